This is an optimization exercise on Yosys and OpenROAD, whose aim is a short achievable clock period and few clock cycles, not a production implementation. RTL that was checked went through simulation tests only; none was proved equivalent to the original. Order is by start time. A run may have started before the one above it ended, and the first run may already hold edits. Not every run is shown, and edits may drop behaviour that the tests do not exercise. The RTL of run 2 was laid out without a check of its function.

==> design/flow/design.v <==
`timescale 1ns / 1ps
module mux4x1 (
    input wire [15:0] in0,
    input wire [15:0] in1,
    input wire [15:0] in2,
    input wire [15:0] in3, 
    input wire [1:0] sel,          
    output wire [15:0] out   
);
    assign out = (sel == 2'b00) ? in0 :
                 (sel == 2'b01) ? in1 :
                 (sel == 2'b10) ? in2 :
                                  in3;
endmodule
`timescale 1ns / 1ps
module ProgramCounter (
    input wire clk,               
    input wire reset,              
    input wire PC_enable,             
    input wire [1:0] PC_op,
    input wire [15:0] offset,   
    output reg [15:0] PC_output    
);
    reg [15:0] PC;   
    always @(posedge clk or posedge reset) begin
        if (reset) begin
            PC <= 16'b0;           
        end 
        else if (PC_enable) begin
            case (PC_op)
                2'b00: PC <= PC;     
                2'b01: PC <= PC + 1;        
                2'b10: PC <= PC + 2;      
                2'b11: PC <= PC + offset;   
                default: PC <= PC;          
            endcase
        end
    end
    always @(*) begin
        PC_output = PC;
    end
endmodule
`timescale 1ns / 1ps
module Register_File(
    input [15:0] Write_data,
    input [3:0] Write_reg,
    input reset,
    input Write_enable,
    input [3:0] Read_reg_1,
    input [3:0] Read_reg_2,
    output [15:0] Read_data_1,
    output [15:0] Read_data_2,
    input [3:0] Read_reg_3,
    output [15:0] Read_data_3,
    input clk
    );
    reg [15:0] Register [0:15];
    integer i; 
    always @(posedge clk or posedge reset) begin
        if (reset) begin
            for (i = 0; i < 16; i = i + 1)
                Register[i] <= 16'b0;
        end else if (Write_enable) begin
            Register[Write_reg] <= Write_data;
        end
    end
    assign Read_data_1 = Register[Read_reg_1];
    assign Read_data_2 = Register[Read_reg_2];
    assign Read_data_3 = Register[Read_reg_3];   
endmodule
`timescale 1ns / 1ps
module IR(
        input [15:0] IR_Input,
        output reg [6:0] IR_control,
        output reg [15:0] instruction_datapath,  
        input clk,
        input reset,
        input IR_enable,
        input IR_control_enable,
        output reg [3:0] IR_data1,  
        output reg [3:0] IR_data2,  
        output reg [4:0] IR_opcode  
);
reg [15:0] instruction_control;
always @(posedge clk)
begin
if(reset)
begin
 instruction_control <= 16'b0;
 instruction_datapath <= 16'b0;
end
else if (IR_enable)
begin
  instruction_control  = (IR_control_enable) ? IR_Input : instruction_control;
  instruction_datapath = (IR_control_enable) ? 16'b0 : IR_Input;
end
end
always @(*) begin
  IR_data1 = instruction_control[8:5];
  IR_data2 = instruction_control[4:1];
  IR_opcode = instruction_control[13:9];
  IR_control = instruction_control[15:9];
end
endmodule
`timescale 1ns / 1ps
module ALU_pro(
    input clk,
    input reset,
    input ALU_enable,
    input [4:0] ALU_op,
    input [15:0] A,
    input [15:0] B,
    output reg [15:0]  ALU_out
    );
    reg [15:0] ALU_out_hold;
    always @(posedge clk)
    ALU_out_hold <= ALU_out;
    always @(*)
    begin
    ALU_out = ALU_out_hold;
    if (reset)
    begin
    ALU_out = 16'b0;
    end
    else
    begin
    if(ALU_enable)
    begin
    case (ALU_op)
    5'b00001: ALU_out = A+B;
    5'b00010: ALU_out = A-B;
    5'b00011: ALU_out = A+1;
    5'b00100: ALU_out = A-1;
    5'b00101: ALU_out = A&B;
    5'b00110: ALU_out = A|B;
    5'b00111: ALU_out = ~A;
    5'b00000: ALU_out = A^B;
    5'b01000: ALU_out = A-B;
    5'b01001: ALU_out = A-B;
    5'b01010: ALU_out = A-B;
    default: ALU_out = A;
    endcase
    end
    end
    end
endmodule
`timescale 1ns / 1ps
module Data_memory(
    input enable_read,
    input enable_write,
    input [5:0] address_write,
    input [15:0] data_write,
    input [5:0] address_read,
    output reg [15:0] data_read,
    input [5:0] address_dbg,
    output [15:0] data_dbg,
    input clk,
    input reset
);
    reg [15:0] data_mem [0:63];
    reg [5:0] address_read_reg;
    reg [5:0] address_write_reg;
    integer i;
    always @(posedge clk) begin
        if (reset) begin
            for (i = 0; i < 64; i = i + 1) begin
                data_mem[i] <= 16'b00;
            end
        end else begin
            if (enable_read) begin
                data_read <= data_mem[address_read_reg]; 
            end
            if (enable_write) begin
                data_mem[address_write_reg] <= data_write; 
            end
        end
    end
    assign data_dbg = data_mem[address_dbg];
    always @(*)
    begin
    address_read_reg = address_read;
    address_write_reg = address_write;
    end
endmodule
`timescale 1ns / 1ps
module AC(
    input clk,
    input reset,
    input [15:0] AC_input,
    output [15:0] AC_output,
    input AC_enable
);
    reg [15:0] AC;
    always @(posedge clk) begin
        if (reset)
            AC <= 16'b0;
        else if (AC_enable)
            AC <= AC_input;
    end
    assign AC_output = AC;
endmodule
`timescale 1ns / 1ps
module Flags(
input clk,
input reset,
input [15:0] ALU_out,
input Zero_flag_enable,
output reg Zero_flag
    );
wire zero_next;  
assign zero_next = (ALU_out == 16'b0);
always @(posedge clk or posedge reset) begin
    if (reset)
       Zero_flag <= 1'b0;
    else if (Zero_flag_enable)
        Zero_flag <= zero_next;
end
endmodule
`timescale 1ns / 1ps
module Shifter(
    input [15:0] A,
    output reg [15:0] Shifter_out,
    input  reset,
    input Shifter_enable,
    input [4:0] Shifter_op
    );
    always @(*)
    begin
    if(reset)
    begin
    Shifter_out = 16'b00;
    end
    else
    begin
    if(Shifter_enable)
    begin
    case (Shifter_op)
    5'b10000 : Shifter_out = {A[0],A[15:1]};
    5'b10001 : Shifter_out = {A[14:0],A[15]};
    5'b10010 : Shifter_out = A >> 1;
    5'b10011 : Shifter_out = A << 1;
    5'b10100 : Shifter_out = {A[15],A[15:1]};
    5'b10101 : Shifter_out = A <<< 1;
    default : Shifter_out = A;
    endcase
    end
    else
    begin
    Shifter_out = A;
    end
    end
    end
endmodule
`timescale 1ns / 1ps
module I_memory(
    input [5:0] address_read,
    output reg [15:0] Instruction_out,
    output [5:0] mem_addr,
    input [15:0] mem_data,
    input clk,
    input reset
    );
    assign mem_addr = address_read;
    always @(posedge clk)
    begin
        if (!reset)
        begin
        Instruction_out <= mem_data;
        end
    end
endmodule
`timescale 1ns / 1ps
module ALU_out_pro (                
    input clk,
    input reset,              
    input ALU_out_enable,             
    input [15:0] ALU_out_in,     
    output reg [15:0] ALU_out_out      
);
    reg [15:0] ALU_out_hold;
    always @(posedge clk)
        ALU_out_hold <= ALU_out_out;
    always @(*) begin
        ALU_out_out = ALU_out_hold;
        if (reset) 
            ALU_out_out = 16'b0;                
        else if (ALU_out_enable) 
            ALU_out_out = ALU_out_in;               
    end
endmodule
`timescale 1ns / 1ps
module AR(
    input clk,
    input reset,
    input [15:0] AR_input,
    output [15:0] AR_output,
    input AR_enable
    );
  reg [15:0] AR ;
always@(posedge clk)
begin
if(reset)
begin
AR <= 16'b0;
end
else
begin
if(AR_enable)
begin
AR <= AR_input;
end
else
begin
AR <= AR;
end
end
end
assign AR_output = AR;
endmodule
`timescale 1ns / 1ps
module DataPath(
    input clk,
    input reset,
    input PC_enable,
    input [1:0] PC_op,
    input [1:0] mux1_sel,
    input [1:0] mux2_sel,
    input Reg_Write_enable,
    input IR_enable,
    input IR_control_enable,
    output [6:0] IR_control,
    input ALU_enable,
    input Datamem_enable_read,
    input Datamem_enable_write,
    input AC_enable,
    input Zero_flag_enable,
    output Zero_flag,
    input Shifter_enable,
    input ALU_out_enable,
    input AR_enable,
    output [5:0] imem_addr,
    input [15:0] imem_data,
    input [5:0] dbg_addr,
    output [15:0] dbg_reg,
    output [15:0] dbg_mem
    );
    wire [15:0] Databus1;
    wire [15:0] Databus2;
    wire [15:0] Addressbus;
    wire [15:0] Data_mem_mux1;
    wire [15:0] ALU_Shifter;
    wire [15:0] IR_mux1;
    wire [15:0] I_mem_IR;
    wire [15:0] AC_ALU;
    wire [15:0] Reg_AC;
    wire [15:0] ALU_out_mux2;
    wire [15:0] Reg_mux1; 
    wire [15:0] Shifter_ALU_out;
    wire [15:0] PC_I_memory;
    wire [3:0] IR_Reg1, IR_Reg2;
    wire [4:0] IR_ALU;
    ProgramCounter PC( .clk(clk), .reset(reset), .PC_enable(PC_enable), .PC_op(PC_op), .offset(Databus1), .PC_output(PC_I_memory));
    mux4x1 mux1( .sel(mux1_sel), .in0(Reg_mux1), .in1(Data_mem_mux1), .in2(IR_mux1), .in3(16'b0), .out(Databus1));
    mux4x1 mux2( .sel(mux2_sel), .in0(ALU_out_mux2), .in1(Databus1), .in2(16'b0), .in3(16'b1111111111111111), .out(Databus2));
    Register_File Registers( .clk(clk), .reset(reset), .Write_enable(Reg_Write_enable), .Write_reg(IR_Reg2), .Read_reg_1(IR_Reg1), .Read_reg_2(IR_Reg2), .Write_data(Databus2), .Read_data_1(Reg_mux1), .Read_data_2(Reg_AC), .Read_reg_3(dbg_addr[3:0]), .Read_data_3(dbg_reg));
    IR IR( .clk(clk), .reset(reset), .IR_enable(IR_enable), .IR_control_enable(IR_control_enable), .IR_control(IR_control), .IR_data1(IR_Reg1), .IR_data2(IR_Reg2), .IR_opcode(IR_ALU), .instruction_datapath(IR_mux1), .IR_Input(I_mem_IR));
    ALU_pro ALU( .clk(clk), .reset(reset), .ALU_enable(ALU_enable), .ALU_op(IR_ALU), .A(AC_ALU), .B(Databus1), .ALU_out(ALU_Shifter));
    Data_memory DM( .clk(clk), .reset(reset), .enable_read(Datamem_enable_read), .enable_write(Datamem_enable_write), .address_write(Addressbus[5:0]), .data_write(Databus2), .address_read(Addressbus[5:0]), .data_read(Data_mem_mux1), .address_dbg(dbg_addr), .data_dbg(dbg_mem));
    AC AC( .clk(clk), .reset(reset), .AC_enable(AC_enable), .AC_input(Reg_AC), .AC_output(AC_ALU) );
    Flags Flags( .clk(clk), .reset(reset), .Zero_flag_enable(Zero_flag_enable), .Zero_flag(Zero_flag), .ALU_out(ALU_out_mux2) );
    Shifter Shifter(  .reset(reset), .Shifter_enable(Shifter_enable), .Shifter_op(IR_ALU), .A(ALU_Shifter), .Shifter_out(Shifter_ALU_out));
    I_memory IM( .clk(clk), .reset(reset), .address_read(PC_I_memory[5:0]), .Instruction_out(I_mem_IR), .mem_addr(imem_addr), .mem_data(imem_data) );
    ALU_out_pro ALU_out( .clk(clk), .reset(reset), .ALU_out_enable(ALU_out_enable), .ALU_out_in(Shifter_ALU_out), .ALU_out_out(ALU_out_mux2));
    AR AR( .clk(clk), .reset(reset), .AR_enable(AR_enable), .AR_input(Databus1), .AR_output(Addressbus));
    endmodule
`timescale 1ns / 1ps
module Control_unit(
    input clk,
    input reset,
    output reg PC_enable,
    output reg [1:0] PC_op,
    output reg [1:0] mux1_sel,
    output reg [1:0] mux2_sel,
    output reg Reg_Write_enable,
    output reg IR_enable,
    output reg IR_control_enable,
    input [6:0] IR_control,
    output reg ALU_enable,
    output reg Datamem_enable_read,
    output reg Datamem_enable_write,
    output reg AC_enable,
    output reg Zero_flag_enable,
    input  Zero_flag,
    output reg Shifter_enable,
    output reg ALU_out_enable,
    output reg AR_enable,
    output halted
    );
    parameter Fetch = 3'b000;
    parameter Decode = 3'b001;
    parameter Decode2 = 3'b010;
    parameter Execute1 = 3'b011;
    parameter Execute2 = 3'b100;
    parameter Wait1 = 3'b101;
    parameter Wait2 = 3'b110;
    parameter Wait3 = 3'b111;
    parameter Direct = 2'b00;
    parameter Indirect = 2'b01;
    parameter Immediate = 2'b10;
    reg [2:0] state;
    reg [2:0] Next_state;
    reg [4:0] opcode;
    reg [1:0] addressing_mode;
    reg execute;
    reg fetch;
    reg PC_enable_hold;
    reg [1:0] PC_op_hold;
    reg [1:0] mux1_sel_hold;
    reg [1:0] mux2_sel_hold;
    reg Reg_Write_enable_hold;
    reg IR_enable_hold;
    reg IR_control_enable_hold;
    reg ALU_enable_hold;
    reg Datamem_enable_read_hold;
    reg Datamem_enable_write_hold;
    reg AC_enable_hold;
    reg Zero_flag_enable_hold;
    reg Shifter_enable_hold;
    reg ALU_out_enable_hold;
    reg AR_enable_hold;
    reg [2:0] Next_state_hold;
    reg [4:0] opcode_hold;
    reg [1:0] addressing_mode_hold;
    reg execute_hold;
    reg fetch_hold;
    always@(posedge clk)
    begin
    PC_enable_hold <= PC_enable;
    PC_op_hold <= PC_op;
    mux1_sel_hold <= mux1_sel;
    mux2_sel_hold <= mux2_sel;
    Reg_Write_enable_hold <= Reg_Write_enable;
    IR_enable_hold <= IR_enable;
    IR_control_enable_hold <= IR_control_enable;
    ALU_enable_hold <= ALU_enable;
    Datamem_enable_read_hold <= Datamem_enable_read;
    Datamem_enable_write_hold <= Datamem_enable_write;
    AC_enable_hold <= AC_enable;
    Zero_flag_enable_hold <= Zero_flag_enable;
    Shifter_enable_hold <= Shifter_enable;
    ALU_out_enable_hold <= ALU_out_enable;
    AR_enable_hold <= AR_enable;
    Next_state_hold <= Next_state;
    opcode_hold <= opcode;
    addressing_mode_hold <= addressing_mode;
    execute_hold <= execute;
    fetch_hold <= fetch;
    end
    assign halted = (state == Decode) &&
                    (((IR_control[6:5] == Indirect) && (IR_control[4:3] != 2'b00)) ||
                     ((IR_control[6:5] == Direct) && (IR_control[4:2] == 3'b111)));
    always@(posedge clk or posedge reset)
    begin
    if(reset)
    begin
    state <= Fetch;
    end
    else
    begin
    state <= Next_state;
    end
    end
    always@(*)
    begin
    PC_enable = PC_enable_hold;
    PC_op = PC_op_hold;
    mux1_sel = mux1_sel_hold;
    mux2_sel = mux2_sel_hold;
    Reg_Write_enable = Reg_Write_enable_hold;
    IR_enable = IR_enable_hold;
    IR_control_enable = IR_control_enable_hold;
    ALU_enable = ALU_enable_hold;
    Datamem_enable_read = Datamem_enable_read_hold;
    Datamem_enable_write = Datamem_enable_write_hold;
    AC_enable = AC_enable_hold;
    Zero_flag_enable = Zero_flag_enable_hold;
    Shifter_enable = Shifter_enable_hold;
    ALU_out_enable = ALU_out_enable_hold;
    AR_enable = AR_enable_hold;
    Next_state = Next_state_hold;
    opcode = opcode_hold;
    addressing_mode = addressing_mode_hold;
    execute = execute_hold;
    fetch = fetch_hold;
    case(state)
    Wait1:begin
            PC_op=2'b00;
            Next_state = Wait2;
         end
    Wait2:begin
            Next_state = Decode;
          end       
    Wait3:begin
            case(addressing_mode)
                Direct:begin
                            casez(opcode)
                            5'b01???:begin
                                        mux2_sel = 2'b00;
                                        Reg_Write_enable = 1'b1;
                                        Next_state = Fetch;                           
                                     end
                            endcase
                       end
                Immediate:begin
                            casez(opcode)
                            5'b00???:begin
                                        mux2_sel = 2'b00;
                                        Reg_Write_enable = 1'b1;
                                        Next_state = Fetch;                           
                                     end
                            5'b11011:begin
                                        Next_state = Fetch;
                                     end
                            5'b11000:begin
                                        Next_state = Fetch;
                                     end
                            default:begin
                                    Next_state = Fetch;
                                    end
                        endcase
                          end
            default:begin
                        Next_state = Fetch;
                    end
            endcase    
          end
    Fetch: begin
            PC_enable=1'b0;
            PC_op=2'b0;
            mux1_sel=2'b11;
            mux2_sel=2'b11;
            Reg_Write_enable=1'b0;
            IR_enable=1'b0;
            IR_control_enable=1'b1;
            ALU_enable=1'b0;
            Datamem_enable_read=1'b0;
            Datamem_enable_write=1'b0;
            AC_enable=1'b0;
            Zero_flag_enable=1'b0;
            Shifter_enable=1'b0;
            ALU_out_enable=1'b0;
            AR_enable=1'b0;
            PC_enable = 1'b1;
            PC_op = 2'b01;
            IR_control_enable = 1'b1;
            IR_enable = 1'b1;
            execute = 1'b0;  
            fetch = 1'b0;  
            Next_state = Wait1;
            end
    Decode:begin
            addressing_mode = IR_control[6:5];
            opcode = IR_control[4:0];
            case(addressing_mode)
            Indirect:begin
                        casez(opcode)
                        5'b00???:begin
                                    mux1_sel = 2'b00;
                                    AR_enable = 1'b1;
                                    Datamem_enable_read = 1'b1;
                                    AC_enable = 1'b1;
                                    Next_state = Execute1;
                                 end
                        endcase
                     end
            Direct:begin
                        casez(opcode)
                        5'b01???:begin
                                    AC_enable = 1'b1;
                                    mux1_sel = 2'b00;
                                    Next_state = Execute1;
                                 end
                        5'b10???:begin
                                    AC_enable = 1'b1;
                                    mux1_sel = 2'b00;
                                    Next_state = Execute1;
                                 end
                        5'b00???:begin
                                    AC_enable = 1'b1;
                                    mux1_sel = 2'b00;
                                    Next_state = Execute1;
                                 end
                        5'b01100:begin
                                    mux2_sel = 2'b11;
                                    Reg_Write_enable = 1'b1;
                                    Next_state = Fetch;
                                 end
                        5'b01011:begin
                                    mux1_sel = 2'b11;
                                    mux2_sel = 2'b01;
                                    Reg_Write_enable = 1'b1;
                                    Next_state = Fetch;
                                 end
                        5'b01010:begin
                                    AC_enable = 1'b1;
                                    mux1_sel = 2'b00;
                                    ALU_enable = 1'b1;
                                    ALU_out_enable = 1'b1;
                                    Zero_flag_enable=1'b1;
                                    Next_state = Execute1;
                                 end
                        5'b11011:begin
                                    mux1_sel = 2'b00;
                                    mux2_sel = 2'b01;
                                    PC_enable = 1'b1;
                                    PC_op = 2'b11;
                                    Next_state = Fetch;
                                 end
                        5'b11010:begin
                                    mux1_sel = 2'b00;
                                    mux2_sel = 2'b01;
                                    Reg_Write_enable = 1'b1;
                                    Next_state = Fetch;
                                 end
                        5'b11000:begin
                                    mux1_sel = 2'b00;
                                    AR_enable = 1'b1;
                                    Datamem_enable_read = 1'b1;
                                    Next_state = Execute1;
                                 end
                        5'b11001:begin
                                    AC_enable = 1'b1;
                                    mux1_sel = 2'b00;
                                    AR_enable = 1'b1;
                                    Next_state = Execute1;
                                 end                        
                        endcase
                   end
            Immediate:begin
                        casez(opcode)
                        5'b00???:begin
                                    PC_enable = 1'b1;
                                    PC_op = 2'b01;
                                    AC_enable = 1'b1;
                                    Next_state = Execute1;
                                 end
                        5'b01010:begin
                                    PC_enable = 1'b1;
                                    PC_op = 2'b01;
                                    AC_enable = 1'b1;
                                    Next_state = Execute1;
                                 end
                        5'b11011:begin
                                    PC_enable = 1'b1;
                                    PC_op = 2'b01;
                                    Next_state = Execute1;                                   
                                 end
                        5'b11000:begin
                                    PC_enable = 1'b1;
                                    PC_op = 2'b01;
                                    Next_state = Execute1;
                                 end
                        default:begin
                                    Next_state = Fetch;
                                end
                        endcase   
                      end
            default:begin
                        Next_state = Fetch;
                    end
            endcase
           end  
    Execute1:begin
            case(addressing_mode)
                Indirect:begin
                            casez(opcode)
                            5'b00???:begin
                                        mux1_sel = 2'b01;
                                        ALU_enable = 1'b1;
                                        ALU_out_enable = 1'b1;
                                        Next_state = Execute2;
                                     end
                            endcase
                         end
                Direct:begin
                        casez(opcode)
                        5'b01???:begin
                                    ALU_enable = 1'b1;
                                    ALU_out_enable = 1'b1;
                                    PC_enable = 1'b0;
                                    Next_state = Execute2;
                                 end 
                        5'b10???:begin
                                    Shifter_enable=1'b1;
                                    ALU_enable = 1'b1;
                                    ALU_out_enable = 1'b1;
                                    mux2_sel = 2'b00;
                                    Reg_Write_enable = 1'b1;
                                    Next_state = Fetch;
                                 end                                       
                        5'b00???:begin
                                    ALU_enable = 1'b1;
                                    ALU_out_enable = 1'b1;
                                    mux2_sel = 2'b00;
                                    Reg_Write_enable = 1'b1;
                                    Next_state = Fetch;
                                 end 
                        5'b01010:begin
                                    Zero_flag_enable=1'b1;
                                    Next_state = Wait3;
                                 end
                        5'b11000:begin
                                    mux1_sel = 2'b01;
                                    mux2_sel = 2'b01;
                                    Reg_Write_enable = 1'b1;
                                    Next_state = Fetch;
                                 end
                        5'b11001:begin
                                    ALU_enable = 1'b1;
                                    ALU_out_enable = 1'b1;
                                    mux2_sel = 2'b00;
                                    Datamem_enable_write = 1'b1;
                                    Next_state = Fetch;
                                 end 
                        endcase
                   end
                Immediate:begin
                        casez(opcode)
                            5'b00???:begin
                                        PC_op = 2'b00;
                                        Next_state = Execute2;                           
                                     end
                            5'b01010:begin
                                        PC_op = 2'b00;
                                        IR_enable=1'b1;
                                        Next_state = Execute2;                                       
                                     end
                            5'b11011:begin
                                        PC_op = 2'b00;
                                        IR_enable=1'b1;
                                        Next_state = Execute2;                                        
                                     end
                            5'b11000:begin
                                        PC_op = 2'b00;
                                        IR_enable=1'b1;
                                        Next_state = Execute2;
                                     end
                            default:begin
                                    Next_state = Fetch;
                                    end
                        endcase
                          end
            default:begin
                        Next_state = Fetch;
                    end
            endcase
            end 
    Execute2:begin
            case(addressing_mode)
                Direct:begin
                            casez(opcode)
                            5'b01???:begin
                                        Next_state = Wait3;
                                     end
                            endcase
                       end
                Indirect:begin
                            casez(opcode)
                            5'b00???:begin
                                        mux2_sel = 2'b00;
                                        Reg_Write_enable = 1'b1;
                                        Next_state = Fetch;
                                     end
                            endcase
                     end
                Immediate:begin
                        casez(opcode)
                            5'b00???:begin
                                        mux1_sel = 2'b10;
                                        ALU_enable = 1'b1;
                                        IR_control_enable = 1'b0;
                                        ALU_out_enable = 1'b1;
                                        Next_state = Wait3;
                                     end
                            5'b01010:begin
                                        IR_control_enable = 1'b0;
                                        mux1_sel = 2'b10;
                                        ALU_enable = 1'b1;
                                        ALU_out_enable = 1'b1;
                                        Zero_flag_enable=1'b0;
                                        Next_state = Wait3;
                                     end
                            5'b11011:begin
                                        IR_control_enable = 1'b0;
                                        mux1_sel = 2'b10;
                                        PC_enable = 1'b1;
                                        PC_op = 2'b11;
                                        Next_state = Wait3;
                                     end
                            5'b11000:begin
                                        IR_control_enable = 1'b0;
                                        mux1_sel = 2'b10;
                                        mux2_sel = 2'b01;
                                        Reg_Write_enable = 1'b1;
                                        Next_state = Wait3;    
                                     end
                            default:begin
                                        Next_state = Fetch;
                                    end
                        endcase
                          end
            default:begin
                        Next_state = Fetch;
                    end
            endcase
             end
     endcase
    end
endmodule
`timescale 1ns / 1ps
module risc16(
    input clk,
    input reset,
    output [5:0] imem_addr,
    input [15:0] imem_data,
    output halted,
    input [5:0] dbg_addr,
    output reg [15:0] dbg_reg,
    output reg [15:0] dbg_mem
    );
    wire PC_enable;
    wire [1:0] PC_op;
    wire [1:0] mux1_sel;
    wire [1:0] mux2_sel;
    wire Reg_Write_enable;
    wire IR_enable;
    wire IR_control_enable;
    wire [6:0] IR_control;
    wire ALU_enable;
    wire Datamem_enable_read;
    wire Datamem_enable_write;
    wire AC_enable;
    wire Zero_flag_enable;
    wire Zero_flag;
    wire Shifter_enable;
    wire ALU_out_enable;
    wire AR_enable;
    wire [15:0] reg_value;
    wire [15:0] mem_value;
    DataPath body( .clk(clk),
                   .reset(reset),
                   .PC_enable(PC_enable),
                   .PC_op(PC_op),
                   .mux1_sel(mux1_sel),
                   .mux2_sel(mux2_sel),
                   .Reg_Write_enable(Reg_Write_enable),
                   .IR_enable(IR_enable),
                   .IR_control_enable(IR_control_enable),
                   .IR_control(IR_control),
                   .ALU_enable(ALU_enable),
                   .Datamem_enable_read(Datamem_enable_read),
                   .Datamem_enable_write(Datamem_enable_write),
                   .AC_enable(AC_enable),
                   .Zero_flag_enable(Zero_flag_enable),
                   .Zero_flag(Zero_flag),
                   .Shifter_enable(Shifter_enable),
                   .ALU_out_enable(ALU_out_enable),
                   .AR_enable(AR_enable),
                   .imem_addr(imem_addr),
                   .imem_data(imem_data),
                   .dbg_addr(dbg_addr),
                   .dbg_reg(reg_value),
                   .dbg_mem(mem_value) );
    Control_unit brain( .clk(clk),
                        .reset(reset),
                        .PC_enable(PC_enable),
                        .PC_op(PC_op), .mux1_sel(mux1_sel),
                        .mux2_sel(mux2_sel),
                        .Reg_Write_enable(Reg_Write_enable),
                        .IR_enable(IR_enable),
                        .IR_control_enable(IR_control_enable),
                        .IR_control(IR_control),
                        .ALU_enable(ALU_enable),
                        .Datamem_enable_read(Datamem_enable_read),
                        .Datamem_enable_write(Datamem_enable_write),
                        .AC_enable(AC_enable),
                        .Zero_flag_enable(Zero_flag_enable),
                        .Zero_flag(Zero_flag),
                        .Shifter_enable(Shifter_enable),
                        .ALU_out_enable(ALU_out_enable),
                        .AR_enable(AR_enable),
                        .halted(halted));
    always @(posedge clk)
    begin
        dbg_reg <= reg_value;
        dbg_mem <= mem_value;
    end
endmodule
==> design/flow/run.sh <==
#!/bin/bash
# synth_recipe.tcl (not shown) runs the flow's synth.tcl, then flattens the netlist and writes it again
# the make line also repeats each setting of config.mk as NAME=value (left out here)
make -C /OpenROAD-flow-scripts/flow DESIGN_CONFIG=/design/flow/config.mk WORK_HOME=/design/flow/orfs CLKGATE_MAP_FILE= SYNTH_SCRIPT=/design/flow/synth_recipe.tcl finish
==> design/flow/config.mk <==
export PLATFORM = sky130hd
export DESIGN_NAME = risc16
export DESIGN_NICKNAME = risc16
export VERILOG_FILES = /design/flow/design.v
export SDC_FILE = /design/flow/constraint.sdc
export NUM_CORES = 4
export LEC_CHECK = 0
export CAP_MARGIN = 40
export CORE_MARGIN = 2
export CORE_UTILIZATION = 25
export PLACE_DENSITY = 0.5
export SLEW_MARGIN = 20
==> design/flow/constraint.sdc <==
create_clock -name core_clock -period 12.0 [get_ports {clk}]
set_input_delay 2.4000 -clock core_clock [delete_from_list [all_inputs] [get_ports {clk}]]
set_output_delay 2.4000 -clock core_clock [all_outputs]
set_load 0.01 [all_outputs]
==> metrics.csv, run 1 <==
stage;metric;value;unit
routing;final_antenna_net_count;0;
routing;route.detailed.drc;0;
timing;timing.final.ws_setup;2.74;ns
status;status;finished clean;
setup_path;critical-path-max-stage-delay;0.80;ns
floorplanning;die-area;0.307;mm2
final_layout;fill_cells;30650;
yosys;ys_warn_count;14;
yosys;synth.distinct_cells;92;
yosys;synth_edf_count;1063;
routing;vias;62654;
setup_path;r2r_start;body.IR.instruction_control[12]$_SDFFE_PP0P_;
setup_path;cp-start-kind;flop;
timing;fin_crit;9.26;ns
final_layout;final_layout_size_suffix_gt1_share;16.3;%
floorplanning;fp.dieH;554;um
hold_path;hold_path.class;reg -> reg;
global_routing;grt_pass1_vias;59433;
timing;tightest_slew;1.02;ns
floorplanning;io_pins;63;
yosys;synthesis.area;0.0756;mm2
yosys;syn_inst;6610;
global_routing;grt_busiest_layer;met2;
job;maxCapViolCount;0;
setup_path;required;12.54;ns
placed_design;dp.cells;10302;
clocking;cts_setup_buffers;0;
final_layout;syn_to_final_growth;16.8;%
timing;max_freq;108;MHz
routing;routed_wl;334000;um
clocking;tritoncts;done;
setup_path;cpMaxStageDelayCell;dfxtp_1;
final_layout;largest_reg_flops;1024;
setup_path;rrSetupSlack;2.74;ns
placed_design;placed_area;0.0828;mm2
yosys;syn_nets;6695;
placed_design;hpwl;213000;um
final_layout;regArea;0.0413;mm2
global_routing;antenna_found_initial;23;
setup_path;end_kind;flop;
clocking;insertion_delay;0.86;ns
setup_path;worstSetupPathType;reg -> reg;
clocking;cts.sinks;1465;
timing;fin_crit_sh;77.2;%
placed_design;gp_congestion;0.943;
hold_path;whs_path_depth;2;
setup_path;worstPathMaxFanout;45;
yosys;ys_ff_latch;1465;
global_routing;use_met2;30.9;%
yosys;ys_seq_area_share;54.6;%
hold_path;worstHoldStart;body.ALU_out.ALU_out_hold[5]$_DFF_P_;
clocking;clockBufferDepth;4;
final_layout;layout_commonest_cell;edfxtp_1;
timing;report.final.setup_viol;0;
clocking;cts.htree.levels;4;
placed_design;numPortBuffers;62;
clocking;cts_repair_resize_count;0;
yosys;avgSynthCellArea;11.4;um2
final_layout;fin_cells;10614;
final_layout;regMostFlops;body.DM.data_mem;
routing;drtIter0Drc;9928;
final_layout;multi_input_area;0.0318;mm2
global_routing;grt_usage;21.0;%
global_routing;grtUsageMet1;28.1;%
global_routing;grt_pass1_wl;467000;um
timing;timing.setup.tns;0;ns
global_routing;grt_max_degree;138;
yosys;yosys.area.top_type;edfxtp_1;
setup_path;worstPathArrival;9.81;ns
routing;dr.pass1.iters;8;
floorplanning;core_area;0.300;mm2
routing;vias_per_cell;5.90;
clocking;cts_inserted_buffers;168;
timing;slew_viol_final;0;
timing;max_slew_margin;31.9;%
final_layout;most-common-layout-cells;1063 x edfxtp_1, 1002 x nor2_1, 599 x a22oi_1, 503 x nand2_1, 340 x mux4_2;
timing;rsz0062_at_grt;no;
floorplanning;initial_utilization;25.2;%
yosys;synthArstFlopShare;18.1;%
timing;clock_skew;0.0776;ns
clocking;path_clk_slew;0.06;ns
yosys;yosysTopAreaCellShare;42.2;%
floorplanning;num_rows;201;
global_routing;use_met3;6.02;%
global_routing;grt_remaining_overflow;0;
timing;hold_viol_final;0;
clocking;cts_hold_buffers;0;
final_layout;fin_nets;6609;
setup_path;r2r_end;body.DM.data_mem[54][13]$_SDFFCE_PN0P_;
final_layout;reg_top3;body.DM.data_mem: 1024 flops, body.Registers.Register: 256 flops;
hold_path;hold_end;body.ALU_out.ALU_out_hold[5]$_DFF_P_;
final_layout;stdcell_area;0.0883;mm2
yosys;synth_area_leaders;edfxtp_1 42%, mux4_2 10%, dfrtp_1 8.8%, a22oi_1 6.0%, nor2_1 5.0%;
setup_path;worstRegToRegCells;31;
floorplanning;die_w;554;um
clocking;cts_root_buffer;clkbuf_16;
yosys;synth_ff_type;edfxtp_1;
placed_design;pre_cts_slack;2.78;ns
routing;wire_per_inst;31.4;um
## routing by layer
metal  wire (um)  vias to the layer above  share of wire (%)
li1            -                    25420                  -
met3       42500                      945                 13
met2      143000                     4651                 43
met1      130000                    31616                 39
met4       18400                       22                5.5
met5         179                        -              0.054
## per-stage QoR
step                      utilization, %  hold slack [ns]
after floorplan                        -            0.406
after global placement              26.9            0.440
after detailed placement            27.6            0.452
after CTS                           29.3            0.461
after global routing                29.4            0.486
final                               29.4            0.458
## cell type report
type,instances,area share [%]
sequential,1465,46.8
multi-input combinational,4402,36.0
tap,3958,5.61
clock buffer,219,5.18
timing repair buffer,410,5.15
clock inverter,75,0.872
inverter,77,0.336
antenna,8,0.0227
## synth_stat cells, types with 127 or more instances
library cell	instances
mux4_2	340
nor3_1	196
a21oi_1	176
edfxtp_1	1063
o21ai_0	314
a22oi_1	599
clkbuf_1	555
dfrtp_1	265
dfxtp_1	137
nor2_1	1008
a221oi_1	127
nand2_1	518
## how the worst max path moves through the flow
| stage | start | endpoint | slack [ns] | cells after the start |
|---|---|---|---|---|
| after floorplan | reset | body.DM.data_mem[26][0]$_SDFFCE_PN0P_ | 2.75 | 5 |
| after global placement | body.IR.instruction_control[13]$_SDFFE_PP0P_ | body.DM.data_mem[38][12]$_SDFFCE_PN0P_ | 2.99 | 29 |
| after detailed placement | body.IR.instruction_control[12]$_SDFFE_PP0P_ | body.DM.data_mem[40][13]$_SDFFCE_PN0P_ | 2.78 | 30 |
| after CTS | body.IR.instruction_control[12]$_SDFFE_PP0P_ | body.DM.data_mem[61][13]$_SDFFCE_PN0P_ | 2.76 | 30 |
| after global routing | body.IR.instruction_control[12]$_SDFFE_PP0P_ | body.DM.data_mem[56][13]$_SDFFCE_PN0P_ | 2.03 | 31 |
| final | body.IR.instruction_control[12]$_SDFFE_PP0P_ | body.DM.data_mem[54][13]$_SDFFCE_PN0P_ | 2.74 | 31 |
## cell families (layout without fill, tap and decap cells)
family                     Yosys count  in the layout  synth area share [%]
and+or+nand+nor                   2102           2102                  12.0
AOI/OAI and AO/OA                 1774           1774                  16.6
DFF                               1465           1465                  54.6
buffers and inverters              743            781                  3.83
muxes                              449            449                  11.6
adders and majority gates           61             61                  1.03
xor gates and xnor gates            16             16                 0.185
other                                0              8                     0
## critical path: cells and delay by family (launching register included)
kind / cells / cell delay [ns]
AO/OA/AOI/OAI: 12 / 2.77
AND/OR/NAND/NOR: 9 / 2.36
buffers and inverters: 6 / 1.95
adder cells (fa/ha/maj): 3 / 0.94
flip-flops: 1 / 0.80
XOR/XNOR: 1 / 0.07
Testbench counts, summed over its fixed seeds: cycles 420,570.
Power of run 1 is not shown: the default activity estimate is doubtful for this run.
==> inputs of run 2 (changes only) <==
==> design/flow/design.v (replaced) <==
module risc16(
    input clk,
    input reset,
    output [5:0] imem_addr,
    input [15:0] imem_data,
    output halted,
    input [5:0] dbg_addr,
    output reg [15:0] dbg_reg,
    output reg [15:0] dbg_mem
    );
    reg [5:0] pc;
    reg [5:0] ar;
    reg [15:0] ir;
    reg ir_v;
    reg hlt;
    reg        e_we_reg;
    reg [3:0]  e_rd;
    reg        e_we_mem;
    reg [5:0]  e_maddr;
    reg [15:0] e_a, e_b;
    reg        e_cin;
    reg        e_sum, e_xor, e_and, e_or, e_shr, e_shl;
    reg        e_fr0, e_fr15, e_fl15;
    assign imem_addr = pc;
    assign halted = hlt;
    wire [15:0] rf [0:15];
    wire [15:0] dm [0:63];
    wire [15:0] e_res;
    genvar gi;
    generate
        for (gi = 0; gi < 16; gi = gi + 1) begin : g_rf
            reg [15:0] r;
            always @(posedge clk or posedge reset)
                if (reset) r <= 16'd0;
                else if (e_we_reg && e_rd == gi) r <= e_res;
            assign rf[gi] = r;
        end
        for (gi = 0; gi < 64; gi = gi + 1) begin : g_dm
            reg [15:0] m;
            always @(posedge clk or posedge reset)
                if (reset) m <= 16'd0;
                else if (e_we_mem && e_maddr == gi) m <= e_a;
            assign dm[gi] = m;
        end
    endgenerate
    wire [15:0] e_add = e_a + e_b + {15'd0, e_cin};
    wire e_fr = (e_fr0 & e_a[0]) | (e_fr15 & e_a[15]);
    wire e_fl = e_fl15 & e_a[15];
    assign e_res = ({16{e_sum}} & e_add)
                 | ({16{e_xor}} & (e_a ^ e_b))
                 | ({16{e_and}} & (e_a & e_b))
                 | ({16{e_or}}  & (e_a | e_b))
                 | ({16{e_shr}} & {e_fr, e_a[15:1]})
                 | ({16{e_shl}} & {e_a[14:0], e_fl});
    wire [1:0] mode = ir[15:14];
    wire [4:0] op   = ir[13:9];
    wire [3:0] rs   = ir[8:5];
    wire [3:0] rd   = ir[4:1];
    wire [2:0] o    = op[2:0];
    wire m00 = mode == 2'b00, m01 = mode == 2'b01, m10 = mode == 2'b10;
    wire d_halt   = (m01 && op[4:3] != 2'b00) || (m00 && op[4:2] == 3'b111);
    wire d_alu_r  = m00 && op[4:3] == 2'b00;           
    wire d_sub_r  = m00 && op[4:3] == 2'b01 && o <= 3'd2;    
    wire d_shift  = m00 && op[4:3] == 2'b10 && o <= 3'd5;
    wire d_load   = m00 && op == 5'b11000;
    wire d_store  = m00 && op == 5'b11001;
    wire d_move   = m00 && op == 5'b11010;
    wire d_jreg   = m00 && op == 5'b11011;
    wire d_alu_m  = m01 && op[4:3] == 2'b00;           
    wire d_alu_i  = m10 && op[4:3] == 2'b00;           
    wire d_ldi    = m10 && op == 5'b11000;
    wire d_jimm   = m10 && op == 5'b11011;
    wire d_two    = d_alu_i || d_ldi || d_jimm || (m10 && op == 5'b01010);
    wire d_alu    = d_alu_r || d_alu_m || d_alu_i;
    wire d_we_reg = d_alu || d_sub_r || d_shift || d_load || d_move || d_ldi;
    wire d_noe    = !(d_we_reg || d_store);           
    wire fwd_s = e_we_reg && e_rd == rs;
    wire fwd_d = e_we_reg && e_rd == rd;
    wire [15:0] rs_v = fwd_s ? e_res : rf[rs];
    wire [15:0] rd_v = fwd_d ? e_res : rf[rd];
    wire [5:0] mra = d_load ? ar : rf[rs][5:0];
    wire [15:0] mv = (e_we_mem && e_maddr == mra) ? e_a : dm[mra];
    wire stall = ir_v && d_alu_m && fwd_s;
    wire [15:0] y = d_alu_i ? imem_data : d_alu_m ? mv : rs_v;
    wire d_cin = d_alu && (o == 3'd2 || o == 3'd3) || d_sub_r;
    reg [15:0] b_n;
    always @(*) begin
        if (d_load) b_n = mv;
        else if (d_move) b_n = rs_v;
        else if (d_ldi) b_n = imem_data;
        else if (d_sub_r) b_n = ~rs_v;
        else case (o)
            3'd2: b_n = ~y;
            3'd3: b_n = 16'h0000;
            3'd4, 3'd7: b_n = 16'hffff;
            default: b_n = y;
        endcase
    end
    wire [15:0] a_n = (d_load || d_move || d_ldi) ? 16'd0 : rd_v;
    wire f_halt = (imem_data[15:14] == 2'b01 && imem_data[13:12] != 2'b00) ||
                  (imem_data[15:14] == 2'b00 && imem_data[13:11] == 3'b111);
    wire d_take = ir_v && (d_jreg || d_two);        
    always @(posedge clk or posedge reset) begin
        if (reset) begin
            pc <= 6'd1; ar <= 6'd0; ir <= 16'd0; ir_v <= 1'b0; hlt <= 1'b0;
            e_we_reg <= 1'b0; e_rd <= 4'd0; e_we_mem <= 1'b0; e_maddr <= 6'd0;
            e_a <= 16'd0; e_b <= 16'd0; e_cin <= 1'b0;
            e_sum <= 1'b0; e_xor <= 1'b0; e_and <= 1'b0; e_or <= 1'b0; e_shr <= 1'b0; e_shl <= 1'b0;
            e_fr0 <= 1'b0; e_fr15 <= 1'b0; e_fl15 <= 1'b0;
        end else if (!hlt) begin
            if (!ir_v || stall || d_halt) begin
                e_we_reg <= 1'b0; e_we_mem <= 1'b0;
            end else begin
                e_we_reg <= d_we_reg; e_we_mem <= d_store;
                e_rd <= rd; e_maddr <= rs_v[5:0];
                e_a <= a_n; e_b <= b_n; e_cin <= d_cin;
                e_sum <= d_alu && (o == 3'd1 || o == 3'd2 || o == 3'd3 || o == 3'd4) || d_sub_r;
                e_xor <= d_alu && (o == 3'd0 || o == 3'd7);
                e_and <= d_alu && o == 3'd5;
                e_or  <= d_alu && o == 3'd6 || d_load || d_move || d_ldi;
                e_shr <= d_shift && (o == 3'd0 || o == 3'd2 || o == 3'd4);
                e_shl <= d_shift && (o == 3'd1 || o == 3'd3 || o == 3'd5);
                e_fr0 <= o == 3'd0; e_fr15 <= o == 3'd4; e_fl15 <= o == 3'd1;
            end
            if (ir_v && !stall && (d_load || d_alu_m)) ar <= mv[5:0];
            else if (ir_v && d_store) ar <= rs_v[5:0];
            if (ir_v && d_halt) begin
                hlt <= 1'b1;
            end else if (stall) begin
            end else if (d_take) begin
                ir_v <= 1'b0;
                if (d_jreg) pc <= pc + rs_v[5:0];
                else if (d_jimm) pc <= pc + 6'd1 + imem_data[5:0];
                else pc <= pc + 6'd1;
            end else begin
                ir <= imem_data; ir_v <= 1'b1;
                pc <= pc + 6'd1;
                if (f_halt && (!ir_v || d_noe)) hlt <= 1'b1;
            end
        end
    end
    always @(posedge clk) begin
        dbg_reg <= rf[dbg_addr[3:0]];
        dbg_mem <= dm[dbg_addr];
    end
endmodule
--- a/design/flow/config.mk
+++ b/design/flow/config.mk
@@ -7,2 +7,3 @@
 export LEC_CHECK = 0
+export ABC_CLOCK_PERIOD_IN_PS = 3000
 export CAP_MARGIN = 40
@@ -11,2 +12,3 @@
 export PLACE_DENSITY = 0.5
+export SETUP_SLACK_MARGIN = 5
 export SLEW_MARGIN = 20
==> metrics.csv, run 2 <==
stage;metric;value;unit;change
setup_path;worstSetupPathType;reg -> reg;;
yosys;syn_inst;7474;;+13%
hold_path;worstHoldStart;e_fr15$_DFFE_PP0P_;;
floorplanning;io_pins;63;;unchanged
global_routing;grt_max_degree;146;;+5.8%
yosys;synthesis.area;0.0714;mm2;-5.6%
routing;final_antenna_net_count;0;;unchanged
clocking;insertion_delay;0.89;ns;+0.03 ns
yosys;ys_top_cells_by_count;1362 x dfrtp_1, 1171 x nand2_1, 1044 x o21ai_0;;
timing;timing.setup.tns;0;ns;unchanged
status;status;finished clean;;
final_layout;fill_cells;29544;;-3.6%
timing;hold_viol_final;0;;unchanged
yosys;post-synth-top-count-cell;dfrtp_1;;
floorplanning;fp.dieH;538;um;-2.8%
yosys;synthArstFlopShare;97.7;%;+80 points
setup_path;r2r_end;e_b[15]$_DFFE_PP0P_;;
final_layout;final_layout_size_suffix_gt1_share;18.1;%;+1.8 points
setup_path;end_kind;flop;;
setup_path;required;12.74;ns;+0.20 ns
timing;max_freq;142;MHz;+31%
floorplanning;core_area;0.284;mm2;-5.3%
placed_design;hpwl;353000;um;+66%
clocking;cts_inserted_buffers;178;;+6.0%
yosys;yosysTopAreaCellShare;47.7;%;+5.5 points
setup_path;rrSetupSlack;4.95;ns;+2.21 ns
setup_path;r2r_start;ir[6]$_DFFE_PP0P_;;
job;maxCapViolCount;0;;unchanged
clocking;cts.htree.levels;4;;unchanged
clocking;path_clk_slew;0.06;ns;about the same
timing;rsz0062_at_grt;yes;;
yosys;synth_edf_count;0;;-100%
yosys;ys_seq_area_share;48.7;%;-6.0 points
yosys;synth_ff_type;dfrtp_1;;
timing;hold_slack;0.488;ns;+0.0297 ns
setup_path;crit_path_start;ir[6]$_DFFE_PP0P_;;
routing;routed.top_layer;met5;;
floorplanning;initial_utilization;25.1;%;-0.077 points
final_layout;layout_commonest_cell;dfrtp_1;;
floorplanning;die_w;538;um;-2.8%
routing;route.detailed.drc;0;;unchanged
global_routing;grt_usage;35.8;%;+15 points
yosys;yosys.area.top_type;dfrtp_1;;
routing;vias_per_cell;6.65;;+13%
routing;routed_wl;536000;um;+61%
placed_design;numPortBuffers;62;;unchanged
yosys;syn_nets;7545;;+13%
final_layout;most-common-layout-cells;1358 x dfrtp_1, 1123 x nand2_1, 1042 x o21ai_0, 599 x a22oi_1;;
hold_path;hold_path.class;reg -> reg;;
final_layout;largest_reg_flops;1024;;unchanged
routing;wl_met3;68300;um;+61%
setup_path;worstPathArrival;7.79;ns;-2.02 ns
routing;wl_met1;208000;um;+60%
floorplanning;die-area;0.290;mm2;-5.5%
global_routing;grt_pass1_vias;69190;;+16%
global_routing;grt_pass1_wl;698000;um;+50%
yosys;avgSynthCellArea;9.55;um2;-16%
routing;drtIter0Drc;14852;;+50%
setup_path;cp-start-kind;flop;;
timing;report.final.setup_viol;0;;unchanged
yosys;synth.distinct_cells;102;;+11%
hold_path;whs_path_depth;2;;unchanged
routing;wl_met2;215000;um;+50%
global_routing;antenna_found_initial;70;;+200%
clocking;cts.sinks;1395;;-4.8%
yosys;synth_area_leaders;dfrtp_1 48%, o21ai_0 7.3%, a22oi_1 6.3%, nand2_1 6.2%, mux2_2 5.5%;;
yosys;ys_ff_latch;1395;;-4.8%
routing;dr.pass1.iters;12;;+4
final_layout;reg_top3;g_dm.m: 1024 flops, g_rf.r: 256 flops;;
clocking;clockBufferDepth;4;;unchanged
floorplanning;num_rows;196;;-2.5%
timing;tightest_slew;1.29;ns;+0.265 ns
timing;max_slew_margin;14.2;%;-18 points
routing;vias;76238;;+22%
timing;fin_crit;7.05;ns;-2.21 ns
final_layout;fin_nets;7572;;+15%
global_routing;grt_remaining_overflow;0;;unchanged
routing;wire_per_inst;46.8;um;+49%
clocking;tritoncts;done;;
final_layout;syn_to_final_growth;20.3;%;
final_layout;regMostFlops;g_dm.m;;
placed_design;gp_congestion;1.03;;+9.5%
setup_path;worstRegToRegCells;20;;-35%
timing;clock_skew;0.0840;ns;+0.00642 ns
clocking;cts_root_buffer;clkbuf_16;;
hold_path;hold_end;e_fr15$_DFFE_PP0P_;;
setup_path;worstPathMaxFanout;53;;+18%
yosys;ys_warn_count;1;;-13
timing;fin_crit_sh;58.8;%;-18 points
timing;slew_viol_final;0;;unchanged
[run 2: final cells by class]
cell class | instances | area (um2) | area share (%)
Clock inverter | 70 | 897 | 1.04
Multi-Input combinational cell | 5360 | 35000 | 40.7
Sequential cell | 1395 | 34800 | 40.5
Antenna cell | 66 | 165 | 0.192
Timing Repair Buffer | 509 | 4960 | 5.78
Tap cell | 3762 | 4710 | 5.48
Clock buffer | 250 | 5160 | 6.01
Inverter | 57 | 223 | 0.259
[run 2: how the worst max path moves through the flow]
| stage | endpoint | slack (ns) | cells after the start |
|---|---|---|---|
| finish | e_b[15]$_DFFE_PP0P_ | 4.95 | 20 |
| global placement | e_b[15]$_DFFE_PP0P_ | 4.30 | 18 |
| floorplan | ar[0]$_DFFE_PP0P_ | -9.25 | 1 |
| detailed placement | e_b[15]$_DFFE_PP0P_ | 4.56 | 19 |
| CTS | e_b[2]$_DFFE_PP0P_ | 5.02 | 18 |
| global route | e_b[1]$_DFFE_PP0P_ | 4.98 | 18 |
[run 2: worst max-delay path: stages (launching register included)]
cell	delay, ns
dfrtp_4	0.63
buf_8	0.37
nor2b_1	0.21
buf_4	0.21
a22o_1	0.18
a221o_1	0.33
o31ai_4	0.62
o21a_2	0.36
nor2_4	0.12
buf_4	0.41
and2_1	0.53
buf_4	0.35
a221oi_1	0.33
nand3_1	0.12
nor4_1	0.35
nand4_1	0.24
o211ai_1	0.47
buf_6	0.25
mux2i_1	0.10
or4_1	0.43
a31oi_1	0.18
[run 2: kinds of logic after synthesis]
logic type	share of synthesized area, %
AND/OR/NAND/NOR	13.4
AO/OA/AOI/OAI	26.1
flip-flops	48.7
buffers and inverters	3.96
multiplexers	6.58
adder cells (fa/ha/maj)	0.866
XOR/XNOR	0.442
[run 2: metrics by stage]
stage / worst slack (ns) / instance area [um2] / std cells / util [%]
global route: 4.98 / 85700 / 11410 / 30.1
global placement: 4.30 / 77900 / 10988 / 27.4
CTS: 5.02 / 85400 / 11387 / 30.0
detailed placement: 4.56 / 79300 / 11067 / 27.9
floorplan: -9.25 / 71400 / 7474 / -
finish: 4.95 / 85900 / 11469 / 30.2
[run 2: what timing repair did]
| action | in CTS | in global routing |
|---|---|---|
| gates cloned | 0 | 1 |
| buffers inserted | 0 | 1 |
| pin swaps | 0 | 1 |
| hold buffers | 0 | 0 |
| setup endpoints to repair | 14 | 11 |
| resized for setup | 11 | 11 |
[run 2: layer usage]
| metal | track usage [%] | vias up |
|---|---|---|
| met2 | 49.4 | 7022 |
| met5 | 0.279 | - |
| met1 | 45.5 | 38723 |
| li1 | - | 28280 |
| met3 | 13.7 | 2183 |
| met4 | 25.0 | 30 |
Power of run 2 is not shown: the default activity estimate is doubtful for this run.
==> inputs of run 3 (changes only) <==
==> design/flow/design.v (replaced) <==
module risc16(
    input clk,
    input reset,
    output [5:0] imem_addr,
    input [15:0] imem_data,
    output halted,
    input [5:0] dbg_addr,
    output reg [15:0] dbg_reg,
    output reg [15:0] dbg_mem
    );
    reg [5:0] pc;
    reg [5:0] pc1;           
    wire [5:0] pc2 = pc1 + 6'd1;
    reg [5:0] ar;
    reg hlt;
    reg rst_q;               
    reg        ir_v;
    reg [3:0]  d_rd;
    reg [15:0] d_rs_oh, d_rd_oh;
    reg [5:0]  ps6;          
    reg        whit_s;       
    reg        hz_s, hz_d;   
    reg        c_halt, c_load, c_store, c_jreg, c_alu_m, c_jimm, c_two, c_we_reg, c_noe;
    reg        c_pass;       
    reg        b_l, b_i, b_in, b_m, b_mn, b_r, b_rn, b_one;
    reg        c_fb;         
    reg        c_inv, c_cin, c_sum, c_xor, c_and, c_shr, c_shl, c_fr0, c_fr15, c_fl15;
    reg [15:0] e_wen;        
    reg        e_we_reg;
    reg        e_we_mem;
    reg [5:0]  e_maddr;
    reg [15:0] e_a, e_b;
    reg        e_fa, e_fb;   
    reg        e_inv, e_cin;
    reg        e_sum, e_xor, e_and, e_shr, e_shl;
    reg        e_fr0, e_fr15, e_fl15;
    reg [15:0] r_last;       
    reg [15:0] r_last_n;     
    assign imem_addr = pc;
    assign halted = hlt;
    wire [15:0] rf [0:15];
    wire [15:0] dm [0:63];
    wire [15:0] e_res;
    wire [15:0] e_av = e_fa ? r_last : e_a;
    wire [15:0] e_bv = e_fb ? (e_inv ? r_last_n : r_last) : e_b;
    genvar gi;
    generate
        for (gi = 0; gi < 16; gi = gi + 1) begin : g_rf
            reg [15:0] r;
            always @(posedge clk or posedge reset)
                if (reset) r <= 16'd0;
                else if (e_wen[gi]) r <= e_res;
            assign rf[gi] = r;
        end
        for (gi = 0; gi < 64; gi = gi + 1) begin : g_dm
            reg [15:0] m;
            always @(posedge clk)
                if (rst_q) m <= 16'd0;
                else if (e_we_mem && e_maddr == gi) m <= e_av;
            assign dm[gi] = m;
        end
    endgenerate
    wire [15:0] e_p = e_av ^ e_bv;
    wire [15:0] e_g = e_av & e_bv;
    wire [15:0] g0 = {e_g[15:1], e_g[0] | (e_p[0] & e_cin)};
    wire [15:0] p0 = e_p;
    wire [15:0] g1 = {g0[15:1] | (p0[15:1] & g0[14:0]), g0[0]};
    wire [15:0] p1 = {p0[15:1] & p0[14:0], p0[0]};
    wire [15:0] g2 = {g1[15:2] | (p1[15:2] & g1[13:0]), g1[1:0]};
    wire [15:0] p2 = {p1[15:2] & p1[13:0], p1[1:0]};
    wire [15:0] g3 = {g2[15:4] | (p2[15:4] & g2[11:0]), g2[3:0]};
    wire [15:0] p3 = {p2[15:4] & p2[11:0], p2[3:0]};
    wire [15:0] g4 = {g3[15:8] | (p3[15:8] & g3[7:0]), g3[7:0]};
    wire [15:0] e_add = e_p ^ {g4[14:0], e_cin};
    wire e_fr = (e_fr0 & e_av[0]) | (e_fr15 & e_av[15]);
    wire e_fl = e_fl15 & e_av[15];
    assign e_res = ({16{e_sum}} & e_add)
                 | ({16{e_xor}} & e_p)
                 | ({16{e_and}} & e_g)
                 | ({16{e_shr}} & {e_fr, e_av[15:1]})
                 | ({16{e_shl}} & {e_av[14:0], e_fl});
    reg [15:0] rs_v, rd_v;
    integer k;
    always @(*) begin
        rs_v = 16'd0; rd_v = 16'd0;
        for (k = 0; k < 16; k = k + 1) begin
            rs_v = rs_v | ({16{d_rs_oh[k]}} & rf[k]);
            rd_v = rd_v | ({16{d_rd_oh[k]}} & rf[k]);
        end
    end
    wire [5:0] rs6 = whit_s ? r_last[5:0] : ps6;
    wire [15:0] mv_l = (e_we_mem && e_maddr == ar) ? e_av : dm[ar];
    wire [15:0] mv_m = (e_we_mem && e_maddr == ps6) ? e_av : dm[ps6];
    wire stall = ir_v && ((c_alu_m || c_jreg || c_store) && hz_s || c_alu_m && whit_s);
    wire [15:0] b_n = ({16{b_l}} & mv_l)
                    | ({16{b_i}} & imem_data) | ({16{b_in}} & ~imem_data)
                    | ({16{b_m}} & mv_m) | ({16{b_mn}} & ~mv_m)
                    | ({16{b_r}} & rs_v) | ({16{b_rn}} & ~rs_v)
                    | {16{b_one}};
    wire [15:0] w = imem_data;
    wire [1:0] f_mode = w[15:14];
    wire [4:0] f_op = w[13:9];
    wire [2:0] f_o = f_op[2:0];
    wire [3:0] f_rs = w[8:5], f_rd = w[4:1];
    wire f_m00 = f_mode == 2'b00, f_m01 = f_mode == 2'b01, f_m10 = f_mode == 2'b10;
    wire f_halt  = (f_m01 && f_op[4:3] != 2'b00) || (f_m00 && f_op[4:2] == 3'b111);
    wire f_alu_r = f_m00 && f_op[4:3] == 2'b00;
    wire f_sub_r = f_m00 && f_op[4:3] == 2'b01 && f_o <= 3'd2;
    wire f_shift = f_m00 && f_op[4:3] == 2'b10 && f_o <= 3'd5;
    wire f_load  = f_m00 && f_op == 5'b11000;
    wire f_store = f_m00 && f_op == 5'b11001;
    wire f_move  = f_m00 && f_op == 5'b11010;
    wire f_jreg  = f_m00 && f_op == 5'b11011;
    wire f_alu_m = f_m01 && f_op[4:3] == 2'b00;
    wire f_alu_i = f_m10 && f_op[4:3] == 2'b00;
    wire f_ldi   = f_m10 && f_op == 5'b11000;
    wire f_jimm  = f_m10 && f_op == 5'b11011;
    wire f_two   = f_alu_i || f_ldi || f_jimm || (f_m10 && f_op == 5'b01010);
    wire f_alu   = f_alu_r || f_alu_m || f_alu_i;
    wire f_we_reg = f_alu || f_sub_r || f_shift || f_load || f_move || f_ldi;
    wire f_noe   = !(f_we_reg || f_store);
    wire f_pass  = f_load || f_move || f_ldi;
    wire f_cst0  = f_alu && f_o == 3'd3;                     
    wire f_cst1  = f_alu && (f_o == 3'd4 || f_o == 3'd7);    
    wire f_var   = f_alu && !f_cst0 && !f_cst1;              
    wire f_sub   = (f_alu && f_o == 3'd2) || f_sub_r;
    reg [5:0] ps6_f;
    always @(*) begin
        ps6_f = 6'd0;
        for (k = 0; k < 16; k = k + 1)
            ps6_f = ps6_f | ({6{f_rs == k}} & rf[k][5:0]);
    end
    wire d_take = ir_v && (c_jreg || c_two);      
    wire d_goes = ir_v && !stall && !c_halt;       
    always @(posedge clk or posedge reset) begin
        if (reset) begin
            pc <= 6'd1; pc1 <= 6'd2; ar <= 6'd0; hlt <= 1'b0; ir_v <= 1'b0;
            whit_s <= 1'b0; hz_s <= 1'b0; hz_d <= 1'b0;
            e_wen <= 16'd0; e_we_reg <= 1'b0; e_we_mem <= 1'b0;
        end else if (!hlt) begin
            e_wen <= d_goes && c_we_reg ? d_rd_oh : 16'd0;
            e_we_reg <= d_goes && c_we_reg;
            e_we_mem <= d_goes && c_store;
            if (d_goes && c_load) ar <= mv_l[5:0];
            else if (d_goes && c_alu_m) ar <= mv_m[5:0];
            else if (d_goes && c_store) ar <= rs6;
            if (ir_v && c_halt) begin
                hlt <= 1'b1;
            end else if (stall) begin
                whit_s <= hz_s; hz_s <= 1'b0; hz_d <= 1'b0;
            end else begin
                if (d_take) begin
                    ir_v <= 1'b0;
                    if (c_jreg) begin pc <= pc + rs6; pc1 <= pc1 + rs6; end
                    else if (c_jimm) begin pc <= pc1 + w[5:0]; pc1 <= pc2 + w[5:0]; end
                    else begin pc <= pc1; pc1 <= pc2; end
                end else begin
                    ir_v <= 1'b1;
                    pc <= pc1; pc1 <= pc2;
                    if (f_halt && (!ir_v || c_noe)) hlt <= 1'b1;
                end
                whit_s <= e_we_reg && e_wen[f_rs];
                hz_s <= d_goes && c_we_reg && d_rd == f_rs;
                hz_d <= d_goes && c_we_reg && d_rd == f_rd;
            end
        end
    end
    always @(posedge clk) begin
        if (!hlt) begin
            if (e_we_reg) begin r_last <= e_res; r_last_n <= ~e_res; end
            if (d_goes) begin
                e_maddr <= rs6;
                e_a <= c_pass ? 16'd0 : rd_v; e_b <= b_n;
                e_fa <= !c_pass && hz_d; e_fb <= c_fb && hz_s;
                e_inv <= c_inv; e_cin <= c_cin;
                e_sum <= c_sum; e_xor <= c_xor; e_and <= c_and; e_shr <= c_shr; e_shl <= c_shl;
                e_fr0 <= c_fr0; e_fr15 <= c_fr15; e_fl15 <= c_fl15;
            end
            if (!(ir_v && c_halt)) begin
                if (stall) begin
                    ps6 <= rs6;
                end else begin
                    d_rd <= f_rd;
                    for (k = 0; k < 16; k = k + 1) begin
                        d_rs_oh[k] <= f_rs == k;
                        d_rd_oh[k] <= f_rd == k;
                    end
                    ps6 <= ps6_f;
                    c_halt <= f_halt; c_load <= f_load; c_store <= f_store; c_jreg <= f_jreg;
                    c_alu_m <= f_alu_m; c_jimm <= f_jimm; c_two <= f_two; c_we_reg <= f_we_reg;
                    c_noe <= f_noe; c_pass <= f_pass;
                    b_l  <= f_load;
                    b_i  <= f_ldi || (f_alu_i && f_var && !f_sub);
                    b_in <= f_alu_i && f_var && f_sub;
                    b_m  <= f_alu_m && f_var && !f_sub;
                    b_mn <= f_alu_m && f_var && f_sub;
                    b_r  <= f_move || (f_alu_r && f_var && !f_sub);
                    b_rn <= f_sub_r || (f_alu_r && f_var && f_sub);
                    b_one <= f_cst1;
                    c_fb <= f_move || f_sub_r || (f_alu_r && f_var);
                    c_inv <= f_sub;
                    c_cin <= (f_alu && (f_o == 3'd2 || f_o == 3'd3)) || f_sub_r;
                    c_sum <= (f_alu && (f_o == 3'd1 || f_o == 3'd2 || f_o == 3'd3 || f_o == 3'd4)) || f_sub_r;
                    c_xor <= (f_alu && (f_o == 3'd0 || f_o == 3'd7 || f_o == 3'd6)) || f_pass;
                    c_and <= f_alu && (f_o == 3'd5 || f_o == 3'd6);
                    c_shr <= f_shift && (f_o == 3'd0 || f_o == 3'd2 || f_o == 3'd4);
                    c_shl <= f_shift && (f_o == 3'd1 || f_o == 3'd3 || f_o == 3'd5);
                    c_fr0 <= f_o == 3'd0; c_fr15 <= f_o == 3'd4; c_fl15 <= f_o == 3'd1;
                end
            end
        end
    end
    reg [15:0] dbg_reg_n, dbg_mem_n;
    always @(*) begin
        dbg_reg_n = 16'd0; dbg_mem_n = 16'd0;
        for (k = 0; k < 16; k = k + 1)
            dbg_reg_n = dbg_reg_n | ({16{dbg_addr[3:0] == k}} & rf[k]);
        for (k = 0; k < 64; k = k + 1)
            dbg_mem_n = dbg_mem_n | ({16{dbg_addr == k}} & dm[k]);
    end
    always @(posedge clk) begin
        rst_q <= reset;
        dbg_reg <= dbg_reg_n;
        dbg_mem <= dbg_mem_n;
    end
endmodule
==> design/flow/flow/run.sh (new file) <==
#!/bin/bash
set -uo pipefail
MARGIN=${MARGIN:-8.3}
bash standard.sh "SETUP_SLACK_MARGIN=$MARGIN" \
    "BUFFER_PORTS_ARGS=-buffer_cell sky130_fd_sc_hd__buf_4" finish > standard.log 2>&1
status=$?
cp orfs/logs/*/risc16/base/*.log . 2>/dev/null || true
exit $status
==> design/flow/standard.sh (new file) <==
#!/bin/bash
# synth_recipe.tcl (not shown) runs the flow's synth.tcl, then flattens the netlist and writes it again
# the make line also repeats each setting of config.mk as NAME=value (left out here)
make -C /OpenROAD-flow-scripts/flow DESIGN_CONFIG=/design/flow/config.mk WORK_HOME=/design/flow/orfs CLKGATE_MAP_FILE= SYNTH_SCRIPT=/design/flow/synth_recipe.tcl "${@:-finish}"
--- a/design/flow/config.mk
+++ b/design/flow/config.mk
@@ -7,8 +7,7 @@
 export LEC_CHECK = 0
-export ABC_CLOCK_PERIOD_IN_PS = 3000
 export CAP_MARGIN = 40
+export CELL_PAD_IN_SITES_GLOBAL_PLACEMENT = 2
 export CORE_MARGIN = 2
-export CORE_UTILIZATION = 25
+export CORE_UTILIZATION = 28
 export PLACE_DENSITY = 0.5
-export SETUP_SLACK_MARGIN = 5
 export SLEW_MARGIN = 20
removed: design/flow/run.sh
==> metrics.csv, run 3 <==
stage;metric;value;unit;change
yosys;synth_ff_type;dfxtp_1;;
clocking;cts.sinks;1506;;+8.0%
setup_path;cp-start-kind;flop;;
timing;slew_viol_final;0;;unchanged
floorplanning;io_pins;63;;unchanged
placed_design;numPortBuffers;62;;unchanged
placed_design;dp.cells;12540;;+13%
hold_path;whs_path_depth;0;;-2
global_routing;grt_pass1_vias;86298;;+25%
global_routing;grt_max_degree;157;;+7.5%
routing;vias;103374;;+36%
routing;wire_per_inst;59.0;um;+26%
routing;vias_per_cell;7.69;;+16%
routing;routed_wl;793000;um;+48%
timing;timing.final.ws_setup;8.04;ns;+3.10 ns
final_layout;reg_top3;g_dm.m: 1024 flops, g_rf.r: 256 flops;;
routing;final_antenna_net_count;0;;unchanged
final_layout;fin_cells;13440;;+17%
setup_path;path_common_cell;nand4_1;;
yosys;syn_nets;9224;;+22%
timing;rsz0062_at_grt;yes;;
timing;clock_skew;0.0684;ns;-0.0156 ns
clocking;cts_hold_buffers;0;;unchanged
setup_path;crit_chain;clkbuf_4 > nor4bb_4 > buf_4 > buf_8 > and2_1 > buf_6 > a22oi_2 > nand4_1 > nor3_1 > nand4_1 > o211ai_1 > nand4_1;;
setup_path;worstPathMaxFanout;20;;-62%
global_routing;grt_remaining_overflow;0;;unchanged
clocking;clockBufferDepth;4;;unchanged
job;maxCapViolCount;0;;unchanged
floorplanning;fp.dieH;535;um;-0.58%
timing;hold_slack;0.422;ns;-0.0659 ns
yosys;ys_seq_area_share;42.0;%;-6.7 points
final_layout;fin_nets;9361;;+24%
floorplanning;die-area;0.286;mm2;-1.2%
yosys;ys_top_cells_by_count;1544 x nor2_1, 1057 x dfxtp_1, 1032 x a211oi_1;;
yosys;synth_edf_count;152;;+152
final_layout;final_layout_size_suffix_gt1_share;20.8;%;+2.6 points
clocking;cts_root_buffer;clkbuf_16;;
setup_path;end_kind;flop;;
clocking;cts_inserted_buffers;189;;+6.2%
routing;drtIter0Drc;20250;;+36%
timing;fin_crit;3.96;ns;-3.10 ns
placed_design;pre_cts_slack;6.52;ns;+1.96 ns
hold_path;worstHoldStart;c_and$_DFFE_PP_;;
placed_design;hpwl;511000;um;+44%
yosys;synthArstFlopShare;19.7;%;-78 points
final_layout;regMostFlops;g_dm.m;;
timing;timing.setup.tns;0;ns;unchanged
global_routing;grtUsageMet1;60.0;%;+14 points
floorplanning;core_area;0.282;mm2;-1.0%
routing;dr.pass1.iters;10;;-2
clocking;path_clk_slew;0.06;ns;about the same
setup_path;required;12.59;ns;-0.15 ns
timing;hold_viol_final;0;;unchanged
routing;route.detailed.drc;0;;unchanged
yosys;synth.distinct_cells;82;;-20%
yosys;yosys.area.top_type;dfxtp_1;;
final_layout;largest_reg_flops;1024;;unchanged
global_routing;use_met3;27.9;%;+14 points
yosys;syn_inst;9157;;+23%
final_layout;most-common-layout-cells;1397 x nor2_1, 1028 x a211oi_1, 1024 x dfxtp_1, 707 x a22oi_1, 522 x nand3_1;;
setup_path;worstSetupPathType;reg -> reg;;
global_routing;grt_busiest_layer;met2;;
setup_path;r2r_end;e_b[10]$_DFFE_PP_;;
setup_path;critical-path-max-stage-delay;0.49;ns;-0.14 ns
setup_path;cpMaxStageDelayCell;dfrtp_4;;
final_layout;syn_to_final_growth;30.4;%;
timing;max_slew_margin;25.4;%;+11 points
floorplanning;initial_utilization;28.1;%;+3.0 points
placed_design;gp_congestion;1.09;;+5.0%
yosys;ys_ff_latch;1506;;+8.0%
global_routing;grt_usage;53.2;%;+17 points
yosys;post-synth-top-count-cell;nor2_1;;
setup_path;rrSetupSlack;8.04;ns;+3.10 ns
global_routing;antenna_found_initial;142;;+100%
timing;fin_crit_sh;33.0;%;-26 points
timing;max_freq;253;MHz;+78%
yosys;avgSynthCellArea;8.63;um2;-9.6%
setup_path;worstRegToRegCells;12;;-40%
hold_path;hold_path.class;reg -> reg;;
yosys;synthesis.area;0.0790;mm2;+11%
timing;report.final.setup_viol;0;;unchanged
yosys;ys_warn_count;1;;unchanged
yosys;synth_area_leaders;dfxtp_1 27%, a211oi_1 9.8%, dfrtp_1 9.3%, nor2_1 7.3%, a22oi_1 6.9%;;
global_routing;use_met2;72.0;%;+23 points
clocking;cts.htree.levels;4;;unchanged
setup_path;worstPathArrival;4.55;ns;-3.24 ns
floorplanning;die_w;535;um;-0.58%
status;status;finished clean;;
setup_path;r2r_start;ar[4]$_DFFE_PP0P_;;
floorplanning;num_rows;195;;-0.51%
final_layout;layout_commonest_cell;nor2_1;;
clocking;tritoncts;done;;
hold_path;hold_end;e_and$_DFFE_PP_;;
yosys;yosysTopAreaCellShare;26.8;%;-21 points
timing;tightest_slew;1.12;ns;-0.169 ns
global_routing;grt_pass1_wl;988000;um;+42%
clocking;insertion_delay;0.96;ns;+0.07 ns
run 3: layout make-up:
type                       instances  area, um2
sequential                      1506      33300
multi-input combinational       6586      46200
antenna                          259        648
inverter                          64        255
timing repair buffer             947      11800
tap                             3743       4680
clock inverter                    72        826
fill                           28480     179000
clock buffer                     263       5370
run 3: worst max path at each step:
stage / start / end / slack (ns)
after floorplan: reset / ar[0]$_DFFE_PP0P_ / 5.66
after global placement: e_fa$_DFFE_PP_ / r_last[12]$_DFFE_PP_ / 6.26
after detailed placement: e_fa$_DFFE_PP_ / r_last[14]$_DFFE_PP_ / 6.52
after CTS: hlt$_DFF_PP0_ / halted / 8.02
after global routing: e_fa$_DFFE_PP_ / g_rf[9].r[12]$_DFFE_PP0P_ / 8.03
final: ar[4]$_DFFE_PP0P_ / e_b[10]$_DFFE_PP_ / 8.04
run 3: kinds of logic (layout without fill, tap and decap cells):
logic type	count (synthesis)	after routing	synth area share [%]
AO/OA/AOI/OAI	3306	3306	31.9
XOR/XNOR	47	47	0.521
other	0	259	0
buffers and inverters	1069	1346	5.22
flip-flops	1506	1506	42.0
adder cells (fa/ha/maj)	43	43	0.738
AND/OR/NAND/NOR	3108	3112	18.5
multiplexers	78	78	1.10
run 3: worst max-delay path: cells and delay by family (launching register included):
family | cells | cell delay, ns
simple gates | 6 | 1.55
compound gates | 2 | 0.67
flops | 1 | 0.49
buf+inv | 4 | 0.79
run 3: timing repair:
| action | in CTS | in global routing |
|---|---|---|
| cloned | 23 | 9 |
| setup endpoints to repair | 366 | 213 |
| hold endpoints to repair | 0 | 0 |
| buffers inserted | 182 | 78 |
| gates resized for setup | 622 | 329 |
| pin swaps | 90 | 90 |
run 3: routing by layer:
| layer | share of wire [%] | wire, um |
|---|---|---|
| met5 | 0.18 | 1420 |
| met2 | 39 | 308000 |
| met3 | 14 | 109000 |
| met4 | 12 | 94700 |
| met1 | 35 | 279000 |
run 3: metrics by stage:
stage / util (%) / cell area (um2)
2_1_floorplan: - / 81000
3_3_place_gp: 30.7 / 86400
3_5_place_dp: 31.7 / 89200
4_1_cts: 35.5 / 99900
5_1_grt: 36.4 / 102000
6_report: 36.6 / 103000
Testbench counts for the RTL of run 3, summed over its fixed seeds: cycles 98,151.
Power of run 3 is not shown: the default activity estimate is doubtful for this run.
==> inputs of run 4 (changes only) <==
==> design/flow/run.sh (new file) <==
#!/bin/bash
# synth_recipe.tcl (not shown) runs the flow's synth.tcl, then flattens the netlist and writes it again
# the make line also repeats each setting of config.mk as NAME=value (left out here)
make -C /OpenROAD-flow-scripts/flow DESIGN_CONFIG=/design/flow/config.mk WORK_HOME=/design/flow/orfs CLKGATE_MAP_FILE= SYNTH_SCRIPT=/design/flow/synth_recipe.tcl finish
--- a/design/flow/config.mk
+++ b/design/flow/config.mk
@@ -7,7 +7,8 @@
 export LEC_CHECK = 0
+export ABC_CLOCK_PERIOD_IN_PS = 4000
 export CAP_MARGIN = 40
-export CELL_PAD_IN_SITES_GLOBAL_PLACEMENT = 2
 export CORE_MARGIN = 2
-export CORE_UTILIZATION = 28
+export CORE_UTILIZATION = 25
 export PLACE_DENSITY = 0.5
+export SETUP_SLACK_MARGIN = 5
 export SLEW_MARGIN = 20
removed: design/flow/flow/run.sh
removed: design/flow/standard.sh
==> metrics.csv, run 4 <==
stage;metric;value;unit;change
clocking;path_clk_slew;0.06;ns;about the same
timing;fin_crit;5.65;ns;+1.69 ns
routing;final_antenna_net_count;1;;+1
final_layout;final_layout_size_suffix_gt1_share;14.2;%;-6.6 points
placed_design;numPortBuffers;62;;unchanged
clocking;insertion_delay;1.01;ns;+0.05 ns
setup_path;end_kind;flop;;
yosys;ys_warn_count;1;;unchanged
timing;timing.setup.tns;0;ns;unchanged
final_layout;fin_nets;9124;;-2.5%
clocking;cts_root_buffer;clkbuf_16;;
clocking;cts_repair_resize_count;0;;-100%
setup_path;worstRegToRegCells;12;;unchanged
setup_path;worstPathMaxFanout;44;;+120%
global_routing;grt_pass1_vias;86125;;-0.20%
yosys;synth_edf_count;152;;unchanged
hold_path;whs_path_depth;0;;unchanged
global_routing;grt_usage;50.3;%;-2.9 points
routing;routed_wl;836000;um;+5.4%
yosys;synthesis.area;0.0790;mm2;unchanged
clocking;clockBufferDepth;4;;unchanged
floorplanning;initial_utilization;25.1;%;-3.0 points
routing;drtIter0Drc;19457;;-3.9%
timing;fin_crit_sh;47.1;%;+14 points
clocking;cts_hold_buffers;0;;unchanged
clocking;cts.sinks;1506;;unchanged
clocking;cts.htree.levels;4;;unchanged
yosys;post-synth-top-count-cell;nor2_1;;
clocking;cts_inserted_buffers;190;;+0.53%
yosys;ys_ff_latch;1506;;unchanged
floorplanning;num_rows;206;;+5.6%
routing;vias_per_cell;7.45;;-3.2%
status;status;complete, but fails checks;;
global_routing;antenna_found_initial;156;;+9.9%
yosys;ys_seq_area_share;42.0;%;unchanged
timing;max_freq;177;MHz;-30%
final_layout;reg_top3;g_dm.m: 1024 flops, g_rf.r: 256 flops;;
yosys;yosys.area.top_type;dfxtp_1;;
yosys;syn_nets;9224;;unchanged
yosys;yosysTopAreaCellShare;26.8;%;unchanged
final_layout;largest_reg_flops;1024;;unchanged
final_layout;most-common-layout-cells;1412 x nor2_1, 1056 x dfxtp_1, 1032 x a211oi_1, 731 x a22oi_1, 534 x nand3_1;;
timing;slew_viol_final;0;;unchanged
placed_design;pre_cts_slack;5.99;ns;-0.529 ns
hold_path;hold_path.class;reg -> reg;;
floorplanning;fp.dieH;566;um;+5.8%
job;maxCapViolCount;0;;unchanged
placed_design;hpwl;588000;um;+15%
setup_path;worstSetupPathType;reg -> reg;;
yosys;syn_inst;9157;;unchanged
timing;tightest_slew;1.20;ns;+0.0775 ns
floorplanning;die_w;566;um;+5.8%
final_layout;syn_to_final_growth;21.8;%;
floorplanning;core_area;0.315;mm2;+12%
floorplanning;die-area;0.321;mm2;+12%
timing;max_slew_margin;20.3;%;-5.2 points
setup_path;worstPathArrival;6.30;ns;+1.75 ns
yosys;synthArstFlopShare;19.7;%;unchanged
routing;vias;101311;;-2.0%
yosys;avgSynthCellArea;8.63;um2;unchanged
yosys;ys_top_cells_by_count;1544 x nor2_1, 1057 x dfxtp_1, 1032 x a211oi_1;;
global_routing;grt_pass1_wl;1040000;um;+5.4%
placed_design;gp_congestion;1.11;;+2.2%
timing;timing.final.ws_setup;6.35;ns;-1.69 ns
timing;rsz0062_at_grt;no;;
floorplanning;io_pins;63;;unchanged
yosys;synth_area_leaders;dfxtp_1 27%, a211oi_1 9.8%, dfrtp_1 9.3%, nor2_1 7.3%, a22oi_1 6.9%;;
yosys;synth_ff_type;dfxtp_1;;
status;so.violations;antenna rules;;
setup_path;cp-start-kind;flop;;
routing;wire_per_inst;61.4;um;+4.1%
final_layout;regMostFlops;g_dm.m;;
final_layout;layout_commonest_cell;nor2_1;;
timing;clock_skew;0.102;ns;+0.0339 ns
routing;dr.pass1.iters;11;;+1
yosys;synth.distinct_cells;82;;unchanged
routing;route.detailed.drc;0;;unchanged
timing;hold_viol_final;0;;unchanged
timing;report.final.setup_viol;0;;unchanged
global_routing;grt_max_degree;176;;+12%
setup_path;required;12.66;ns;+0.07 ns
clocking;cts_setup_buffers;0;;-100%
clocking;tritoncts;done;;
global_routing;grt_remaining_overflow;0;;unchanged
-- run 4: metrics by stage --
stage | hold WS, ns | area (um2) | std cells | util, %
2_1_floorplan | 0.400 | 79000 | 9157 | -
3_3_place_gp | 0.407 | 86200 | 12874 | 27.4
3_5_place_dp | 0.405 | 88500 | 12998 | 28.1
4_1_cts | 0.419 | 95100 | 13341 | 30.2
5_1_grt | 0.424 | 95700 | 13400 | 30.4
6_report | 0.417 | 96200 | 13607 | 30.6
-- run 4: kinds of logic after synthesis --
family	count (synthesis)	synth area share, %
buffers and inverters	1069	5.22
DFF	1506	42.0
muxes	78	1.10
and+or+nand+nor	3108	18.5
xor gates and xnor gates	47	0.521
AOI/OAI and AO/OA	3306	31.9
adders and majority gates	43	0.738
-- run 4: cell type report --
cell class / count / area [um2]
diodes: 239 / 598
clock buffers: 261 / 5380
clock inverters: 82 / 1240
fillers: 32756 / 219000
inverters: 64 / 244
multi-input cells: 6582 / 43200
flip-flops and latches: 1506 / 33200
well taps: 4160 / 5200
repair buffers: 713 / 7170
-- run 4: worst paths after layout --
kind	start	to	slack, ns
worst max-delay path	ps6[4]$_DFFE_PP_	e_b[8]$_DFFE_PP_	6.35
worst min-delay path	c_sum$_DFFE_PP_	e_sum$_DFFE_PP_	0.42
worst max register to register	ps6[4]$_DFFE_PP_	e_b[8]$_DFFE_PP_	6.35
worst min register to register	c_sum$_DFFE_PP_	e_sum$_DFFE_PP_	0.42
max in group asynchronous	reset	g_rf[10].r[8]$_DFFE_PP0P_	8.00
min in group asynchronous	reset	ar[5]$_DFFE_PP0P_	1.86
-- run 4: critical path: stages, from the launching register on --
cell and delay (ns):
edfxtp_1 0.64, nor2b_4 0.23, buf_4 0.58, buf_4 0.75
and2_2 0.95, buf_4 0.47, a22oi_1 0.17, nand4_1 0.16
nor4_1 0.08, a211oi_1 0.60, buf_4 0.25, mux2i_1 0.20
o2111ai_1 0.12
-- run 4: per-layer routing --
metal	vias up	global-route usage [%]	share of wire (%)
li1	35803	-	-
met1	50215	54.8	36
met2	11077	69.2	40
met3	4176	27.1	13
met4	40	46.8	12
met5	-	0.193	0.050
Power of run 4 is not shown: the default activity estimate is doubtful for this run.

re-timing with driven ports:
No port has a modelled driver above. Below, the same layouts with a new extraction and two added sets of constraints. Step 1 (the two cells are an assumption about what drives the block):
set clk [get_ports {clk}]
set_driving_cell -lib_cell sky130_fd_sc_hd__clkbuf_16 $clk
set_driving_cell -lib_cell sky130_fd_sc_hd__buf_2 [delete_from_list [all_inputs] $clk]
Step 2 also shifts input and output timing later by t, the mid clock arrival at the registers, as if the neighbouring blocks saw the same clock. Three values: ideal, step 1, step 2; two values: the first two.
run	t, ns	setup slack, ns	hold slack, ns	worst data-port slew with drivers (ns)	pins driven straight from the clock port
run 1	0.923	2.736 / 2.736 / 2.736	0.458 / 0.458 / 0.458	0.21	1
run 2	0.956	4.945 / 4.945 / 4.945	0.488 / 0.488 / 0.488	0.06	1
run 3	1.036	8.044 / 7.932 / 7.159	0.422 / 0.422 / 0.422	0.09	1
run 4	1.059	6.352 / 6.352 / 5.760	0.417 / 0.417 / 0.417	0.07	1
For run 3, which loses most, drivers alone change the setup slack by -0.112 ns; drivers and shift together by -0.885 ns.
